Source: an optimization exercise on an open RTL-to-GDS flow (aim: small area). Production flows keep margins and buffers that such runs may drop. Function was checked by simulation only, so behaviour that the tests miss may differ from the original. Order is by start time. A run may have started before the one above it ended, and the first run may already hold edits. The series may have gaps, and a smaller design here may also do less where the tests do not look. No activity file was given, so power comes from the tool's default toggle rates.

## flow/config.mk

```make
export PLATFORM = sky130hd
export DESIGN_NAME = tsn_switch_core
export DESIGN_NICKNAME = tsn_switch_core
export VERILOG_FILES = /design/flow/design.v
export SDC_FILE = /design/flow/constraint.sdc
export NUM_CORES = 4
export LEC_CHECK = 0
export CAP_MARGIN = 40
export CORE_MARGIN = 2
export CORE_UTILIZATION = 20
export PLACE_DENSITY = 0.35
export SLEW_MARGIN = 40
```

## flow/constraint.sdc

```tcl
create_clock -name core_clock -period 10.0 [get_ports {clk}]
set_input_delay 2.0000 -clock core_clock [delete_from_list [all_inputs] [get_ports {clk}]]
set_output_delay 2.0000 -clock core_clock [all_outputs]
set_load 0.01 [all_outputs]
```

## flow/design.v

```verilog
module tsn_switch_core (
    input  wire         clk,
    input  wire         rst_n,
    input  wire [3:0]   rx_valid,
    input  wire [3:0]   rx_sof,
    input  wire [3:0]   rx_eof,
    input  wire [127:0] rx_data,
    input  wire [7:0]   rx_mod,
    input  wire [3:0]   rx_error,
    input  wire [191:0] rx_dst_mac,
    input  wire [191:0] rx_src_mac,
    input  wire [63:0]  rx_ethertype,
    input  wire [47:0]  rx_vlan_id,
    input  wire [11:0]  rx_priority,
    input  wire [3:0]   rx_vlan_valid,
    output wire [3:0]   tx_valid,
    output wire [3:0]   tx_sof,
    output wire [3:0]   tx_eof,
    output wire [127:0] tx_data,
    output wire [7:0]   tx_mod,
    output wire [11:0]  tx_priority,
    input  wire [3:0]   tx_ready,
    input  wire [63:0]  ptp_time,
    input  wire         time_valid,
    output wire [63:0]  frame_timestamp,
    input  wire         learning_enable,
    input  wire         cut_through_enable,
    input  wire [15:0]  default_vlan,
    input  wire [3:0]   port_enable,
    input  wire         security_enable,
    input  wire [47:0]  allowed_mac_base,
    input  wire [15:0]  allowed_mac_mask,
    input  wire [15:0]  blocked_ethertypes,
    output wire [127:0] forwarded_frames_packed,
    output wire [127:0] dropped_frames_packed,
    output wire [31:0]  learned_addresses,
    output wire [31:0]  security_violations,
    output wire [15:0]  switch_status,
    output wire [31:0]  cut_through_count,
    output wire [31:0]  store_forward_count
);
    switching_matrix #(
        .NUM_PORTS(4),
        .MAC_TABLE_SIZE(8),
        .VLAN_TABLE_SIZE(256),
        .CUT_THROUGH_THRESHOLD(64)
    ) switch_matrix (
        .clk(clk),
        .rst_n(rst_n),
        .rx_valid(rx_valid),
        .rx_sof(rx_sof),
        .rx_eof(rx_eof),
        .rx_data(rx_data),
        .rx_mod(rx_mod),
        .rx_error(rx_error),
        .rx_dst_mac(rx_dst_mac),
        .rx_src_mac(rx_src_mac),
        .rx_ethertype(rx_ethertype),
        .rx_vlan_id(rx_vlan_id),
        .rx_priority(rx_priority),
        .rx_vlan_valid(rx_vlan_valid),
        .tx_valid(tx_valid),
        .tx_sof(tx_sof),
        .tx_eof(tx_eof),
        .tx_data(tx_data),
        .tx_mod(tx_mod),
        .tx_priority(tx_priority),
        .tx_ready(tx_ready),
        .ptp_time(ptp_time),
        .time_valid(time_valid),
        .frame_timestamp(frame_timestamp),
        .learning_enable(learning_enable),
        .cut_through_enable(cut_through_enable),
        .default_vlan(default_vlan),
        .port_enable(port_enable),
        .security_enable(security_enable),
        .allowed_mac_base(allowed_mac_base),
        .allowed_mac_mask(allowed_mac_mask),
        .blocked_ethertypes(blocked_ethertypes),
        .vlan_member_packed({1024{1'b1}}),
        .vlan_untag_packed({1024{1'b0}}),
        .forwarded_frames_packed(forwarded_frames_packed),
        .dropped_frames_packed(dropped_frames_packed),
        .learned_addresses(learned_addresses),
        .security_violations(security_violations),
        .switch_status(switch_status),
        .cut_through_count(cut_through_count),
        .store_forward_count(store_forward_count)
    );
endmodule

module switching_matrix #(
    parameter NUM_PORTS = 4,                 
    parameter MAC_TABLE_SIZE = 8,            
    parameter VLAN_TABLE_SIZE = 256,         
    parameter CUT_THROUGH_THRESHOLD = 64     
) (
    input  wire         clk,                 
    input  wire         rst_n,               
    input  wire [3:0]   rx_valid,            
    input  wire [3:0]   rx_sof,              
    input  wire [3:0]   rx_eof,              
    input  wire [127:0] rx_data,             
    input  wire [7:0]   rx_mod,              
    input  wire [3:0]   rx_error,            
    input  wire [191:0] rx_dst_mac,          
    input  wire [191:0] rx_src_mac,          
    input  wire [63:0]  rx_ethertype,        
    input  wire [47:0]  rx_vlan_id,          
    input  wire [11:0]  rx_priority,         
    input  wire [3:0]   rx_vlan_valid,       
    output wire [3:0]   tx_valid,            
    output wire [3:0]   tx_sof,              
    output wire [3:0]   tx_eof,              
    output wire [127:0] tx_data,             
    output wire [7:0]   tx_mod,              
    output wire [11:0]  tx_priority,         
    input  wire [3:0]   tx_ready,            
    input  wire [63:0]  ptp_time,            
    input  wire         time_valid,          
    output wire [63:0]  frame_timestamp,     
    input  wire         learning_enable,     
    input  wire         cut_through_enable,  
    input  wire [15:0]  default_vlan,        
    input  wire [3:0]   port_enable,         
    input  wire         security_enable,     
    input  wire [47:0]  allowed_mac_base,    
    input  wire [15:0]  allowed_mac_mask,    
    input  wire [15:0]  blocked_ethertypes,  
    input  wire [1023:0] vlan_member_packed,    
    input  wire [1023:0] vlan_untag_packed,     
    output wire [127:0]  forwarded_frames_packed,  
    output wire [127:0]  dropped_frames_packed,    
    output wire [31:0]  learned_addresses,       
    output wire [31:0]  security_violations,     
    output wire [15:0]  switch_status,           
    output wire [31:0]  cut_through_count,       
    output wire [31:0]  store_forward_count      
);
    reg [47:0]  mac_table_addr [0:MAC_TABLE_SIZE-1];     
    reg [1:0]   mac_table_port [0:MAC_TABLE_SIZE-1];     
    reg [11:0]  mac_table_vlan [0:MAC_TABLE_SIZE-1];     
    reg [31:0]  mac_table_timestamp [0:MAC_TABLE_SIZE-1];  
    reg         mac_table_valid [0:MAC_TABLE_SIZE-1];    
    reg [9:0]   mac_table_next_free;         
    reg [3:0]   forward_port_mask [0:3];     
    reg [2:0]   forward_priority [0:3];      
    reg         forward_valid [0:3];         
    reg         forward_drop [0:3];          
    reg         forward_cut_through [0:3];   
    reg [7:0]   cut_through_count_reg [0:3];  
    reg [63:0]  frame_start_time [0:3];       
    reg [31:0]  forwarded_frames_reg [0:3];
    reg [31:0]  dropped_frames_reg [0:3];
    reg [31:0]  learned_addresses_reg;
    reg [31:0]  security_violations_reg;
    reg [31:0]  cut_through_count_reg_total;
    reg [31:0]  store_forward_count_reg;
    wire [3:0] vlan_member [0:255];
    wire [3:0] vlan_untag [0:255];
    genvar v;
    generate
        for (v = 0; v < 256; v = v + 1) begin : unpack_vlan
            assign vlan_member[v] = vlan_member_packed[4*v+3:4*v];
            assign vlan_untag[v] = vlan_untag_packed[4*v+3:4*v];
        end
    endgenerate
    wire [47:0] port_src_mac [0:3];
    wire [47:0] port_dst_mac [0:3];
    wire [11:0] port_vlan_id [0:3];
    wire [15:0] port_ethertype [0:3];
    wire [2:0]  port_priority [0:3];
    genvar port;
    generate
        for (port = 0; port < NUM_PORTS; port = port + 1) begin : gen_fields
            assign port_src_mac[port] = rx_src_mac[(port*48) +: 48];
            assign port_dst_mac[port] = rx_dst_mac[(port*48) +: 48];
            assign port_vlan_id[port] = rx_vlan_valid[port] ? rx_vlan_id[(port*12) +: 12] : default_vlan[11:0];
            assign port_ethertype[port] = rx_ethertype[(port*16) +: 16];
            assign port_priority[port] = rx_priority[(port*3) +: 3];
        end
    endgenerate
    integer lp, li;
    reg learn_found;
    always @(posedge clk or negedge rst_n) begin
        if (!rst_n) begin
            for (li = 0; li < MAC_TABLE_SIZE; li = li + 1) begin
                mac_table_valid[li] <= 1'b0;
            end
            mac_table_next_free <= 10'h0;
            learned_addresses_reg <= 32'h0;
        end else begin
            for (lp = 0; lp < NUM_PORTS; lp = lp + 1) begin
                if (learning_enable && rx_valid[lp] && rx_sof[lp]) begin
                    learn_found = 1'b0;
                    for (li = 0; li < MAC_TABLE_SIZE; li = li + 1) begin
                        if (mac_table_valid[li] && 
                            mac_table_addr[li] == port_src_mac[lp] && 
                            mac_table_vlan[li] == port_vlan_id[lp]) begin
                            mac_table_port[li] <= lp[1:0];
                            mac_table_timestamp[li] <= ptp_time[31:0];
                            learn_found = 1'b1;
                        end
                    end
                    if (!learn_found && mac_table_next_free < MAC_TABLE_SIZE) begin
                        mac_table_addr[mac_table_next_free] <= port_src_mac[lp];
                        mac_table_port[mac_table_next_free] <= lp[1:0];
                        mac_table_vlan[mac_table_next_free] <= port_vlan_id[lp];
                        mac_table_timestamp[mac_table_next_free] <= ptp_time[31:0];
                        mac_table_valid[mac_table_next_free] <= 1'b1;
                        mac_table_next_free <= mac_table_next_free + 1;
                        learned_addresses_reg <= learned_addresses_reg + 1;
                    end
                end
            end
        end
    end
    integer fp, fi;
    reg [3:0] output_ports;
    reg drop_frame;
    reg security_violation;
    reg lookup_found;
    always @(posedge clk or negedge rst_n) begin
        if (!rst_n) begin
            for (fp = 0; fp < NUM_PORTS; fp = fp + 1) begin
                forward_port_mask[fp] <= 4'h0;
                forward_priority[fp] <= 3'h0;
                forward_valid[fp] <= 1'b0;
                forward_drop[fp] <= 1'b0;
                forward_cut_through[fp] <= 1'b0;
                cut_through_count_reg[fp] <= 8'h0;
                forwarded_frames_reg[fp] <= 32'h0;
                dropped_frames_reg[fp] <= 32'h0;
                frame_start_time[fp] <= 64'h0;
            end
            security_violations_reg <= 32'h0;
        end else begin
            for (fp = 0; fp < NUM_PORTS; fp = fp + 1) begin
                if (rx_valid[fp] && rx_sof[fp] && !rx_error[fp]) begin
                    output_ports = 4'h0;
                    drop_frame = 1'b0;
                    security_violation = 1'b0;
                    if (security_enable) begin
                        if ((port_src_mac[fp] & {32'hFFFFFFFF, allowed_mac_mask}) != 
                            (allowed_mac_base & {32'hFFFFFFFF, allowed_mac_mask})) begin
                            security_violation = 1'b1;
                            drop_frame = 1'b1;
                        end
                        if (blocked_ethertypes[port_ethertype[fp][3:0]]) begin
                            drop_frame = 1'b1;
                        end
                    end
                    if (!drop_frame) begin
                        if (port_dst_mac[fp][40]) begin  
                            if (port_dst_mac[fp] == 48'hFFFFFFFFFFFF) begin
                                output_ports = vlan_member[port_vlan_id[fp][7:0]] & ~(4'b0001 << fp);
                            end else begin
                                output_ports = vlan_member[port_vlan_id[fp][7:0]] & ~(4'b0001 << fp);
                            end
                        end else begin
                            lookup_found = 1'b0;
                            for (fi = 0; fi < MAC_TABLE_SIZE; fi = fi + 1) begin
                                if (mac_table_valid[fi] && 
                                    mac_table_addr[fi] == port_dst_mac[fp] && 
                                    mac_table_vlan[fi] == port_vlan_id[fp]) begin
                                    if (mac_table_port[fi] != fp[1:0]) begin  
                                        output_ports = 4'b0001 << mac_table_port[fi];
                                    end
                                    lookup_found = 1'b1;
                                end
                            end
                            if (!lookup_found) begin
                                output_ports = vlan_member[port_vlan_id[fp][7:0]] & ~(4'b0001 << fp);
                            end
                        end
                    end
                    output_ports = output_ports & port_enable;
                    forward_port_mask[fp] <= output_ports;
                    forward_priority[fp] <= port_priority[fp];
                    forward_valid[fp] <= 1'b1;
                    forward_drop[fp] <= drop_frame;
                    forward_cut_through[fp] <= cut_through_enable && 
                                               (cut_through_count_reg[fp] >= CUT_THROUGH_THRESHOLD) &&
                                               !drop_frame;
                    if (drop_frame) begin
                        dropped_frames_reg[fp] <= dropped_frames_reg[fp] + 1;
                        if (security_violation) begin
                            security_violations_reg <= security_violations_reg + 1;
                        end
                    end else if (|output_ports) begin
                        forwarded_frames_reg[fp] <= forwarded_frames_reg[fp] + 1;
                    end
                    frame_start_time[fp] <= ptp_time;
                end else if (rx_eof[fp]) begin
                    forward_valid[fp] <= 1'b0;
                    cut_through_count_reg[fp] <= 8'h0;
                end else if (rx_valid[fp]) begin
                    if (cut_through_count_reg[fp] < 8'hFF) begin
                        cut_through_count_reg[fp] <= cut_through_count_reg[fp] + 4;
                    end
                end
            end
        end
    end
    reg [3:0]  output_arbitration [0:3];  
    reg [1:0]  current_input [0:3];       
    reg        output_active [0:3];
    reg [31:0] output_data [0:3];
    reg        output_valid [0:3];
    reg        output_sof [0:3];
    reg        output_eof [0:3];
    reg [1:0]  output_mod [0:3];
    reg [2:0]  output_priority [0:3];
    integer op, oi, check_port;
    reg [1:0] selected_input;
    reg found;
    always @(posedge clk or negedge rst_n) begin
        if (!rst_n) begin
            for (op = 0; op < NUM_PORTS; op = op + 1) begin
                current_input[op] <= 2'h0;
                output_active[op] <= 1'b0;
                output_valid[op] <= 1'b0;
                output_sof[op] <= 1'b0;
                output_eof[op] <= 1'b0;
                output_data[op] <= 32'h0;
                output_mod[op] <= 2'h0;
                output_priority[op] <= 3'h0;
                output_arbitration[op] <= 4'h1;  
            end
            cut_through_count_reg_total <= 32'h0;
            store_forward_count_reg <= 32'h0;
        end else begin
            for (op = 0; op < NUM_PORTS; op = op + 1) begin
                output_sof[op] <= 1'b0;
                output_eof[op] <= 1'b0;
                if (!output_active[op] && tx_ready[op]) begin
                    found = 1'b0;
                    selected_input = 2'h0;
                    for (oi = 0; oi < NUM_PORTS; oi = oi + 1) begin
                        check_port = (oi + output_arbitration[op]) % NUM_PORTS;
                        if (!found && forward_valid[check_port] && 
                            forward_port_mask[check_port][op] && 
                            !forward_drop[check_port]) begin
                            selected_input = check_port[1:0];
                            found = 1'b1;
                        end
                    end
                    if (found) begin
                        current_input[op] <= selected_input;
                        output_active[op] <= 1'b1;
                        output_priority[op] <= forward_priority[selected_input];
                        output_sof[op] <= 1'b1;
                        output_valid[op] <= 1'b1;
                        output_arbitration[op] <= (output_arbitration[op] + 1) % NUM_PORTS;
                        output_data[op] <= rx_data[(selected_input*32) +: 32];
                        if (forward_cut_through[selected_input]) begin
                            cut_through_count_reg_total <= cut_through_count_reg_total + 1;
                        end else begin
                            store_forward_count_reg <= store_forward_count_reg + 1;
                        end
                    end
                end else if (output_active[op]) begin
                    output_valid[op] <= rx_valid[current_input[op]];
                    output_data[op] <= rx_data[(current_input[op]*32) +: 32];
                    output_mod[op] <= rx_mod[(current_input[op]*2) +: 2];
                    if (rx_eof[current_input[op]]) begin
                        output_eof[op] <= 1'b1;
                        output_active[op] <= 1'b0;
                    end
                end else begin
                    output_valid[op] <= 1'b0;
                end
            end
        end
    end
    generate
        for (port = 0; port < NUM_PORTS; port = port + 1) begin : gen_output
            assign tx_valid[port] = output_valid[port];
            assign tx_sof[port] = output_sof[port];
            assign tx_eof[port] = output_eof[port];
            assign tx_data[(port*32) +: 32] = output_data[port];
            assign tx_mod[(port*2) +: 2] = output_mod[port];
            assign tx_priority[(port*3) +: 3] = output_priority[port];
        end
    endgenerate
    assign forwarded_frames_packed = {forwarded_frames_reg[3], forwarded_frames_reg[2], 
                                     forwarded_frames_reg[1], forwarded_frames_reg[0]};
    assign dropped_frames_packed = {dropped_frames_reg[3], dropped_frames_reg[2], 
                                   dropped_frames_reg[1], dropped_frames_reg[0]};
    assign learned_addresses = learned_addresses_reg;
    assign security_violations = security_violations_reg;
    assign cut_through_count = cut_through_count_reg_total;
    assign store_forward_count = store_forward_count_reg;
    assign switch_status = {
        security_violations_reg[31],      
        |dropped_frames_reg[0],           
        |dropped_frames_reg[1],           
        |dropped_frames_reg[2],           
        |dropped_frames_reg[3],           
        cut_through_enable,               
        learning_enable,                  
        security_enable,                  
        port_enable                       
    };
    assign frame_timestamp = frame_start_time[0];  
endmodule
```

## flow/run.sh

```bash
#!/bin/bash
# synth_recipe.tcl (not shown) runs the flow's synth.tcl, then flattens the netlist and writes it again
# the make line also repeats each setting of config.mk as NAME=value (left out here)
make -C /OpenROAD-flow-scripts/flow DESIGN_CONFIG=/design/flow/config.mk WORK_HOME=/design/flow/orfs CLKGATE_MAP_FILE= SYNTH_SCRIPT=/design/flow/synth_recipe.tcl finish
```

==> impl_metrics.env, run 1 <==
export IMPL_reg2reg_to="switch_matrix.mac_table_addr[7][24]"
export IMPL_synth_warnings=24
export IMPL_largest_reg_flops=384
export IMPL_synth_edf_count=496
export IMPL_combPwrFrac_pct=48.0
export IMPL_final_common_cell="xnor2_1"
export IMPL_core_area_mm2=0.5931
export IMPL_power_switching_share_pct=47.43
export IMPL_synth_area_mm2=0.1189
export IMPL_globalplace_congestion=1.116
export IMPL_drc=0
export IMPL_dr_pass1_iters=9
export IMPL_nNetsFinal=16380
export IMPL_synth_top_family_by_area="XOR/XNOR gates"
export IMPL_cp_max_fo=35
export IMPL_cp_start_kind="input pin"
export IMPL_final_hold_viol_count=0
export IMPL_wire_per_inst_um=48.31
export IMPL_hold_depth=0
export IMPL_synth_top_cell_area_share_pct=18.25
export IMPL_cpMostUsedCell="buf_4"
export IMPL_synth_cell_types=113
export IMPL_synth_async_reset_ratio_pct=58.74
export IMPL_routed_wl_um=1138000
export IMPL_synth_xor_area_share_pct=27.91
export IMPL_hpwl_um=851000
export IMPL_synthAdderAreaFrac_pct=0.6101
export IMPL_overflow=0
export IMPL_grt_util_all_layers_pct=35.96
export IMPL_yosys_area_share_simple_pct=19.27
export IMPL_reg2reg_from="switch_matrix.mac_table_addr[5][15]"
export IMPL_initial_core_util_pct=20.06
export IMPL_ant_nets=0
export IMPL_cts_repair_resized=0
export IMPL_htree_levels=4
export IMPL_routed_via_density=5.923
export IMPL_fin_tns_setup_ps=0
export IMPL_synthFlopType="dfrtp_1"
export IMPL_clk_path_buf_depth=4
export IMPL_cts_hold_buffers=0
export IMPL_cp_slowest_cell="mux2i_4"
export IMPL_p_leak_uw=0.05526
export IMPL_p_int_uw=14320
export IMPL_slowest_delay_ps=750
export IMPL_yosys_area_top_type="xnor2_1"
export IMPL_status="no timing/DRC/antenna violations"
export IMPL_cts_inserted_buffers=180
export IMPL_worst_pin_slew_ps=1154
export IMPL_grt_pass1_vias=124000
export IMPL_fmax_mhz=129.1
export IMPL_fin_crit_ps=7747
export IMPL_endpoint="switch_matrix.mac_table_addr[7][16]"
export IMPL_critPathRequiredTime_ps=10660
export IMPL_clk_pin_slew_ps=60
export IMPL_grt_pass1_wl_um=1422000
export IMPL_critical_path_startpoint="default_vlan[0]"
export IMPL_peakVddDrop_v=0.0001636
export IMPL_synth_area_top_cells="xnor2_1 18%, dfrtp_1 15%, edfxtp_1 13%"
export IMPL_finClkSkew_ps=121.3
export IMPL_top_register="switch_matrix.mac_table_addr"
export IMPL_io_buffer_count=1404
export IMPL_arrival_ps=8410
export IMPL_clock_latency_ps=1010
export IMPL_cts_root_buf="clkbuf_16"
export IMPL_die_w_um=775.2
export IMPL_first_iter_violations=24020
export IMPL_synth_seq_area_share_pct=27.38
export IMPL_dr_total_vias=139600
export IMPL_switchingPower_uw=12920
export IMPL_setup_violations=0
export IMPL_synth_seq_cells=1202
export IMPL_maxCapViolations=0
export IMPL_cts_sinks=1202
export IMPL_io_pin_count=1462
export IMPL_timing_worst_setup_path_type="input pin to register"
export IMPL_pwr_share_seq_pct=26.7
export IMPL_crit_path_cell_trace="clkdlybuf4s50_1 -> mux2i_4 -> buf_4 -> xor2_1 -> nand2_1 -> or4_1 -> buf_4 -> nor4_2 -> buf_4 -> or4b_1 -> or4_4 -> or2_4 -> buf_4 -> nor2_4 -> buf_4 -> buf_4 -> a211o_1 -> o21ai_0"
export IMPL_final_max_slew_viol_count=0
export IMPL_holdCritPathClass="register to register"
export IMPL_num_rows=283
export IMPL_final_min_period_over_clock_period_pct=77.47
export IMPL_rsz0062_at_grt="false"
export IMPL_synthMuxAreaShare_pct=4.194
export IMPL_synth_compound_area_share_pct=13.90
export IMPL_synth_avg_cell_area_um2=8.171
export IMPL_die_h_um=775.2
export IMPL_cts_tree="yes"
export IMPL_fin_util_pct=25.46
export IMPL_drive_gt1_share_pct=12.15
export IMPL_p_per_area_mw_per_mm2=180.5
export IMPL_rr_worst_depth=14
export IMPL_reg2reg_slack_ps=3680
export IMPL_die_area_mm2=0.6009
export IMPL_grt_max_degree=123
export IMPL_antenna_found_initial=209
export IMPL_final_cell_mix="2478 x xnor2_1, 1783 x nand2_1, 1312 x xor2_1, 1187 x clkdlybuf4s50_1, 998 x buf_4"
export IMPL_crit_path_end_kind="register"
export IMPL_pwr_share_clk_pct=25.3
export IMPL_synth_cells=14560
export IMPL_relSlewSlack_pct=22.84
export IMPL_postCtsSetupRepairBufs=0
export IMPL_area_growth_pct=26.93
Yosys cell counts (all sizes together) (31+ instances only):
master   number
xnor2      2478
nand2      1804
clkbuf     1395
xor2       1312
o21ai       828
nand4       765
dfrtp       702
nor4        562
edfxtp      496
nor2        458
buf         353
nand3       350
o211ai      312
mux2i       296
a22oi       267
inv         257
a21oi       204
o22ai       189
nor3        151
and3        106
nand2b       87
a211oi       84
nor2b        81
mux2         76
a31oi        64
ha           58
o221ai       57
a21boi       54
o21a         54
and2         53
a222oi       48
a22o         48
mux4         37
or4          37
a221o        34
o2111ai      33
and4         32
or3          31
cells by family after synthesis:
family / after synthesis
xor+xnor: 3790
other cells: 1
buf+inv: 2009
simple gates: 4600
compound gates: 2488
mux: 409
fa+ha+maj: 58
flops: 1202
layer usage:
metal / GRT usage, % / vias to the layer above / wire length (um)
met2: 49.96 / 12430 / 447200
li1: - / 52850 / -
met3: 15.07 / 4046 / 147500
met1: 43.47 / 70130 / 430000
met5: 0.5137 / - / 1352
met4: 27.94 / 86 / 112200
area by class of cell:
| class | count | area (um^2) |
|---|---|---|
| fillers | 64460 | 442100 |
| multi-input cells | 11350 | 79260 |
| flip-flops and latches | 1202 | 32570 |
| repair buffers | 2489 | 22210 |
| well taps | 7837 | 9806 |
| clock buffers | 240 | 4954 |
| inverters | 261 | 980.9 |
| clock inverters | 86 | 962.2 |
| diodes | 98 | 245.2 |
worst max-delay path, delay by kind of cell:
family | cells | cell delay [ps]
buffers and inverters | 7 | 2900
and+or+nand+nor | 7 | 2330
muxes | 1 | 750
AOI/OAI and AO/OA | 2 | 220
xor gates and xnor gates | 1 | 90
through the flow:
step | power (uW) | setup slack, ps | cell area, um^2 | instances | hold slack, ps
detailed placement | 19730 | 1504 | 144400 | 23120 | 359.9
global placement | 19660 | 1453 | 143300 | 23040 | 360.1
floorplan | 12970 | 4189 | 119000 | 14560 | 421.4
CTS | 26670 | 2457 | 150400 | 23450 | 371.9
finish | 27250 | 2253 | 151000 | 23560 | 371.4
global route | 27700 | 2310 | 150800 | 23480 | 388.7
worst min path at each step:
stage | slack [ps] | to | from
global placement | 360 | switch_matrix.mac_table_next_free[6] | switch_matrix.mac_table_next_free[6]
finish | 370 | switch_matrix.mac_table_next_free[5] | switch_matrix.mac_table_next_free[5]
detailed placement | 360 | switch_matrix.mac_table_next_free[4] | switch_matrix.mac_table_next_free[4]
global route | 390 | switch_matrix.mac_table_next_free[6] | switch_matrix.mac_table_next_free[6]
CTS | 370 | switch_matrix.mac_table_next_free[4] | switch_matrix.mac_table_next_free[4]
floorplan | 420 | switch_matrix.mac_table_next_free[6] | switch_matrix.mac_table_next_free[6]
power by group through the flow:
stage	sequential [uW]	combinational [uW]	clock [uW]
3_3_place_gp	7460	12200	0
3_5_place_dp	7340	12400	0
2_1_floorplan	6740	6230	0
4_1_cts	7250	12400	6980
5_1_grt	7330	13200	7130
6_report	7280	13100	6900
==> run 2: changes to the inputs <==
==> flow/design.v (replaced) <==
module tsn_switch_core (
    input  wire         clk,
    input  wire         rst_n,
    input  wire [3:0]   rx_valid,
    input  wire [3:0]   rx_sof,
    input  wire [3:0]   rx_eof,
    input  wire [127:0] rx_data,
    input  wire [7:0]   rx_mod,
    input  wire [3:0]   rx_error,
    input  wire [191:0] rx_dst_mac,
    input  wire [191:0] rx_src_mac,
    input  wire [63:0]  rx_ethertype,
    input  wire [47:0]  rx_vlan_id,
    input  wire [11:0]  rx_priority,
    input  wire [3:0]   rx_vlan_valid,
    output wire [3:0]   tx_valid,
    output wire [3:0]   tx_sof,
    output wire [3:0]   tx_eof,
    output wire [127:0] tx_data,
    output wire [7:0]   tx_mod,
    output wire [11:0]  tx_priority,
    input  wire [3:0]   tx_ready,
    input  wire [63:0]  ptp_time,
    input  wire         time_valid,
    output wire [63:0]  frame_timestamp,
    input  wire         learning_enable,
    input  wire         cut_through_enable,
    input  wire [15:0]  default_vlan,
    input  wire [3:0]   port_enable,
    input  wire         security_enable,
    input  wire [47:0]  allowed_mac_base,
    input  wire [15:0]  allowed_mac_mask,
    input  wire [15:0]  blocked_ethertypes,
    output wire [127:0] forwarded_frames_packed,
    output wire [127:0] dropped_frames_packed,
    output wire [31:0]  learned_addresses,
    output wire [31:0]  security_violations,
    output wire [15:0]  switch_status,
    output wire [31:0]  cut_through_count,
    output wire [31:0]  store_forward_count
);
    switching_matrix #(
        .NUM_PORTS(4),
        .MAC_TABLE_SIZE(8),
        .VLAN_TABLE_SIZE(256),
        .CUT_THROUGH_THRESHOLD(64)
    ) switch_matrix (
        .clk(clk),
        .rst_n(rst_n),
        .rx_valid(rx_valid),
        .rx_sof(rx_sof),
        .rx_eof(rx_eof),
        .rx_data(rx_data),
        .rx_mod(rx_mod),
        .rx_error(rx_error),
        .rx_dst_mac(rx_dst_mac),
        .rx_src_mac(rx_src_mac),
        .rx_ethertype(rx_ethertype),
        .rx_vlan_id(rx_vlan_id),
        .rx_priority(rx_priority),
        .rx_vlan_valid(rx_vlan_valid),
        .tx_valid(tx_valid),
        .tx_sof(tx_sof),
        .tx_eof(tx_eof),
        .tx_data(tx_data),
        .tx_mod(tx_mod),
        .tx_priority(tx_priority),
        .tx_ready(tx_ready),
        .ptp_time(ptp_time),
        .time_valid(time_valid),
        .frame_timestamp(frame_timestamp),
        .learning_enable(learning_enable),
        .cut_through_enable(cut_through_enable),
        .default_vlan(default_vlan),
        .port_enable(port_enable),
        .security_enable(security_enable),
        .allowed_mac_base(allowed_mac_base),
        .allowed_mac_mask(allowed_mac_mask),
        .blocked_ethertypes(blocked_ethertypes),
        .vlan_member_packed({1024{1'b1}}),
        .vlan_untag_packed({1024{1'b0}}),
        .forwarded_frames_packed(forwarded_frames_packed),
        .dropped_frames_packed(dropped_frames_packed),
        .learned_addresses(learned_addresses),
        .security_violations(security_violations),
        .switch_status(switch_status),
        .cut_through_count(cut_through_count),
        .store_forward_count(store_forward_count)
    );
endmodule

module switching_matrix #(
    parameter NUM_PORTS = 4,
    parameter MAC_TABLE_SIZE = 8,
    parameter VLAN_TABLE_SIZE = 256,
    parameter CUT_THROUGH_THRESHOLD = 64
) (
    input  wire         clk,
    input  wire         rst_n,
    input  wire [3:0]   rx_valid,
    input  wire [3:0]   rx_sof,
    input  wire [3:0]   rx_eof,
    input  wire [127:0] rx_data,
    input  wire [7:0]   rx_mod,
    input  wire [3:0]   rx_error,
    input  wire [191:0] rx_dst_mac,
    input  wire [191:0] rx_src_mac,
    input  wire [63:0]  rx_ethertype,
    input  wire [47:0]  rx_vlan_id,
    input  wire [11:0]  rx_priority,
    input  wire [3:0]   rx_vlan_valid,
    output wire [3:0]   tx_valid,
    output wire [3:0]   tx_sof,
    output wire [3:0]   tx_eof,
    output wire [127:0] tx_data,
    output wire [7:0]   tx_mod,
    output wire [11:0]  tx_priority,
    input  wire [3:0]   tx_ready,
    input  wire [63:0]  ptp_time,
    input  wire         time_valid,
    output wire [63:0]  frame_timestamp,
    input  wire         learning_enable,
    input  wire         cut_through_enable,
    input  wire [15:0]  default_vlan,
    input  wire [3:0]   port_enable,
    input  wire         security_enable,
    input  wire [47:0]  allowed_mac_base,
    input  wire [15:0]  allowed_mac_mask,
    input  wire [15:0]  blocked_ethertypes,
    input  wire [1023:0] vlan_member_packed,
    input  wire [1023:0] vlan_untag_packed,
    output wire [127:0]  forwarded_frames_packed,
    output wire [127:0]  dropped_frames_packed,
    output wire [31:0]  learned_addresses,
    output wire [31:0]  security_violations,
    output wire [15:0]  switch_status,
    output wire [31:0]  cut_through_count,
    output wire [31:0]  store_forward_count
);
    integer p, i, o, k;
    reg [47:0] src [0:3];
    reg [47:0] dst [0:3];
    reg [11:0] vid [0:3];
    always @(*) begin
        for (p = 0; p < 4; p = p + 1) begin
            src[p] = rx_src_mac[p*48 +: 48];
            dst[p] = rx_dst_mac[p*48 +: 48];
            vid[p] = rx_vlan_valid[p] ? rx_vlan_id[p*12 +: 12] : default_vlan[11:0];
        end
    end
    reg [47:0] t_addr [0:7];
    reg [11:0] t_vlan [0:7];
    reg [1:0]  t_port [0:7];
    reg [3:0]  next_free;                  
    reg [7:0]  t_valid;
    reg [7:0]  vhit [0:3];                 
    reg [7:0]  lhit [0:3];                 
    reg [7:0]  fhit [0:3];                 
    reg [3:0]  learn_req, add;
    reg        any_add;
    reg [1:0]  add_port;
    reg [7:0]  slot_sel;
    reg [7:0]  port_we;
    reg [1:0]  port_wd [0:7];
    always @(*) begin
        for (i = 0; i < 8; i = i + 1)
            t_valid[i] = (next_free > i);
        for (p = 0; p < 4; p = p + 1) begin
            for (i = 0; i < 8; i = i + 1) begin
                vhit[p][i] = t_valid[i] && (t_vlan[i] == vid[p]);
                lhit[p][i] = vhit[p][i] && (t_addr[i] == src[p]);
                fhit[p][i] = vhit[p][i] && (t_addr[i] == dst[p]);
            end
            learn_req[p] = learning_enable && rx_valid[p] && rx_sof[p];
            add[p] = learn_req[p] && !(|lhit[p]) && !next_free[3];
        end
        any_add = |add;
        add_port = add[3] ? 2'd3 : add[2] ? 2'd2 : add[1] ? 2'd1 : 2'd0;
        for (i = 0; i < 8; i = i + 1)
            slot_sel[i] = any_add && (next_free[2:0] == i);
        for (i = 0; i < 8; i = i + 1) begin
            port_we[i] = slot_sel[i];
            port_wd[i] = add_port;
            for (p = 0; p < 4; p = p + 1) begin
                if (learn_req[p] && lhit[p][i]) begin
                    port_we[i] = 1'b1;
                    port_wd[i] = p;
                end
            end
        end
    end
    always @(posedge clk or negedge rst_n) begin
        if (!rst_n)
            next_free <= 4'd0;
        else if (any_add)
            next_free <= next_free + 4'd1;
    end
    always @(posedge clk) begin
        for (i = 0; i < 8; i = i + 1) begin
            if (slot_sel[i]) begin
                t_addr[i] <= src[add_port];
                t_vlan[i] <= vid[add_port];
            end
            if (port_we[i])
                t_port[i] <= port_wd[i];
        end
    end
    reg [3:0]  fwd_req;
    reg [3:0]  viol, drop;
    reg [3:0]  ports [0:3];
    reg [3:0]  uni;
    reg [3:0]  fwd_inc, drop_inc;
    always @(*) begin
        for (p = 0; p < 4; p = p + 1) begin
            fwd_req[p] = rx_valid[p] && rx_sof[p] && !rx_error[p];
            viol[p] = security_enable &&
                      ((src[p][47:16] != allowed_mac_base[47:16]) ||
                       (((src[p][15:0] ^ allowed_mac_base[15:0]) & allowed_mac_mask) != 16'h0));
            drop[p] = viol[p] || (security_enable && blocked_ethertypes[rx_ethertype[p*16 +: 4]]);
            uni = 4'h0;
            for (i = 0; i < 8; i = i + 1)
                if (fhit[p][i])
                    uni = uni | (4'b0001 << t_port[i]);
            if (drop[p])
                ports[p] = 4'h0;
            else if (dst[p][40] || !(|fhit[p]))
                ports[p] = ~(4'b0001 << p) & port_enable;
            else
                ports[p] = uni & ~(4'b0001 << p) & port_enable;
            drop_inc[p] = fwd_req[p] && drop[p];
            fwd_inc[p]  = fwd_req[p] && !drop[p] && (|ports[p]);
        end
    end
    reg [3:0]  pend [0:3];
    reg [2:0]  fprio [0:3];
    reg [3:0]  fct;
    reg [5:0]  wcnt [0:3];                 
    reg [63:0] ts0;
    reg [31:0] fwd_cnt [0:3];
    reg [31:0] drop_cnt [0:3];
    reg [31:0] sec_cnt;
    always @(posedge clk or negedge rst_n) begin
        if (!rst_n) begin
            for (p = 0; p < 4; p = p + 1) begin
                pend[p] <= 4'h0;
                fprio[p] <= 3'h0;
                fct[p] <= 1'b0;
                wcnt[p] <= 6'h0;
                fwd_cnt[p] <= 32'h0;
                drop_cnt[p] <= 32'h0;
            end
            ts0 <= 64'h0;
            sec_cnt <= 32'h0;
        end else begin
            for (p = 0; p < 4; p = p + 1) begin
                if (fwd_req[p]) begin
                    pend[p] <= ports[p];
                    fprio[p] <= rx_priority[p*3 +: 3];
                    fct[p] <= cut_through_enable && (wcnt[p][5:4] != 2'b00);
                end else if (rx_eof[p]) begin
                    pend[p] <= 4'h0;
                    wcnt[p] <= 6'h0;
                end else if (rx_valid[p]) begin
                    wcnt[p] <= wcnt[p] + 6'd1;
                end
                if (fwd_inc[p])
                    fwd_cnt[p] <= fwd_cnt[p] + 32'd1;
                if (drop_inc[p])
                    drop_cnt[p] <= drop_cnt[p] + 32'd1;
            end
            if (fwd_req[0])
                ts0 <= ptp_time;
            if (|(fwd_req & viol))
                sec_cnt <= sec_cnt + 32'd1;
        end
    end
    reg [1:0]  arb [0:3];
    reg [1:0]  cur [0:3];
    reg [3:0]  active;
    reg [3:0]  o_valid, o_sof, o_eof;
    reg [31:0] o_data [0:3];
    reg [1:0]  o_mod [0:3];
    reg [2:0]  o_prio [0:3];
    reg [31:0] ct_cnt, sf_cnt;
    reg [3:0]  start;                      
    reg [1:0]  sel [0:3];
    reg        hit;
    reg [1:0]  cp;
    reg [3:0]  ld_src [0:3];               
    reg        ct_inc, sf_inc;
    always @(*) begin
        ct_inc = 1'b0;
        sf_inc = 1'b0;
        for (o = 0; o < 4; o = o + 1) begin
            hit = 1'b0;
            sel[o] = 2'd0;
            for (k = 0; k < 4; k = k + 1) begin
                cp = arb[o] + k;
                if (!hit && cp != o && pend[cp][o]) begin
                    sel[o] = cp;
                    hit = 1'b1;
                end
            end
            start[o] = !active[o] && tx_ready[o] && hit;
            for (k = 0; k < 4; k = k + 1)
                ld_src[o][k] = (k != o) &&
                               ((active[o] && cur[o] == k) || (start[o] && sel[o] == k));
            if (start[o]) begin
                if (fct[sel[o]])
                    ct_inc = 1'b1;
                else
                    sf_inc = 1'b1;
            end
        end
    end
    reg [31:0] dnext;
    always @(posedge clk or negedge rst_n) begin
        if (!rst_n) begin
            for (o = 0; o < 4; o = o + 1) begin
                arb[o] <= 2'd1;
                cur[o] <= 2'd0;
                active[o] <= 1'b0;
                o_valid[o] <= 1'b0;
                o_sof[o] <= 1'b0;
                o_eof[o] <= 1'b0;
                o_data[o] <= 32'h0;
                o_mod[o] <= 2'h0;
                o_prio[o] <= 3'h0;
            end
            ct_cnt <= 32'h0;
            sf_cnt <= 32'h0;
        end else begin
            for (o = 0; o < 4; o = o + 1) begin
                o_sof[o] <= start[o];
                o_eof[o] <= active[o] && rx_eof[cur[o]];
                if (|ld_src[o]) begin
                    dnext = 32'h0;
                    for (k = 0; k < 4; k = k + 1)
                        if (ld_src[o][k])
                            dnext = dnext | rx_data[k*32 +: 32];
                    o_data[o] <= dnext;
                end
                if (start[o]) begin
                    cur[o] <= sel[o];
                    active[o] <= 1'b1;
                    o_prio[o] <= fprio[sel[o]];
                    o_valid[o] <= 1'b1;
                    arb[o] <= arb[o] + 2'd1;
                end else if (active[o]) begin
                    o_valid[o] <= rx_valid[cur[o]];
                    o_mod[o] <= rx_mod[cur[o]*2 +: 2];
                    if (rx_eof[cur[o]])
                        active[o] <= 1'b0;
                end else if (!tx_ready[o]) begin
                    o_valid[o] <= 1'b0;
                end
            end
            if (ct_inc)
                ct_cnt <= ct_cnt + 32'd1;
            if (sf_inc)
                sf_cnt <= sf_cnt + 32'd1;
        end
    end
    genvar g;
    generate
        for (g = 0; g < 4; g = g + 1) begin : gen_out
            assign tx_valid[g] = o_valid[g];
            assign tx_sof[g] = o_sof[g];
            assign tx_eof[g] = o_eof[g];
            assign tx_data[g*32 +: 32] = o_data[g];
            assign tx_mod[g*2 +: 2] = o_mod[g];
            assign tx_priority[g*3 +: 3] = o_prio[g];
            assign forwarded_frames_packed[g*32 +: 32] = fwd_cnt[g];
            assign dropped_frames_packed[g*32 +: 32] = drop_cnt[g];
        end
    endgenerate
    assign learned_addresses = {28'h0, next_free};
    assign security_violations = sec_cnt;
    assign cut_through_count = ct_cnt;
    assign store_forward_count = sf_cnt;
    assign frame_timestamp = ts0;
    assign switch_status = {
        sec_cnt[31],
        |drop_cnt[0],
        |drop_cnt[1],
        |drop_cnt[2],
        |drop_cnt[3],
        cut_through_enable,
        learning_enable,
        security_enable,
        port_enable
    };
endmodule
==> run 2 against run 1 <==
Net effect: critical path depth down 5; via count down 28%; core utilization up 1.2 points; critical path type unchanged; critical endpoint is now switch_matrix.t_addr[0][27]; largest cell class unchanged.
==> impl_metrics.env, run 2 <==
export IMPL_synth_top_cell_area_share_pct=22.11
export IMPL_fmax_mhz=134.0
export IMPL_cts_root_buf="clkbuf_16"
export IMPL_worst_pin_slew_ps=1027
export IMPL_synth_area_mm2=0.09368
export IMPL_routed_wl_um=966500
export IMPL_grt_pass1_wl_um=1173000
export IMPL_dr_total_vias=100200
export IMPL_cp_max_fo=69
export IMPL_synth_cells=9960
export IMPL_synth_warnings=24
export IMPL_io_pin_count=1462
export IMPL_reg2reg_slack_ps=4160
export IMPL_setup_violations=0
export IMPL_arrival_ps=7990
export IMPL_cts_repair_resized=0
export IMPL_first_iter_violations=16040
export IMPL_reg2reg_to="switch_matrix.t_addr[3][20]"
export IMPL_final_common_cell="xnor2_1"
export IMPL_dp_cells=17450
export IMPL_peakVddDrop_v=0.0001955
export IMPL_postCtsSetupRepairBufs=0
export IMPL_p_int_uw=12460
export IMPL_routed_via_density=5.617
export IMPL_globalplace_congestion=1.075
export IMPL_drive_gt1_share_pct=14.22
export IMPL_grt_max_degree=140
export IMPL_p_leak_uw=0.04467
export IMPL_p_per_area_mw_per_mm2=182.1
export IMPL_power_switching_share_pct=45.07
export IMPL_fin_tns_setup_ps=0
export IMPL_synth_cell_types=85
export IMPL_reg2reg_from="switch_matrix.t_addr[4][41]"
export IMPL_critical_path_startpoint="rx_vlan_valid[3]"
export IMPL_die_h_um=688.4
export IMPL_pwr_share_clk_pct=26.9
export IMPL_area_growth_pct=32.90
export IMPL_clock_latency_ps=950
export IMPL_core_area_mm2=0.4670
export IMPL_cp_start_kind="input pin"
export IMPL_final_min_period_over_clock_period_pct=74.64
export IMPL_cts_inserted_buffers=159
export IMPL_die_w_um=688.4
export IMPL_critPathRequiredTime_ps=10530
export IMPL_drc=0
export IMPL_clk_pin_slew_ps=60
export IMPL_wire_per_inst_um=54.20
export IMPL_crit_path_end_kind="register"
export IMPL_final_hold_viol_count=0
export IMPL_rr_worst_depth=12
export IMPL_grt_util_all_layers_pct=39.22
export IMPL_cts_sinks=1148
export IMPL_top_register="switch_matrix.t_addr"
export IMPL_fin_cells=17830
export IMPL_final_cell_mix="2365 x xnor2_1, 1637 x xor2_1, 1208 x clkdlybuf4s50_1, 878 x buf_4, 670 x nand4_1"
export IMPL_ys_top_cells_by_count="2365 x xnor2_1, 1637 x xor2_1, 846 x clkbuf_1"
export IMPL_pwr_share_seq_pct=30.2
export IMPL_grt_pass1_vias=91730
export IMPL_final_max_slew_viol_count=0
export IMPL_synth_async_reset_ratio_pct=56.79
export IMPL_holdCritPathClass="register to register"
export IMPL_synth_seq_area_share_pct=33.32
export IMPL_switchingPower_uw=10220
export IMPL_maxCapViolations=0
export IMPL_synth_edf_count=496
export IMPL_hpwl_um=737000
export IMPL_status="no timing/DRC/antenna violations"
export IMPL_relSlewSlack_pct=31.34
export IMPL_yosysMostFrequentCell="xnor2_1"
export IMPL_timing_worst_setup_path_type="input pin to register"
export IMPL_dr_pass1_iters=9
export IMPL_num_rows=251
export IMPL_io_buffer_count=1376
export IMPL_ant_nets=0
export IMPL_overflow=0
export IMPL_combPwrFrac_pct=43.0
export IMPL_cts_hold_buffers=0
export IMPL_antenna_found_initial=168
export IMPL_synth_seq_cells=1148
export IMPL_yosys_area_top_type="xnor2_1"
export IMPL_endpoint="switch_matrix.t_addr[0][27]"
export IMPL_htree_levels=4
export IMPL_die_area_mm2=0.4739
export IMPL_finClkSkew_ps=94.75
export IMPL_synth_avg_cell_area_um2=9.406
export IMPL_rsz0062_at_grt="false"
export IMPL_cts_tree="yes"
export IMPL_largest_reg_flops=384
export IMPL_synth_area_top_cells="xnor2_1 22%, dfrtp_1 17%, edfxtp_1 16%"
export IMPL_clk_path_buf_depth=4
export IMPL_initial_core_util_pct=20.06
export IMPL_synthFlopType="dfrtp_1"
export IMPL_nNetsFinal=12320
export IMPL_fin_crit_ps=7464
run 2: cell types whose count changed after synthesis, sizes merged, moves of 152 or more:
cell,change
nand2,-1159
o21ai,-745
clkbuf,-549
xor2,+325
o211ai,-302
mux2i,-228
a22oi,-222
inv,-167
nand3,-153
nor2,-152
run 2: area by class of cell:
class | count | area (um^2)
timing repair buffer | 2343 | 20740
multi-input combinational | 7679 | 58960
clock inverter | 73 | 853.3
inverter | 90 | 337.8
sequential | 1148 | 31210
fill | 49530 | 342500
clock buffer | 211 | 4428
antenna | 89 | 222.7
tap | 6198 | 7755
run 2: cells by family (layout without fill, tap and decap cells):
group	after synthesis	in the layout	synth area share, %
xor+xnor	4002	4002	37.41
buf+inv	1164	2717	4.913
compound gates	634	634	5.004
flops	1148	1148	33.32
other cells	1	121	0.004003
simple gates	2816	2816	16.09
mux	138	138	2.492
fa+ha+maj	57	57	0.7613
run 2: critical path, cell delays in order:
cell and delay, ps:
clkdlybuf4s50_1 460, buf_4 350, mux2i_2 770, xor2_1 200, nand4_1 110, nor4_1 510
nand3_1 790, nor4_2 650, buf_4 290, or4_4 190, buf_12 360, nor2_1 160
a211oi_4 860
run 2: per-stage QoR:
step	util, %	setup WS [ps]	total power (uW)	hold WS [ps]	area (um^2)
after detailed placement	25.45	1768	16360	462.0	118900
final	26.66	2536	22680	462.8	124500
after CTS	26.58	2739	22500	470.7	124100
after global routing	26.63	2639	23160	483.3	124300
after floorplan	-	3035	10330	446.6	93800
after global placement	25.23	1137	16260	457.7	117800
run 2: per-layer routing:
metal | GRT usage, % | up-vias | wire length, um
met4 | 33.88 | 72 | 103400
met5 | 0.03061 | - | 506
met2 | 58.24 | 8461 | 404700
li1 | - | 37310 | -
met3 | 13.36 | 2753 | 102200
met1 | 45.03 | 51560 | 355600
run 2: power groups by stage:
stage / clock [uW] / combinational [uW] / sequential [uW]
after floorplan: 0 / 3970 / 6360
after global placement: 0 / 9290 / 6960
after detailed placement: 0 / 9420 / 6940
after CTS: 6180 / 9460 / 6860
after global routing: 6350 / 9920 / 6890
final: 6100 / 9740 / 6840
run 2: worst min path at each step:
| stage | from | to | slack, ps | cells after the start |
|---|---|---|---|---|
| after floorplan | switch_matrix.pend[0][2] | switch_matrix.pend[0][2] | 450 | 2 |
| after global placement | switch_matrix.fwd_cnt[2][31] | switch_matrix.fwd_cnt[2][31] | 460 | 1 |
| after detailed placement | switch_matrix.o_data[1][25] | switch_matrix.o_data[1][25] | 460 | 2 |
| after CTS | switch_matrix.fwd_cnt[2][31] | switch_matrix.fwd_cnt[2][31] | 470 | 1 |
| after global routing | switch_matrix.fwd_cnt[2][31] | switch_matrix.fwd_cnt[2][31] | 480 | 1 |
| final | switch_matrix.fwd_cnt[2][31] | switch_matrix.fwd_cnt[2][31] | 460 | 1 |
==> run 3: changes to the inputs <==
--- a/flow/design.v
+++ b/flow/design.v
@@ -241,2 +241,46 @@
     reg [31:0] sec_cnt;
+    reg [31:0] fwd_tgl [0:3];
+    reg [31:0] drop_tgl [0:3];
+    reg [31:0] sec_tgl;
+    reg        fwd_lo [0:3];
+    reg        drop_lo [0:3];
+    reg        sec_lo;
+    integer    ci, cn;
+    always @(*) begin
+        for (cn = 0; cn < 4; cn = cn + 1) begin
+            fwd_lo[cn] = 1'b1;
+            drop_lo[cn] = 1'b1;
+            for (ci = 0; ci < 32; ci = ci + 1) begin
+                if (ci % 8 == 0) begin
+                    if (ci > 0) begin
+                        fwd_lo[cn] = fwd_lo[cn] & (&fwd_cnt[cn][ci-8 +: 8]);
+                        drop_lo[cn] = drop_lo[cn] & (&drop_cnt[cn][ci-8 +: 8]);
+                    end
+                    fwd_tgl[cn][ci] = fwd_inc[cn] & fwd_lo[cn];
+                    drop_tgl[cn][ci] = drop_inc[cn] & drop_lo[cn];
+                end else begin
+                    fwd_tgl[cn][ci] = fwd_tgl[cn][ci-1] & fwd_cnt[cn][ci-1];
+                    drop_tgl[cn][ci] = drop_tgl[cn][ci-1] & drop_cnt[cn][ci-1];
+                end
+            end
+        end
+        sec_lo = 1'b1;
+        for (ci = 0; ci < 32; ci = ci + 1) begin
+            if (ci % 8 == 0) begin
+                if (ci > 0)
+                    sec_lo = sec_lo & (&sec_cnt[ci-8 +: 8]);
+                sec_tgl[ci] = (|(fwd_req & viol)) & sec_lo;
+            end else begin
+                sec_tgl[ci] = sec_tgl[ci-1] & sec_cnt[ci-1];
+            end
+        end
+    end
+    always @(posedge clk) begin
+        for (p = 0; p < 4; p = p + 1) begin
+            if (fwd_req[p]) begin
+                fprio[p] <= rx_priority[p*3 +: 3];
+                fct[p] <= cut_through_enable && (wcnt[p][5:4] != 2'b00);
+            end
+        end
+    end
     always @(posedge clk or negedge rst_n) begin
@@ -245,4 +289,2 @@
                 pend[p] <= 4'h0;
-                fprio[p] <= 3'h0;
-                fct[p] <= 1'b0;
                 wcnt[p] <= 6'h0;
@@ -257,4 +299,2 @@
                     pend[p] <= ports[p];
-                    fprio[p] <= rx_priority[p*3 +: 3];
-                    fct[p] <= cut_through_enable && (wcnt[p][5:4] != 2'b00);
                 end else if (rx_eof[p]) begin
@@ -265,6 +305,4 @@
                 end
-                if (fwd_inc[p])
-                    fwd_cnt[p] <= fwd_cnt[p] + 32'd1;
-                if (drop_inc[p])
-                    drop_cnt[p] <= drop_cnt[p] + 32'd1;
+                fwd_cnt[p] <= fwd_cnt[p] ^ fwd_tgl[p];
+                drop_cnt[p] <= drop_cnt[p] ^ drop_tgl[p];
             end
@@ -272,4 +310,3 @@
                 ts0 <= ptp_time;
-            if (|(fwd_req & viol))
-                sec_cnt <= sec_cnt + 32'd1;
+            sec_cnt <= sec_cnt ^ sec_tgl;
         end
@@ -316,2 +353,27 @@
     reg [31:0] dnext;
+    reg [31:0] ct_tgl, sf_tgl;
+    reg        ct_lo, sf_lo;
+    integer    ei;
+    always @(*) begin
+        ct_lo = 1'b1;
+        sf_lo = 1'b1;
+        for (ei = 0; ei < 32; ei = ei + 1) begin
+            if (ei % 8 == 0) begin
+                if (ei > 0) begin
+                    ct_lo = ct_lo & (&ct_cnt[ei-8 +: 8]);
+                    sf_lo = sf_lo & (&sf_cnt[ei-8 +: 8]);
+                end
+                ct_tgl[ei] = ct_inc & ct_lo;
+                sf_tgl[ei] = sf_inc & sf_lo;
+            end else begin
+                ct_tgl[ei] = ct_tgl[ei-1] & ct_cnt[ei-1];
+                sf_tgl[ei] = sf_tgl[ei-1] & sf_cnt[ei-1];
+            end
+        end
+    end
+    always @(posedge clk) begin
+        for (o = 0; o < 4; o = o + 1)
+            if (start[o])
+                cur[o] <= sel[o];
+    end
     always @(posedge clk or negedge rst_n) begin
@@ -320,3 +382,2 @@
                 arb[o] <= 2'd1;
-                cur[o] <= 2'd0;
                 active[o] <= 1'b0;
@@ -343,3 +404,2 @@
                 if (start[o]) begin
-                    cur[o] <= sel[o];
                     active[o] <= 1'b1;
@@ -357,6 +417,4 @@
             end
-            if (ct_inc)
-                ct_cnt <= ct_cnt + 32'd1;
-            if (sf_inc)
-                sf_cnt <= sf_cnt + 32'd1;
+            ct_cnt <= ct_cnt ^ ct_tgl;
+            sf_cnt <= sf_cnt ^ sf_tgl;
         end
==> flow/flow/run.sh (new file) <==
#!/bin/bash
# The standard layout (standard.sh) with these changes:
#  - after the standard synthesis, the combinational logic is mapped again
#    with ABC's area-oriented mapper (amap); flip-flops, their names and
#    cell types are left exactly as the standard synthesis made them
#  - ports get the smallest buffer, sky130_fd_sc_hd__buf_1
#  - the buffers Yosys/ABC inserted are removed at floorplan
set -euo pipefail
WORK=$(pwd)
R=$WORK/orfs/results/$FLOW_PLATFORM/tsn_switch_core/base
LIB=$FLOW_HOME/platforms/$FLOW_PLATFORM/lib/sky130_fd_sc_hd__tt_025C_1v80.lib
YOSYS=$FLOW_HOME/../tools/install/yosys/bin/yosys
[[ -x $YOSYS ]] || YOSYS=yosys

export BUFFER_PORTS_ARGS="-buffer_cell sky130_fd_sc_hd__buf_1"
export REMOVE_ABC_BUFFERS=1
export CTS_ARGS="-sink_clustering_enable -repair_clock_nets -dont_use_dummy_load"

# 1. standard synthesis
bash standard.sh synth > make_synth.log 2>&1

# 2. remap the combinational cells
cp $R/1_2_yosys.v $WORK/standard_synth.v
printf 'strash\ndch -f\namap\ntopo\n' > $WORK/amap.abc
cat > $WORK/remap.ys <<EOT
read_liberty -ignore_miss_func $LIB
blackbox sky130_fd_sc_hd__df* sky130_fd_sc_hd__edf* sky130_fd_sc_hd__sdf* sky130_fd_sc_hd__sedf* sky130_fd_sc_hd__dl* sky130_fd_sc_hd__conb_1
read_verilog $WORK/standard_synth.v
hierarchy -check -top $FLOW_TOP
flatten
opt_clean -purge
abc -script $WORK/amap.abc -liberty $LIB -dont_use sky130_fd_sc_hd__probe_p_8 -dont_use sky130_fd_sc_hd__probec_p_8 -dont_use sky130_fd_sc_hd__lpflow_*
opt_clean -purge
hilomap -singleton -hicell sky130_fd_sc_hd__conb_1 HI -locell sky130_fd_sc_hd__conb_1 LO
insbuf -buf sky130_fd_sc_hd__buf_1 A X
splitnets
opt_clean -purge
check
stat -liberty $LIB
write_verilog -noattr -nohex -nodec $WORK/remapped.v
EOT
$YOSYS -l $WORK/remap.log -q $WORK/remap.ys > /dev/null
cp $WORK/remapped.v $R/1_2_yosys.v
rm -f $R/1_synth.odb $R/1_synth.sdc

# 3. the rest of the standard layout
bash standard.sh > make_layout.log 2>&1
==> flow/standard.sh (new file) <==
#!/bin/bash
# synth_recipe.tcl (not shown) runs the flow's synth.tcl, then flattens the netlist and writes it again
# the make line also repeats each setting of config.mk as NAME=value (left out here)
make -C /OpenROAD-flow-scripts/flow DESIGN_CONFIG=/design/flow/config.mk WORK_HOME=/design/flow/orfs CLKGATE_MAP_FILE= SYNTH_SCRIPT=/design/flow/synth_recipe.tcl "${@:-finish}"
--- a/flow/config.mk
+++ b/flow/config.mk
@@ -7,6 +7,7 @@
 export LEC_CHECK = 0
-export CAP_MARGIN = 40
+export CAP_MARGIN = 0
 export CORE_MARGIN = 2
 export CORE_UTILIZATION = 20
+export GPL_TIMING_DRIVEN = 0
 export PLACE_DENSITY = 0.35
-export SLEW_MARGIN = 40
+export SLEW_MARGIN = 0
removed: flow/run.sh
==> run 3 against run 2 <==
Net effect: the run now fails in global routing (5_1_grt); synthesized area is 9.8% lower; synthesized cell count is 4.1% higher.
==> impl_metrics.env, run 3 <==
export IMPL_hpwl_um=1231000
export IMPL_initial_core_util_pct=20.10
export IMPL_die_w_um=654.1
export IMPL_io_pin_count=1462
export IMPL_pre_cts_ws_ps=-2798
export IMPL_grt_pass1_wl_um=2302000
export IMPL_die_h_um=654.1
export IMPL_clk_path_buf_depth=4
export IMPL_grt_pass1_vias=162000
export IMPL_cts_inserted_buffers=157
export IMPL_lastStage="global routing (5_1_grt)"
export IMPL_globalplace_congestion=1.505
export IMPL_synth_avg_cell_area_um2=8.151
export IMPL_first_error="[ERROR GRT-0116] Global routing finished with congestion. Check the congestion regions in the DRC Viewer."
export IMPL_grt_max_degree=78
export IMPL_io_buffer_count=1376
export IMPL_htree_levels=4
export IMPL_synth_area_mm2=0.08452
export IMPL_cts_hold_buffers=0
export IMPL_dp_cells=17260
export IMPL_synth_warnings=28
export IMPL_num_rows=238
export IMPL_overflow=2389
export IMPL_cts_root_buf="clkbuf_16"
export IMPL_grt_util_all_layers_pct=82.72
export IMPL_synth_cells=10370
export IMPL_status="did not finish"
[run 3: per-layer routing]
layer	GRT overflow	track usage, %
met1	352	84.74
met2	831	91.04
met3	463	75.41
met4	707	75.96
met5	36	61.65
[run 3: how the worst max path moves through the flow]
| stage | depth (start not counted) | endpoint | startpoint |
|---|---|---|---|
| CTS | 23 | switch_matrix.fwd_cnt[0][31] | rx_vlan_valid[0] |
| detailed placement | 25 | switch_matrix.fwd_cnt[2][31] | rx_vlan_valid[2] |
| global placement | 14 | switch_matrix.t_port[6][0] | rx_src_mac[116] |
| floorplan | 15 | switch_matrix.t_port[2][0] | rx_vlan_valid[2] |
[run 3: timing repair]
action	4_1_cts
buffers inserted	24
setup endpoints to repair	840
pin swaps	8
cloned	0
resized for setup	60
[run 3: per-stage QoR]
| step | utilization, % | setup TNS, ps | instance area (um^2) | total power [uW] |
|---|---|---|---|---|
| 2_1_floorplan | - | -3238790 | 82340 | 8550 |
| 3_3_place_gp | 22.49 | - | 94560 | 12650 |
| 3_5_place_dp | 24.88 | -1275370 | 104600 | 13040 |
| 4_1_cts | 25.92 | 0 | 109000 | 18130 |
[run 3: power groups by stage]
stage | combinational [uW] | sequential [uW] | clock (uW)
CTS | 6830 | 6150 | 5140
detailed placement | 6810 | 6230 | 0
global placement | 6450 | 6200 | 0
floorplan | 2380 | 6170 | 0
==> run 4: changes to the inputs <==
--- a/flow/config.mk
+++ b/flow/config.mk
@@ -9,5 +9,5 @@
 export CORE_MARGIN = 2
-export CORE_UTILIZATION = 20
+export CORE_UTILIZATION = 13
 export GPL_TIMING_DRIVEN = 0
-export PLACE_DENSITY = 0.35
+export PLACE_DENSITY = 0.3
 export SLEW_MARGIN = 0
==> run 4 against run 3 <==
Net effect: the flow stops in global placement (3_3_place_gp); synthesized cell count is the same; synthesized area is the same.
==> impl_metrics.env, run 4 <==
export IMPL_io_pin_count=1462
export IMPL_synth_cells=10370
export IMPL_lastStage="global placement (3_3_place_gp)"
export IMPL_synth_area_mm2=0.08452
export IMPL_first_error="[ERROR GPL-0305] RePlAce diverged during gradient descent calculation, resulting in an invalid step length (Inf or NaN). This is often caused by numerical instability ..."
export IMPL_die_h_um=810.3
export IMPL_synth_avg_cell_area_um2=8.151
export IMPL_status="did not finish"
export IMPL_die_w_um=810.3
export IMPL_io_buffer_count=1376
export IMPL_num_rows=296
export IMPL_synth_warnings=28
export IMPL_initial_core_util_pct=13.03
==> run 5: changes to the inputs <==
==> flow/flow/run.sh (replaced) <==
#!/bin/bash
# The standard layout (standard.sh) with these changes:
#  - ports get the smallest buffer, sky130_fd_sc_hd__buf_1
#  - the buffers Yosys/ABC inserted are removed at floorplan
#  - after the (unchanged) standard synthesis, buf_8/12/16 join the platform's
#    don't-use list, so repair builds buffer trees from smaller buffers
set -euo pipefail
export BUFFER_PORTS_ARGS="-buffer_cell sky130_fd_sc_hd__buf_1"
export REMOVE_ABC_BUFFERS=1
export CTS_ARGS="-sink_clustering_enable -repair_clock_nets -dont_use_dummy_load -buf_list sky130_fd_sc_hd__clkbuf_8 -sink_clustering_size 25 -sink_clustering_max_diameter 60"

# standard synthesis, unchanged
bash standard.sh synth > make_synth.log 2>&1

# the rest of the layout, with the extra don't-use cells on make's command line
# (the platform's own list is repeated, as a command-line value replaces it)
PLATFORM_DU=$(sed -n '/^export DONT_USE_CELLS += /,/^#/p' "$FLOW_HOME/platforms/$FLOW_PLATFORM/config.mk" | grep -o 'sky130_fd_sc_hd__[a-z0-9_]*' | tr '\n' ' ')
bash standard.sh "DONT_USE_CELLS=$PLATFORM_DU sky130_fd_sc_hd__buf_8 sky130_fd_sc_hd__buf_12 sky130_fd_sc_hd__buf_16" finish > make_layout.log 2>&1
--- a/flow/config.mk
+++ b/flow/config.mk
@@ -7,7 +7,7 @@
 export LEC_CHECK = 0
-export CAP_MARGIN = 0
+export CAP_MARGIN = 30
 export CORE_MARGIN = 2
-export CORE_UTILIZATION = 13
+export CORE_UTILIZATION = 20
 export GPL_TIMING_DRIVEN = 0
-export PLACE_DENSITY = 0.3
-export SLEW_MARGIN = 0
+export PLACE_DENSITY = 0.35
+export SLEW_MARGIN = 30
==> run 5 against run 4 <==
Net effect: now clean on timing, DRC and antenna; synthesized area increased by 10%; synthesized cell count is 9.5% lower.
==> impl_metrics.env, run 5 <==
export IMPL_setup_violations=0
export IMPL_drive_gt1_share_pct=17.98
export IMPL_cts_tree="yes"
export IMPL_final_cell_mix="2076 x xnor2_1, 1629 x xor2_1, 1005 x buf_6, 991 x buf_1, 706 x nand4_1"
export IMPL_final_common_cell="xnor2_1"
export IMPL_pre_cts_ws_ps=842.8
export IMPL_core_area_mm2=0.4633
export IMPL_finClkSkew_ps=197.7
export IMPL_grt_util_all_layers_pct=38.75
export IMPL_cts_hold_buffers=0
export IMPL_crit_buf_inv=5
export IMPL_dr_pass1_iters=22
export IMPL_htree_levels=4
export IMPL_synth_top_cell_area_share_pct=19.56
export IMPL_antenna_found_initial=145
export IMPL_drc=0
export IMPL_clock_latency_ps=1230
export IMPL_synth_edf_count=520
export IMPL_synth_cell_types=88
export IMPL_final_area_mm2=0.1183
export IMPL_die_area_mm2=0.4703
export IMPL_final_hold_viol_count=0
export IMPL_synth_area_mm2=0.09297
export IMPL_grt_pass1_vias=90220
export IMPL_ys_top_cells_by_count="2076 x xnor2_1, 1629 x xor2_1, 795 x clkbuf_1"
export IMPL_hpwl_um=774100
export IMPL_peakVddDrop_v=0.0001540
export IMPL_rsz0062_at_grt="false"
export IMPL_routed_wl_um=950400
export IMPL_relSlewSlack_pct=17.16
export IMPL_cts_repair_resized=0
export IMPL_die_w_um=685.8
export IMPL_fin_cells=17340
export IMPL_holdCritPathClass="register to register"
export IMPL_postCtsSetupRepairBufs=0
export IMPL_slowest_delay_ps=1000
export IMPL_cp_max_fo=9
export IMPL_die_h_um=685.8
export IMPL_crit_path_end_kind="register"
export IMPL_setup_ws_ps=1705
export IMPL_fin_tns_setup_ps=0
export IMPL_reg2reg_slack_ps=2340
export IMPL_ant_nets=0
export IMPL_synth_seq_cells=1148
export IMPL_area_growth_pct=27.25
export IMPL_io_buffer_count=1376
export IMPL_synth_warnings=28
export IMPL_yosys_area_top_type="xnor2_1"
export IMPL_place_area_mm2=0.1152
export IMPL_clk_path_buf_depth=4
export IMPL_first_iter_violations=18670
export IMPL_fin_crit_ps=8295
export IMPL_dp_cells=17010
export IMPL_rr_worst_depth=20
export IMPL_synth_async_reset_ratio_pct=54.70
export IMPL_initial_core_util_pct=20.07
export IMPL_num_rows=250
export IMPL_synth_area_top_cells="xnor2_1 20%, dfrtp_1 17%, edfxtp_1 17%"
export IMPL_largest_reg_flops=384
export IMPL_overflow=0
export IMPL_synth_cells=9384
export IMPL_clk_pin_slew_ps=60
export IMPL_arrival_ps=9280
export IMPL_synthFlopType="dfrtp_1"
export IMPL_yosysMostFrequentCell="xnor2_1"
export IMPL_path_depth=23
export IMPL_nNetsFinal=12220
export IMPL_worst_pin_slew_ps=1243
export IMPL_synth_seq_area_share_pct=33.71
export IMPL_synth_avg_cell_area_um2=9.907
export IMPL_status="no timing/DRC/antenna violations"
export IMPL_p_leak_uw=0.04458
export IMPL_p_per_area_mw_per_mm2=141.3
export IMPL_cts_root_buf="clkbuf_8"
export IMPL_timing_worst_setup_path_type="input pin to register"
export IMPL_hold_depth=1
export IMPL_io_pin_count=1462
export IMPL_crit_path_cell_trace="buf_2 -> buf_6 -> mux2i_4 -> xnor2_1 -> nor4_1 -> nand4_1 -> buf_6 -> nor4_2 -> buf_4 -> buf_6 -> nor4b_1 -> a31oi_2 -> a311o_1 -> nand3_2 -> nor3b_2 -> ha_1 -> ha_1 -> ha_1 -> ha_1 -> ha_1 -> ha_1 -> ha_1 -> xor2_1"
export IMPL_maxCapViolations=0
export IMPL_final_max_slew_viol_count=0
export IMPL_cts_sinks=1148
export IMPL_critPathRequiredTime_ps=10980
export IMPL_cpMostUsedCell="ha_1"
export IMPL_cp_top_family="simple AND/OR/NAND/NOR gates"
export IMPL_cp_start_kind="input pin"
export IMPL_routed_via_density=5.843
export IMPL_globalplace_congestion=1.141
export IMPL_final_min_period_over_clock_period_pct=82.95
export IMPL_cp_slowest_cell="nor4_1"
export IMPL_fmax_mhz=120.5
export IMPL_grt_max_degree=65
export IMPL_cts_inserted_buffers=187
export IMPL_dr_total_vias=101300
export IMPL_grt_pass1_wl_um=1151000
export IMPL_top_register="switch_matrix.t_addr"
export IMPL_wire_per_inst_um=54.82
==> run 5: path summary, 6_finish.rpt <==
path	startpoint	endpoint
max	rx_vlan_valid[1]	switch_matrix.fwd_cnt[1][15]
max reg2reg	switch_matrix.t_addr[6][13]	switch_matrix.fwd_cnt[3][31]
max in group asynchronous	rst_n	switch_matrix.sec_cnt[2]
min	switch_matrix.ct_cnt[31]	switch_matrix.ct_cnt[31]
min reg2reg	switch_matrix.ct_cnt[31]	switch_matrix.ct_cnt[31]
min in group asynchronous	rst_n	switch_matrix.ts0[33]
==> run 5: per-layer routing <==
| metal | part of all wire, % | global-route usage (%) |
|---|---|---|
| met1 | 35 | 40.90 |
| met2 | 39 | 53.39 |
| met3 | 15 | 22.83 |
| met4 | 11 | 34.37 |
| met5 | 0.51 | 8.327 |
==> run 5: kinds of logic after synthesis <==
family / Yosys count / synth area share, %
flops: 1148 / 33.71
buf+inv: 1082 / 4.689
compound gates: 576 / 4.494
mux: 247 / 3.989
simple gates: 2275 / 13.50
xor+xnor: 3705 / 34.90
fa+ha+maj: 350 / 4.710
other cells: 1 / 0.004034
==> run 5: cell type report <==
class                      count  area [um^2]
fill                       50200       345000
multi-input combinational   7185        58430
sequential                  1148        31340
timing repair buffer        2456        17690
tap                         6174         7725
clock buffer                 187         2574
antenna                      132        330.3
inverter                      56        222.7
==> run 5: report_power, final <==
| part | leakage [uW] | total, uW | switching [uW] | internal (uW) |
|---|---|---|---|---|
| registers | 0.0129 | 6130 | 617 | 5520 |
| logic | 0.0303 | 6810 | 4720 | 2090 |
| clock network | 0.00135 | 3780 | 2150 | 1630 |
| total | 0.0446 | 16700 | 7480 | 9240 |
==> run 5: metrics by stage <==
stage | power (uW) | utilization, % | hold slack (ps)
after floorplan | 8880 | - | 469.3
after global placement | 12520 | 21.98 | 451.5
after detailed placement | 12850 | 24.88 | 459.7
after CTS | 16670 | 25.43 | 466.9
after global routing | 17250 | 25.49 | 490.0
final | 16720 | 25.54 | 466.2
==> run 6: changes to the inputs <==
--- a/flow/design.v
+++ b/flow/design.v
@@ -139,3 +139,2 @@
 );
-    integer p, i, o, k;
     reg [47:0] src [0:3];
@@ -143,7 +142,8 @@
     reg [11:0] vid [0:3];
+    integer    hp;
     always @(*) begin
-        for (p = 0; p < 4; p = p + 1) begin
-            src[p] = rx_src_mac[p*48 +: 48];
-            dst[p] = rx_dst_mac[p*48 +: 48];
-            vid[p] = rx_vlan_valid[p] ? rx_vlan_id[p*12 +: 12] : default_vlan[11:0];
+        for (hp = 0; hp < 4; hp = hp + 1) begin
+            src[hp] = rx_src_mac[hp*48 +: 48];
+            dst[hp] = rx_dst_mac[hp*48 +: 48];
+            vid[hp] = rx_vlan_valid[hp] ? rx_vlan_id[hp*12 +: 12] : default_vlan[11:0];
         end
@@ -161,16 +161,19 @@
     reg [1:0]  add_port;
-    reg [7:0]  slot_sel;
+    reg [7:0]  free_slot;
     reg [7:0]  port_we;
     reg [1:0]  port_wd [0:7];
+    integer    lp, li;
     always @(*) begin
-        for (i = 0; i < 8; i = i + 1)
-            t_valid[i] = (next_free > i);
-        for (p = 0; p < 4; p = p + 1) begin
-            for (i = 0; i < 8; i = i + 1) begin
-                vhit[p][i] = t_valid[i] && (t_vlan[i] == vid[p]);
-                lhit[p][i] = vhit[p][i] && (t_addr[i] == src[p]);
-                fhit[p][i] = vhit[p][i] && (t_addr[i] == dst[p]);
+        for (li = 0; li < 8; li = li + 1) begin
+            t_valid[li] = (next_free > li);
+            free_slot[li] = (next_free == li);
+        end
+        for (lp = 0; lp < 4; lp = lp + 1) begin
+            for (li = 0; li < 8; li = li + 1) begin
+                vhit[lp][li] = t_valid[li] && (t_vlan[li] == vid[lp]);
+                lhit[lp][li] = vhit[lp][li] && (t_addr[li] == src[lp]);
+                fhit[lp][li] = vhit[lp][li] && (t_addr[li] == dst[lp]);
             end
-            learn_req[p] = learning_enable && rx_valid[p] && rx_sof[p];
-            add[p] = learn_req[p] && !(|lhit[p]) && !next_free[3];
+            learn_req[lp] = learning_enable && rx_valid[lp] && rx_sof[lp];
+            add[lp] = learn_req[lp] && !(|lhit[lp]) && !next_free[3];
         end
@@ -178,11 +181,9 @@
         add_port = add[3] ? 2'd3 : add[2] ? 2'd2 : add[1] ? 2'd1 : 2'd0;
-        for (i = 0; i < 8; i = i + 1)
-            slot_sel[i] = any_add && (next_free[2:0] == i);
-        for (i = 0; i < 8; i = i + 1) begin
-            port_we[i] = slot_sel[i];
-            port_wd[i] = add_port;
-            for (p = 0; p < 4; p = p + 1) begin
-                if (learn_req[p] && lhit[p][i]) begin
-                    port_we[i] = 1'b1;
-                    port_wd[i] = p;
+        for (li = 0; li < 8; li = li + 1) begin
+            port_we[li] = free_slot[li];
+            port_wd[li] = add_port;
+            for (lp = 0; lp < 4; lp = lp + 1) begin
+                if (learn_req[lp] && lhit[lp][li]) begin
+                    port_we[li] = 1'b1;
+                    port_wd[li] = lp;
                 end
@@ -197,10 +198,11 @@
     end
+    integer wi;
     always @(posedge clk) begin
-        for (i = 0; i < 8; i = i + 1) begin
-            if (slot_sel[i]) begin
-                t_addr[i] <= src[add_port];
-                t_vlan[i] <= vid[add_port];
+        for (wi = 0; wi < 8; wi = wi + 1) begin
+            if (free_slot[wi]) begin
+                t_addr[wi] <= src[add_port];
+                t_vlan[wi] <= vid[add_port];
             end
-            if (port_we[i])
-                t_port[i] <= port_wd[i];
+            if (port_we[wi])
+                t_port[wi] <= port_wd[wi];
         end
@@ -212,21 +214,22 @@
     reg [3:0]  fwd_inc, drop_inc;
+    integer    fp, fi;
     always @(*) begin
-        for (p = 0; p < 4; p = p + 1) begin
-            fwd_req[p] = rx_valid[p] && rx_sof[p] && !rx_error[p];
-            viol[p] = security_enable &&
-                      ((src[p][47:16] != allowed_mac_base[47:16]) ||
-                       (((src[p][15:0] ^ allowed_mac_base[15:0]) & allowed_mac_mask) != 16'h0));
-            drop[p] = viol[p] || (security_enable && blocked_ethertypes[rx_ethertype[p*16 +: 4]]);
+        for (fp = 0; fp < 4; fp = fp + 1) begin
+            fwd_req[fp] = rx_valid[fp] && rx_sof[fp] && !rx_error[fp];
+            viol[fp] = security_enable &&
+                       ((src[fp][47:16] != allowed_mac_base[47:16]) ||
+                        (((src[fp][15:0] ^ allowed_mac_base[15:0]) & allowed_mac_mask) != 16'h0));
+            drop[fp] = viol[fp] || (security_enable && blocked_ethertypes[rx_ethertype[fp*16 +: 4]]);
             uni = 4'h0;
-            for (i = 0; i < 8; i = i + 1)
-                if (fhit[p][i])
-                    uni = uni | (4'b0001 << t_port[i]);
-            if (drop[p])
-                ports[p] = 4'h0;
-            else if (dst[p][40] || !(|fhit[p]))
-                ports[p] = ~(4'b0001 << p) & port_enable;
+            for (fi = 0; fi < 8; fi = fi + 1)
+                if (fhit[fp][fi])
+                    uni = uni | (4'b0001 << t_port[fi]);
+            if (drop[fp])
+                ports[fp] = 4'h0;
+            else if (dst[fp][40] || !(|fhit[fp]))
+                ports[fp] = ~(4'b0001 << fp) & port_enable;
             else
-                ports[p] = uni & ~(4'b0001 << p) & port_enable;
-            drop_inc[p] = fwd_req[p] && drop[p];
-            fwd_inc[p]  = fwd_req[p] && !drop[p] && (|ports[p]);
+                ports[fp] = uni & ~(4'b0001 << fp) & port_enable;
+            drop_inc[fp] = fwd_req[fp] && drop[fp];
+            fwd_inc[fp]  = fwd_req[fp] && !drop[fp] && (|ports[fp]);
         end
@@ -234,4 +237,4 @@
     reg [3:0]  pend [0:3];
-    reg [2:0]  fprio [0:3];
-    reg [3:0]  fct;
+    reg [2:0]  fprio [0:3];                
+    reg [3:0]  fct;                        
     reg [5:0]  wcnt [0:3];                 
@@ -244,10 +247,8 @@
     reg [31:0] sec_tgl;
-    reg        fwd_lo [0:3];
-    reg        drop_lo [0:3];
-    reg        sec_lo;
-    integer    ci, cn;
+    reg        fwd_lo, drop_lo, sec_lo;
+    integer    cn, ci;
     always @(*) begin
         for (cn = 0; cn < 4; cn = cn + 1) begin
-            fwd_lo[cn] = 1'b1;
-            drop_lo[cn] = 1'b1;
+            fwd_lo = 1'b1;
+            drop_lo = 1'b1;
             for (ci = 0; ci < 32; ci = ci + 1) begin
@@ -255,7 +256,7 @@
                     if (ci > 0) begin
-                        fwd_lo[cn] = fwd_lo[cn] & (&fwd_cnt[cn][ci-8 +: 8]);
-                        drop_lo[cn] = drop_lo[cn] & (&drop_cnt[cn][ci-8 +: 8]);
+                        fwd_lo = fwd_lo & (&fwd_cnt[cn][ci-8 +: 8]);
+                        drop_lo = drop_lo & (&drop_cnt[cn][ci-8 +: 8]);
                     end
-                    fwd_tgl[cn][ci] = fwd_inc[cn] & fwd_lo[cn];
-                    drop_tgl[cn][ci] = drop_inc[cn] & drop_lo[cn];
+                    fwd_tgl[cn][ci] = fwd_inc[cn] & fwd_lo;
+                    drop_tgl[cn][ci] = drop_inc[cn] & drop_lo;
                 end else begin
@@ -277,7 +278,8 @@
     end
+    integer dp;
     always @(posedge clk) begin
-        for (p = 0; p < 4; p = p + 1) begin
-            if (fwd_req[p]) begin
-                fprio[p] <= rx_priority[p*3 +: 3];
-                fct[p] <= cut_through_enable && (wcnt[p][5:4] != 2'b00);
+        for (dp = 0; dp < 4; dp = dp + 1) begin
+            if (fwd_req[dp]) begin
+                fprio[dp] <= rx_priority[dp*3 +: 3];
+                fct[dp] <= cut_through_enable && (wcnt[dp][5:4] != 2'b00);
             end
@@ -285,9 +287,10 @@
     end
+    integer rp;
     always @(posedge clk or negedge rst_n) begin
         if (!rst_n) begin
-            for (p = 0; p < 4; p = p + 1) begin
-                pend[p] <= 4'h0;
-                wcnt[p] <= 6'h0;
-                fwd_cnt[p] <= 32'h0;
-                drop_cnt[p] <= 32'h0;
+            for (rp = 0; rp < 4; rp = rp + 1) begin
+                pend[rp] <= 4'h0;
+                wcnt[rp] <= 6'h0;
+                fwd_cnt[rp] <= 32'h0;
+                drop_cnt[rp] <= 32'h0;
             end
@@ -296,13 +299,13 @@
         end else begin
-            for (p = 0; p < 4; p = p + 1) begin
-                if (fwd_req[p]) begin
-                    pend[p] <= ports[p];
-                end else if (rx_eof[p]) begin
-                    pend[p] <= 4'h0;
-                    wcnt[p] <= 6'h0;
-                end else if (rx_valid[p]) begin
-                    wcnt[p] <= wcnt[p] + 6'd1;
+            for (rp = 0; rp < 4; rp = rp + 1) begin
+                if (fwd_req[rp]) begin
+                    pend[rp] <= ports[rp];
+                end else if (rx_eof[rp]) begin
+                    pend[rp] <= 4'h0;
+                    wcnt[rp] <= 6'h0;
+                end else if (rx_valid[rp]) begin
+                    wcnt[rp] <= wcnt[rp] + 6'd1;
                 end
-                fwd_cnt[p] <= fwd_cnt[p] ^ fwd_tgl[p];
-                drop_cnt[p] <= drop_cnt[p] ^ drop_tgl[p];
+                fwd_cnt[rp] <= fwd_cnt[rp] ^ fwd_tgl[rp];
+                drop_cnt[rp] <= drop_cnt[rp] ^ drop_tgl[rp];
             end
@@ -314,3 +317,3 @@
     reg [1:0]  arb [0:3];
-    reg [1:0]  cur [0:3];
+    reg [1:0]  cur [0:3];                  
     reg [3:0]  active;
@@ -324,5 +327,6 @@
     reg        hit;
-    reg [1:0]  cp;
+    reg [1:0]  cand;
     reg [3:0]  ld_src [0:3];               
     reg        ct_inc, sf_inc;
+    integer    so, sk;
     always @(*) begin
@@ -330,9 +334,9 @@
         sf_inc = 1'b0;
-        for (o = 0; o < 4; o = o + 1) begin
+        for (so = 0; so < 4; so = so + 1) begin
             hit = 1'b0;
-            sel[o] = 2'd0;
-            for (k = 0; k < 4; k = k + 1) begin
-                cp = arb[o] + k;
-                if (!hit && cp != o && pend[cp][o]) begin
-                    sel[o] = cp;
+            sel[so] = 2'd0;
+            for (sk = 0; sk < 4; sk = sk + 1) begin
+                cand = arb[so] + sk;
+                if (!hit && cand != so && pend[cand][so]) begin
+                    sel[so] = cand;
                     hit = 1'b1;
@@ -340,8 +344,8 @@
             end
-            start[o] = !active[o] && tx_ready[o] && hit;
-            for (k = 0; k < 4; k = k + 1)
-                ld_src[o][k] = (k != o) &&
-                               ((active[o] && cur[o] == k) || (start[o] && sel[o] == k));
-            if (start[o]) begin
-                if (fct[sel[o]])
+            start[so] = !active[so] && tx_ready[so] && hit;
+            for (sk = 0; sk < 4; sk = sk + 1)
+                ld_src[so][sk] = (sk != so) &&
+                                 ((active[so] && cur[so] == sk) || (start[so] && sel[so] == sk));
+            if (start[so]) begin
+                if (fct[sel[so]])
                     ct_inc = 1'b1;
@@ -352,3 +356,2 @@
     end
-    reg [31:0] dnext;
     reg [31:0] ct_tgl, sf_tgl;
@@ -373,18 +376,21 @@
     end
+    integer co;
     always @(posedge clk) begin
-        for (o = 0; o < 4; o = o + 1)
-            if (start[o])
-                cur[o] <= sel[o];
+        for (co = 0; co < 4; co = co + 1)
+            if (start[co])
+                cur[co] <= sel[co];
     end
+    reg [31:0] dnext;
+    integer    oo, ok;
     always @(posedge clk or negedge rst_n) begin
         if (!rst_n) begin
-            for (o = 0; o < 4; o = o + 1) begin
-                arb[o] <= 2'd1;
-                active[o] <= 1'b0;
-                o_valid[o] <= 1'b0;
-                o_sof[o] <= 1'b0;
-                o_eof[o] <= 1'b0;
-                o_data[o] <= 32'h0;
-                o_mod[o] <= 2'h0;
-                o_prio[o] <= 3'h0;
+            for (oo = 0; oo < 4; oo = oo + 1) begin
+                arb[oo] <= 2'd1;
+                active[oo] <= 1'b0;
+                o_valid[oo] <= 1'b0;
+                o_sof[oo] <= 1'b0;
+                o_eof[oo] <= 1'b0;
+                o_data[oo] <= 32'h0;
+                o_mod[oo] <= 2'h0;
+                o_prio[oo] <= 3'h0;
             end
@@ -393,24 +399,24 @@
         end else begin
-            for (o = 0; o < 4; o = o + 1) begin
-                o_sof[o] <= start[o];
-                o_eof[o] <= active[o] && rx_eof[cur[o]];
-                if (|ld_src[o]) begin
+            for (oo = 0; oo < 4; oo = oo + 1) begin
+                o_sof[oo] <= start[oo];
+                o_eof[oo] <= active[oo] && rx_eof[cur[oo]];
+                if (|ld_src[oo]) begin
                     dnext = 32'h0;
-                    for (k = 0; k < 4; k = k + 1)
-                        if (ld_src[o][k])
-                            dnext = dnext | rx_data[k*32 +: 32];
-                    o_data[o] <= dnext;
+                    for (ok = 0; ok < 4; ok = ok + 1)
+                        if (ld_src[oo][ok])
+                            dnext = dnext | rx_data[ok*32 +: 32];
+                    o_data[oo] <= dnext;
                 end
-                if (start[o]) begin
-                    active[o] <= 1'b1;
-                    o_prio[o] <= fprio[sel[o]];
-                    o_valid[o] <= 1'b1;
-                    arb[o] <= arb[o] + 2'd1;
-                end else if (active[o]) begin
-                    o_valid[o] <= rx_valid[cur[o]];
-                    o_mod[o] <= rx_mod[cur[o]*2 +: 2];
-                    if (rx_eof[cur[o]])
-                        active[o] <= 1'b0;
-                end else if (!tx_ready[o]) begin
-                    o_valid[o] <= 1'b0;
+                if (start[oo]) begin
+                    active[oo] <= 1'b1;
+                    o_prio[oo] <= fprio[sel[oo]];
+                    o_valid[oo] <= 1'b1;
+                    arb[oo] <= arb[oo] + 2'd1;
+                end else if (active[oo]) begin
+                    o_valid[oo] <= rx_valid[cur[oo]];
+                    o_mod[oo] <= rx_mod[cur[oo]*2 +: 2];
+                    if (rx_eof[cur[oo]])
+                        active[oo] <= 1'b0;
+                end else if (!tx_ready[oo]) begin
+                    o_valid[oo] <= 1'b0;
                 end
==> flow/flow/run.sh (replaced) <==
#!/bin/bash
# The standard layout (standard.sh) with these changes:
#  - ports get the smallest buffer, sky130_fd_sc_hd__buf_1
#  - the buffers Yosys/ABC inserted are removed at floorplan
#  - after the (unchanged) standard synthesis, the buffers larger than buf_4
#    join the platform's don't-use list, so repair fixes slew and load with
#    small buffers
set -euo pipefail
export BUFFER_PORTS_ARGS="-buffer_cell sky130_fd_sc_hd__buf_1"
export REMOVE_ABC_BUFFERS=1
export CTS_ARGS="-sink_clustering_enable -repair_clock_nets -dont_use_dummy_load -buf_list sky130_fd_sc_hd__clkbuf_8 -sink_clustering_size 20 -sink_clustering_max_diameter 50"

# standard synthesis, unchanged
bash standard.sh synth > make_synth.log 2>&1

# the rest of the layout, with the extra don't-use cells on make's command line
# (the platform's own list is repeated, as a command-line value replaces it)
PLATFORM_DU=$(sed -n '/^export DONT_USE_CELLS += /,/^#/p' "$FLOW_HOME/platforms/$FLOW_PLATFORM/config.mk" | grep -o 'sky130_fd_sc_hd__[a-z0-9_]*' | tr '\n' ' ')
EXTRA_DU="sky130_fd_sc_hd__buf_6 sky130_fd_sc_hd__buf_8 sky130_fd_sc_hd__buf_12 sky130_fd_sc_hd__buf_16 sky130_fd_sc_hd__bufbuf_8 sky130_fd_sc_hd__bufbuf_16 sky130_fd_sc_hd__bufinv_8 sky130_fd_sc_hd__bufinv_16"
bash standard.sh "DONT_USE_CELLS=$PLATFORM_DU $EXTRA_DU" finish > make_layout.log 2>&1
--- a/flow/config.mk
+++ b/flow/config.mk
@@ -9,5 +9,6 @@
 export CORE_MARGIN = 2
-export CORE_UTILIZATION = 20
+export CORE_UTILIZATION = 25
 export GPL_TIMING_DRIVEN = 0
 export PLACE_DENSITY = 0.35
+export SETUP_SLACK_MARGIN = 0.3
 export SLEW_MARGIN = 30
==> run 6 against run 5 <==
Net effect: worst setup slack better by 52 ps; cell count is 9.7% lower; core utilization is 4.5 points higher; critical path type unchanged; global-route usage is 6.7 points higher; largest cell class unchanged; worst hold slack worse by 5.7 ps; still clean on timing, DRC and antenna; clock-buffer cell count is 38 higher; via count is 3.5% lower; fmax is 0.63% higher; synthesized area is 1.1% lower; non-clock buffer count is 238 lower.
==> impl_metrics.env, run 6 <==
export IMPL_status="no timing/DRC/antenna violations"
export IMPL_pre_cts_ws_ps=1041
export IMPL_synth_area_top_cells="xnor2_1 21%, dfrtp_1 17%, edfxtp_1 17%"
export IMPL_synth_async_reset_ratio_pct=54.70
export IMPL_path_depth=18
export IMPL_core_area_mm2=0.3658
export IMPL_cts_sinks=1148
export IMPL_final_max_slew_viol_count=0
export IMPL_antenna_found_initial=84
export IMPL_setup_violations=0
export IMPL_initial_core_util_pct=25.14
export IMPL_reg2reg_slack_ps=2590
export IMPL_grt_max_degree=60
export IMPL_endpoint="switch_matrix.t_addr[7][27]"
export IMPL_grt_pass1_vias=88690
export IMPL_routed_via_density=6.242
export IMPL_first_iter_violations=18280
export IMPL_top_register="switch_matrix.t_addr"
export IMPL_fin_tns_setup_ps=0
export IMPL_cp_start_kind="input pin"
export IMPL_fmax_mhz=121.3
export IMPL_postCtsSetupRepairBufs=0
export IMPL_crit_path_cell_trace="buf_2 -> buf_4 -> mux2i_4 -> xnor2_1 -> nor4_1 -> nand4_1 -> buf_4 -> nor4_2 -> buf_2 -> buf_2 -> nor4_1 -> nand2_4 -> buf_4 -> nand3_4 -> buf_4 -> o22ai_1 -> a21oi_4 -> buf_4"
export IMPL_finClkSkew_ps=241.4
export IMPL_relSlewSlack_pct=16.95
export IMPL_arrival_ps=9000
export IMPL_num_rows=222
export IMPL_p_leak_uw=0.04117
export IMPL_worst_pin_slew_ps=1246
export IMPL_holdCritPathClass="register to register"
export IMPL_synth_seq_cells=1148
export IMPL_reg2reg_to="switch_matrix.fwd_cnt[3][31]"
export IMPL_final_hold_viol_count=0
export IMPL_drc=0
export IMPL_synth_top_cell_area_share_pct=20.75
export IMPL_cts_hold_buffers=0
export IMPL_place_area_mm2=0.1067
export IMPL_final_area_mm2=0.1100
export IMPL_grt_util_all_layers_pct=45.44
export IMPL_hpwl_um=684000
export IMPL_routed_wl_um=881400
export IMPL_io_pin_count=1462
export IMPL_maxCapViolations=0
export IMPL_final_cell_mix="2179 x xnor2_1, 1527 x xor2_1, 999 x buf_1, 766 x buf_4, 672 x nand4_1"
export IMPL_ant_nets=0
export IMPL_combPwrFrac_pct=49.2
export IMPL_area_growth_pct=19.60
export IMPL_cp_max_fo=49
export IMPL_pwr_share_clk_pct=18.5
export IMPL_pwr_share_seq_pct=32.3
export IMPL_p_per_area_mw_per_mm2=205.0
export IMPL_clock_latency_ps=1240
export IMPL_crit_buf_inv=8
export IMPL_yosys_area_top_type="xnor2_1"
export IMPL_synth_seq_area_share_pct=34.07
export IMPL_cp_slowest_cell="mux2i_4"
export IMPL_htree_levels=4
export IMPL_synth_avg_cell_area_um2=9.830
export IMPL_dr_pass1_iters=14
export IMPL_die_h_um=610.5
export IMPL_clk_pin_slew_ps=70
export IMPL_timing_worst_setup_path_type="input pin to register"
export IMPL_die_area_mm2=0.3727
export IMPL_cts_repair_resized=0
export IMPL_synthFlopType="dfrtp_1"
export IMPL_synth_cells=9355
export IMPL_crit_path_end_kind="register"
export IMPL_cts_tree="yes"
export IMPL_grt_pass1_wl_um=1076000
export IMPL_switchingPower_uw=11530
export IMPL_reg2reg_from="switch_matrix.t_addr[0][30]"
export IMPL_yosysMostFrequentCell="xnor2_1"
export IMPL_nNetsFinal=11980
export IMPL_overflow=0
export IMPL_critical_path_startpoint="rx_vlan_valid[2]"
export IMPL_synth_cell_types=81
export IMPL_rsz0062_at_grt="false"
export IMPL_largest_reg_flops=384
export IMPL_synth_edf_count=520
export IMPL_drive_gt1_share_pct=15.77
export IMPL_cts_root_buf="clkbuf_8"
export IMPL_synth_warnings=26
export IMPL_peakVddDrop_v=0.0001294
export IMPL_globalplace_congestion=1.206
export IMPL_cp_top_family="buffers and inverters"
export IMPL_p_int_uw=11020
export IMPL_rr_worst_depth=19
export IMPL_final_min_period_over_clock_period_pct=82.44
export IMPL_cts_inserted_buffers=225
export IMPL_setup_ws_ps=1756
export IMPL_power_switching_share_pct=51.11
export IMPL_ys_top_cells_by_count="2179 x xnor2_1, 1527 x xor2_1, 815 x clkbuf_1"
export IMPL_fin_crit_ps=8244
export IMPL_slowest_delay_ps=800
export IMPL_critPathRequiredTime_ps=10760
export IMPL_final_common_cell="xnor2_1"
export IMPL_cpMostUsedCell="buf_4"
export IMPL_die_w_um=610.5
export IMPL_whs_ps=460.5
export IMPL_dr_total_vias=97780
export IMPL_wire_per_inst_um=56.27
export IMPL_synth_area_mm2=0.09196
export IMPL_clk_path_buf_depth=4
export IMPL_io_buffer_count=1376
run 6: cell count changes in the layout (fill, tap and decap cells not counted), sizes merged, moves of 55 or more:
cell,delta
buf,-233
xnor2,+103
mux2,-55
diode,-79
mux2i,-64
a21oi,+61
xor2,-102
run 6: worst min path at each step:
stage                     cells after the start                            to                          from  slack (ps)
after floorplan                               2      switch_matrix.pend[0][2]      switch_matrix.pend[0][2]         450
after global placement                        1  switch_matrix.fwd_cnt[0][31]  switch_matrix.fwd_cnt[0][31]         450
after detailed placement                      1  switch_matrix.fwd_cnt[3][31]  switch_matrix.fwd_cnt[3][31]         450
after CTS                                     1  switch_matrix.fwd_cnt[3][31]  switch_matrix.fwd_cnt[3][31]         470
after global routing                          1      switch_matrix.sf_cnt[31]      switch_matrix.sf_cnt[31]         480
final                                         1      switch_matrix.sf_cnt[31]      switch_matrix.sf_cnt[31]         460
run 6: kinds of logic after synthesis:
family,count (synthesis),share of synthesized area [%]
DFF,1148,34.07
muxes,128,2.469
xor gates and xnor gates,3706,35.30
AOI/OAI and AO/OA,700,5.249
other,1,0.004078
and+or+nand+nor,2237,13.49
buffers and inverters,1087,4.687
adders and majority gates,348,4.735
run 6: metal layers:
| layer | track usage, % | share of wire [%] | wire, um |
|---|---|---|---|
| met1 | 48.54 | 34 | 303400 |
| met2 | 63.78 | 40 | 349700 |
| met3 | 26.35 | 15 | 131400 |
| met4 | 37.76 | 11 | 93980 |
| met5 | 5.502 | 0.33 | 2925 |
run 6: area by class of cell:
type,count,area [um^2]
flip-flops and latches,1148,31340
multi-input cells,7151,57410
well taps,4816,6026
fillers,38530,255800
diodes,53,132.6
clock buffers,225,3097
repair buffers,2218,11780
inverters,52,205.2
run 6: worst register-to-register path, cell delays in order (launching register included):
cell and delay, ps:
edfxtp_1 840, buf_4 570, xnor2_1 200, nand4_1 140
nor4_2 810, nand3_1 790, nor3_1 790, nor2_1 110
a31oi_1 360, a311o_1 430, nand3_1 340, nor4b_2 290
ha_1 280, ha_1 220, ha_1 180, ha_1 180
ha_1 190, ha_1 190, ha_1 200, xor2_1 160
run 6: power by group through the flow:
stage / sequential, uW / clock (uW) / combinational [uW]
5_1_grt: 7260 / 4400 / 11200
3_5_place_dp: 7270 / 0 / 10400
3_3_place_gp: 8720 / 0 / 8390
4_1_cts: 7190 / 4230 / 10400
6_report: 7290 / 4170 / 11100
2_1_floorplan: 7130 / 0 / 4080
run 6: metrics by stage:
stage / power [uW] / util [%] / instances
floorplan: 11210 / - / 8351
global placement: 17110 / 27.11 / 14540
detailed placement: 17670 / 29.17 / 15380
CTS: 21870 / 30.01 / 15600
global route: 22830 / 30.04 / 15620
finish: 22550 / 30.07 / 15660
==> run 7: changes to the inputs <==
--- a/flow/flow/run.sh
+++ b/flow/flow/run.sh
@@ -4,3 +4,3 @@
 #  - the buffers Yosys/ABC inserted are removed at floorplan
-#  - after the (unchanged) standard synthesis, the buffers larger than buf_4
+#  - after the (unchanged) standard synthesis, the buffers larger than buf_2
 #    join the platform's don't-use list, so repair fixes slew and load with
@@ -18,3 +18,3 @@
 PLATFORM_DU=$(sed -n '/^export DONT_USE_CELLS += /,/^#/p' "$FLOW_HOME/platforms/$FLOW_PLATFORM/config.mk" | grep -o 'sky130_fd_sc_hd__[a-z0-9_]*' | tr '\n' ' ')
-EXTRA_DU="sky130_fd_sc_hd__buf_6 sky130_fd_sc_hd__buf_8 sky130_fd_sc_hd__buf_12 sky130_fd_sc_hd__buf_16 sky130_fd_sc_hd__bufbuf_8 sky130_fd_sc_hd__bufbuf_16 sky130_fd_sc_hd__bufinv_8 sky130_fd_sc_hd__bufinv_16"
+EXTRA_DU="sky130_fd_sc_hd__buf_4 sky130_fd_sc_hd__buf_6 sky130_fd_sc_hd__buf_8 sky130_fd_sc_hd__buf_12 sky130_fd_sc_hd__buf_16 sky130_fd_sc_hd__bufbuf_8 sky130_fd_sc_hd__bufbuf_16 sky130_fd_sc_hd__bufinv_8 sky130_fd_sc_hd__bufinv_16"
 bash standard.sh "DONT_USE_CELLS=$PLATFORM_DU $EXTRA_DU" finish > make_layout.log 2>&1
--- a/flow/config.mk
+++ b/flow/config.mk
@@ -12,3 +12,3 @@
 export PLACE_DENSITY = 0.35
-export SETUP_SLACK_MARGIN = 0.3
+export SETUP_SLACK_MARGIN = 0.5
 export SLEW_MARGIN = 30
==> run 7 against run 6 <==
Net effect: largest cell class unchanged; total power down 1.5%; synthesized area unchanged; core utilization fell by 0.52 points; sequential power is essentially flat; global-route usage up 0.15 points; still clean on timing, DRC and antenna; non-clock buffer count rose by 11.
==> impl_metrics.env, run 7 <==
export IMPL_status="no timing/DRC/antenna violations"
export IMPL_finClkSkew_ps=212.1
export IMPL_rsz0062_at_grt="false"
export IMPL_p_leak_uw=0.04053
export IMPL_core_area_mm2=0.3658
export IMPL_crit_buf_inv=9
export IMPL_io_buffer_count=1376
export IMPL_top_register="switch_matrix.t_addr"
export IMPL_drive_gt1_share_pct=15.77
export IMPL_final_max_slew_viol_count=0
export IMPL_first_iter_violations=17800
export IMPL_synth_cell_types=81
export IMPL_fillers=38860
export IMPL_cts_tree="yes"
export IMPL_hp_start="switch_matrix.fwd_cnt[3][31]"
export IMPL_slowest_delay_ps=760
export IMPL_pre_cts_ws_ps=-832.0
export IMPL_critPathRequiredTime_ps=10820
export IMPL_synth_async_reset_ratio_pct=54.70
export IMPL_setup_ws_ps=440.3
export IMPL_maxCapViolations=0
export IMPL_setup_violations=0
export IMPL_crit_path_end_kind="register"
export IMPL_cts_root_buf="clkbuf_8"
export IMPL_fin_crit_ps=9560
export IMPL_relSlewSlack_pct=18.06
export IMPL_top_usage_layer="met2"
export IMPL_synthFlopType="dfrtp_1"
export IMPL_clock_latency_ps=1170
export IMPL_grtUsageMet2_pct=64.22
export IMPL_yosysMostFrequentCell="xnor2_1"
export IMPL_globalplace_congestion=1.206
export IMPL_cts_sinks=1148
export IMPL_dr_total_vias=98210
export IMPL_reg2reg_to="switch_matrix.t_addr[7][38]"
export IMPL_num_rows=222
export IMPL_fin_cells=15680
export IMPL_fmax_mhz=104.6
export IMPL_synth_top_cell_area_share_pct=20.75
export IMPL_wire_per_inst_um=56.10
export IMPL_overflow=0
export IMPL_cp_top_family="buffers and inverters"
export IMPL_drc=0
export IMPL_dr_pass1_iters=14
export IMPL_clk_path_buf_depth=4
export IMPL_synth_warnings=26
export IMPL_final_hold_viol_count=0
export IMPL_peakVddDrop_v=0.0001291
export IMPL_reg2reg_slack_ps=1730
export IMPL_hpwl_um=684200
export IMPL_antenna_found_initial=85
export IMPL_grt_max_degree=49
export IMPL_whs_ps=461.1
export IMPL_synth_seq_area_share_pct=34.07
export IMPL_nNetsFinal=11980
export IMPL_htree_levels=4
export IMPL_routed_via_density=6.263
export IMPL_synth_cells=9355
export IMPL_die_area_mm2=0.3727
export IMPL_crit_path_cell_trace="buf_2 -> buf_2 -> mux2i_4 -> xnor2_1 -> nor4_1 -> nand4_1 -> nor4_2 -> buf_2 -> nor2_1 -> nand3_4 -> buf_2 -> clkbuf_4 -> buf_2 -> clkbuf_4 -> nand3_4 -> buf_2 -> o22ai_1 -> a21oi_4 -> clkbuf_8"
export IMPL_die_h_um=610.5
export IMPL_synth_avg_cell_area_um2=9.830
export IMPL_synth_area_top_cells="xnor2_1 21%, dfrtp_1 17%, edfxtp_1 17%"
export IMPL_globalRouteMet3Util_pct=27.31
export IMPL_fin_util_pct=29.54
export IMPL_cp_start_kind="input pin"
export IMPL_io_pin_count=1462
export IMPL_dp_cells=15390
export IMPL_hold_depth=1
export IMPL_worst_pin_slew_ps=1229
export IMPL_cp_max_fo=42
export IMPL_cts_hold_buffers=0
export IMPL_cpMostUsedCell="buf_2"
export IMPL_grt_pass1_wl_um=1079000
export IMPL_reg2reg_from="switch_matrix.t_addr[0][26]"
export IMPL_holdCritPathClass="register to register"
export IMPL_ys_top_cells_by_count="2179 x xnor2_1, 1527 x xor2_1, 815 x clkbuf_1"
export IMPL_final_min_period_over_clock_period_pct=95.60
export IMPL_use_met1_pct=48.13
export IMPL_clk_pin_slew_ps=70
export IMPL_final_common_cell="xnor2_1"
export IMPL_initial_core_util_pct=25.14
export IMPL_holdPathEnd="switch_matrix.fwd_cnt[3][31]"
export IMPL_synth_seq_cells=1148
export IMPL_p_per_area_mw_per_mm2=205.6
export IMPL_timing_worst_setup_path_type="input pin to register"
export IMPL_synth_area_mm2=0.09196
export IMPL_routed_wl_um=879800
export IMPL_synth_edf_count=520
export IMPL_cts_inserted_buffers=216
export IMPL_grt_util_all_layers_pct=45.59
export IMPL_arrival_ps=10380
export IMPL_yosys_area_top_type="xnor2_1"
export IMPL_largest_reg_flops=384
export IMPL_grt_pass1_vias=89110
export IMPL_rr_worst_depth=17
export IMPL_area_growth_pct=17.51
export IMPL_ant_nets=0
export IMPL_die_w_um=610.5
export IMPL_cp_slowest_cell="o22ai_1"
export IMPL_final_cell_mix="2179 x xnor2_1, 1527 x xor2_1, 1218 x buf_2, 999 x buf_1, 672 x nand4_1"
run 7: cell types whose count changed in the layout (fill, tap and decap cells not counted):
| cell | change |
|---|---|
| a21oi_1 | +1 |
| buf_2 | +772 |
| clkbuf_4 | +4 |
| clkbuf_2 | -1 |
| buf_4 | -766 |
| a21oi_2 | -1 |
| diode_2 | +17 |
| clkbuf_8 | -7 |
run 7: stage by stage:
step	cell area [um^2]	TNS, ps	power (uW)
after global placement	99160	-	17110
after floorplan	87960	0	11210
after global routing	107900	0	22530
after detailed placement	104800	-199370	17450
final	108100	0	22220
after CTS	107800	0	21560
run 7: what timing repair did:
action | in CTS | in global routing
buffers inserted | 2 | 0
pin swaps | 1 | 0
resized for setup | 0 | 2
cloned | 1 | 0
setup endpoints to repair | 135 | 177
run 7: cells by family after synthesis:
family | Yosys count | share of synthesized area [%]
other | 1 | 0.004078
AOI/OAI and AO/OA | 700 | 5.249
adders and majority gates | 348 | 4.735
muxes | 128 | 2.469
and+or+nand+nor | 2237 | 13.49
xor gates and xnor gates | 3706 | 35.30
DFF | 1148 | 34.07
buffers and inverters | 1087 | 4.687
run 7: metal layers:
metal | vias to the layer above | wire, um
met1 | 49620 | 300900
met2 | 9856 | 351100
li1 | 35380 | -
met4 | 73 | 91970
met3 | 3284 | 132800
met5 | - | 3011
run 7: how the worst max path moves through the flow:
stage                          start                          end  slack [ps]  cells after the start
CTS                 rx_vlan_valid[3]   switch_matrix.t_addr[4][1]         570                     19
finish              rx_vlan_valid[3]  switch_matrix.t_addr[7][38]         440                     19
floorplan           rx_vlan_valid[3]   switch_matrix.t_addr[0][0]        1890                     10
global route        rx_vlan_valid[3]  switch_matrix.t_addr[7][38]         530                     19
detailed placement  rx_vlan_valid[3]   switch_matrix.t_addr[6][1]        -830                     19
global placement               rst_n  switch_matrix.o_data[2][21]      -28800                      1
run 7: report_power, final:
| group | total [uW] | internal, uW | switching, uW |
|---|---|---|---|
| Sequential | 7300 | 5960 | 1340 |
| Combinational | 10900 | 2930 | 7950 |
| Clock | 4050 | 1870 | 2170 |
| Total | 22200 | 10800 | 11500 |
run 7: layout make-up:
| type | count | area, um^2 | area share (%) |
|---|---|---|---|
| multi-input cells | 7151 | 57410 | 53.12 |
| flip-flops and latches | 1148 | 31340 | 29.00 |
| repair buffers | 2229 | 9945 | 9.202 |
| well taps | 4816 | 6026 | 5.576 |
| clock buffers | 216 | 2973 | 2.751 |
| inverters | 52 | 205.2 | 0.1899 |
| diodes | 70 | 175.2 | 0.1621 |
==> run 8: changes to the inputs <==
--- a/flow/config.mk
+++ b/flow/config.mk
@@ -9,3 +9,3 @@
 export CORE_MARGIN = 2
-export CORE_UTILIZATION = 25
+export CORE_UTILIZATION = 30
 export GPL_TIMING_DRIVEN = 0
==> run 8 against run 7 <==
Net effect: sequential share of layout area is 0.23 points higher; core utilization grew 5.6 points; highest routed layer unchanged; first-iteration DRC count rose by 16%; wire length up 3.3%; global-route usage rose by 11 points; non-clock buffer count up 58.
==> impl_metrics.env, run 8 <==
export IMPL_cp_slowest_cell="mux2i_4"
export IMPL_nNetsFinal=12020
export IMPL_die_h_um=557.7
export IMPL_synth_top_cell_area_share_pct=20.75
export IMPL_yosys_area_top_type="xnor2_1"
export IMPL_antenna_found_initial=149
export IMPL_finClkSkew_ps=174.7
export IMPL_globalplace_congestion=1.201
export IMPL_htree_levels=4
export IMPL_top_register="switch_matrix.t_addr"
export IMPL_cts_tree="yes"
export IMPL_hpwl_um=730400
export IMPL_initial_core_util_pct=30.12
export IMPL_timing_worst_setup_path_type="input pin to register"
export IMPL_p_per_area_mw_per_mm2=209.5
export IMPL_drc=0
export IMPL_cts_inserted_buffers=196
export IMPL_synth_async_reset_ratio_pct=54.70
export IMPL_largest_reg_flops=384
export IMPL_synth_top_family_by_area="XOR/XNOR gates"
export IMPL_clock_latency_ps=1120
export IMPL_fin_crit_ps=9681
export IMPL_dr_pass1_iters=20
export IMPL_final_max_slew_viol_count=0
export IMPL_clk_path_buf_depth=4
export IMPL_slowest_delay_ps=820
export IMPL_synth_cells=9355
export IMPL_synth_xor_area_share_pct=35.30
export IMPL_arrival_ps=10380
export IMPL_grt_pass1_vias=88270
export IMPL_routed_wl_um=908900
export IMPL_reg2reg_slack_ps=1440
export IMPL_maxCapViolations=0
export IMPL_final_cell_mix="2179 x xnor2_1, 1527 x xor2_1, 1244 x buf_2, 1031 x buf_1, 672 x nand4_1"
export IMPL_clk_pin_slew_ps=90
export IMPL_ys_top_cells_by_count="2179 x xnor2_1, 1527 x xor2_1, 815 x clkbuf_1"
export IMPL_grt_max_degree=48
export IMPL_synth_area_top_cells="xnor2_1 21%, dfrtp_1 17%, edfxtp_1 17%"
export IMPL_crit_path_cell_trace="buf_2 -> buf_2 -> mux2i_4 -> xnor2_1 -> nor4_1 -> nand4_1 -> nor4_4 -> nor2_1 -> nand3_4 -> clkbuf_4 -> buf_2 -> buf_2 -> nand3_4 -> buf_2 -> o22ai_1 -> a21oi_2 -> buf_2"
export IMPL_yosysMostFrequentCell="xnor2_1"
export IMPL_synth_seq_cells=1148
export IMPL_final_min_period_over_clock_period_pct=96.81
export IMPL_rr_worst_depth=14
export IMPL_die_area_mm2=0.3110
export IMPL_core_area_mm2=0.3053
export IMPL_first_iter_violations=20600
export IMPL_fin_util_pct=35.12
export IMPL_io_pin_count=1462
export IMPL_cpMostUsedCell="buf_2"
export IMPL_status="no timing/DRC/antenna violations"
export IMPL_num_rows=203
export IMPL_synth_compound_area_share_pct=5.249
export IMPL_cts_hold_buffers=0
export IMPL_cts_sinks=1148
export IMPL_grt_util_all_layers_pct=56.13
export IMPL_final_hold_viol_count=0
export IMPL_holdCritPathClass="register to register"
export IMPL_reg2reg_to="switch_matrix.t_addr[3][21]"
export IMPL_synthFlopType="dfrtp_1"
export IMPL_cp_max_fo=34
export IMPL_setup_violations=0
export IMPL_peakVddDrop_v=0.0002065
export IMPL_final_common_cell="xnor2_1"
export IMPL_cts_root_buf="clkbuf_8"
export IMPL_synth_avg_cell_area_um2=9.830
export IMPL_relSlewSlack_pct=18.13
export IMPL_dr_total_vias=102200
export IMPL_worst_pin_slew_ps=1228
export IMPL_synthMuxAreaShare_pct=2.469
export IMPL_wire_per_inst_um=60.37
export IMPL_synth_edf_count=520
export IMPL_holdPathEnd="switch_matrix.fwd_cnt[3][31]"
export IMPL_die_w_um=557.7
export IMPL_io_buffer_count=1376
export IMPL_synth_seq_area_share_pct=34.07
export IMPL_fmax_mhz=103.3
export IMPL_critical_path_startpoint="rx_vlan_valid[3]"
export IMPL_drive_gt1_share_pct=15.82
export IMPL_yosys_area_share_simple_pct=13.49
export IMPL_hp_start="switch_matrix.fwd_cnt[3][31]"
export IMPL_area_growth_pct=16.60
export IMPL_hold_depth=1
export IMPL_crit_path_end_kind="register"
export IMPL_synth_warnings=26
export IMPL_routed_via_density=6.788
export IMPL_synth_cell_types=81
export IMPL_p_leak_uw=0.04055
export IMPL_overflow=0
export IMPL_synthAdderAreaFrac_pct=4.735
export IMPL_total_power_uw=22470
export IMPL_rsz0062_at_grt="false"
export IMPL_ant_nets=0
export IMPL_grt_pass1_wl_um=1097000
export IMPL_synth_area_mm2=0.09196
export IMPL_cp_start_kind="input pin"
export IMPL_reg2reg_from="switch_matrix.next_free[3]"
export IMPL_critPathRequiredTime_ps=10700
## run 8: cell types whose count changed in the layout (fill, tap and decap cells not counted), sizes merged
| cell | before | now |
|---|---|---|
| buf | 2217 | 2275 |
| diode | 70 | 122 |
| clkbuf | 228 | 208 |
## run 8: per-layer routing
layer  share of wire [%]  global-route usage (%)  wire [um]  vias up
li1                    -                       -          -    35500
met2                  36                   71.59     330000    11400
met1                  34                   60.54     312300    51740
met3                  17                   37.81     154500     3460
met5                0.56                   12.87       5116        -
met4                  12                   50.67     106900      104
## run 8: worst max-delay path by stage
stage                                    endpoint  cells after the start
floorplan              switch_matrix.t_addr[0][0]                     10
global placement    switch_matrix.drop_cnt[1][19]                      1
detailed placement    switch_matrix.t_addr[1][21]                     17
CTS                   switch_matrix.t_addr[4][16]                     17
global route          switch_matrix.t_addr[4][16]                     17
finish                switch_matrix.t_addr[3][21]                     17
## run 8: cells by family after synthesis
logic type | after synthesis
compound gates | 700
xor+xnor | 3706
fa+ha+maj | 348
buf+inv | 1087
flops | 1148
mux | 128
other cells | 1
simple gates | 2237
## run 8: through the flow
step | area [um^2] | hold WS [ps] | TNS, ps | setup WS (ps) | std cells
floorplan | 87960 | 446.6 | 0 | 1895 | 8351
finish | 107200 | 464.0 | 0 | 319.0 | 15060
CTS | 106800 | 467.1 | 0 | 816.0 | 14930
global route | 107000 | 483.5 | 0 | 650.0 | 14980
detailed placement | 104100 | 453.3 | -139700 | -817.0 | 14730
global placement | 98260 | 450.5 | - | -28080 | 13830
## run 8: timing repair
action,4_1_cts,5_1_grt
setup buffers,2,2
cloned,1,0
endpoints found under the setup margin,109,65
gates resized for setup,1,2
pin swaps,1,2
## run 8: critical path, delay by kind of cell
| family | cells | cell delay [ps] |
|---|---|---|
| mux | 1 | 820 |
| simple gates | 6 | 3110 |
| xor+xnor | 1 | 120 |
| buf+inv | 7 | 3330 |
| compound gates | 2 | 840 |
## run 8: area by class of cell
cell class / instances / area, um^2
antenna: 122 / 305.3
sequential: 1148 / 31340
fill: 31900 / 198100
inverter: 52 / 205.2
tap: 4100 / 5130
clock buffer: 196 / 2698
timing repair buffer: 2287 / 10180
multi-input combinational: 7151 / 57370
## run 8: where the power goes
part           internal [uW]  total [uW]  switching, uW
clock network           1710        3780           2070
registers               5960        7420           1460
logic                   2900       11300           8370
total                  10600       22500          11900
==> run 9: changes to the inputs <==
--- a/flow/config.mk
+++ b/flow/config.mk
@@ -9,3 +9,3 @@
 export CORE_MARGIN = 2
-export CORE_UTILIZATION = 30
+export CORE_UTILIZATION = 25
 export GPL_TIMING_DRIVEN = 0
@@ -13,2 +13,2 @@
 export SETUP_SLACK_MARGIN = 0.5
-export SLEW_MARGIN = 30
+export SLEW_MARGIN = 25
==> run 9 against run 8 <==
Net effect: synthesized cell count unchanged; clock-buffer cell count increased by 28; global-route usage shrank 11 points; still clean.
==> impl_metrics.env, run 9 <==
export IMPL_maxCapViolations=0
export IMPL_p_leak_uw=0.04011
export IMPL_yosysMostFrequentCell="xnor2_1"
export IMPL_routed_via_density=6.247
export IMPL_p_int_uw=10790
export IMPL_synth_cells=9355
export IMPL_io_buffer_count=1376
export IMPL_path_depth=19
export IMPL_synth_edf_count=520
export IMPL_drc=0
export IMPL_status="no timing/DRC/antenna violations"
export IMPL_core_area_mm2=0.3658
export IMPL_yosys_area_top_type="xnor2_1"
export IMPL_relSlewSlack_pct=14.44
export IMPL_cts_root_buf="clkbuf_8"
export IMPL_endpoint="switch_matrix.t_addr[7][44]"
export IMPL_setup_violations=0
export IMPL_critical_path_startpoint="rx_vlan_valid[3]"
export IMPL_synth_avg_cell_area_um2=9.830
export IMPL_rsz0062_at_grt="false"
export IMPL_synth_cell_types=81
export IMPL_wl_met2_um=348500
export IMPL_wire_per_inst_um=56.23
export IMPL_grt_util_all_layers_pct=45.28
export IMPL_ys_top_cells_by_count="2179 x xnor2_1, 1527 x xor2_1, 815 x clkbuf_1"
export IMPL_hpwl_um=678700
export IMPL_critPathRequiredTime_ps=10610
export IMPL_final_max_slew_viol_count=0
export IMPL_synth_warnings=26
export IMPL_rr_worst_depth=17
export IMPL_pwr_share_seq_pct=33.3
export IMPL_slowest_delay_ps=800
export IMPL_die_h_um=610.5
export IMPL_reg2reg_from="switch_matrix.t_addr[5][42]"
export IMPL_cp_slowest_cell="nor4_2"
export IMPL_nNetsFinal=11890
export IMPL_place_area_mm2=0.1042
export IMPL_holdCritPathClass="register to register"
export IMPL_clock_latency_ps=1230
export IMPL_fmax_mhz=102.6
export IMPL_io_pin_count=1462
export IMPL_initial_core_util_pct=25.14
export IMPL_peakVddDrop_v=0.0001321
export IMPL_switchingPower_uw=11470
export IMPL_combPwrFrac_pct=48.0
export IMPL_routed_wl_um=875800
export IMPL_drive_gt1_share_pct=14.81
export IMPL_p_per_area_mw_per_mm2=207.0
export IMPL_cts_tree="yes"
export IMPL_final_cell_mix="2179 x xnor2_1, 1527 x xor2_1, 1091 x buf_2, 1024 x buf_1, 672 x nand4_1"
export IMPL_drt_met1_wl_um=300600
export IMPL_maxUsedRoutingLayer="met5"
export IMPL_final_min_period_over_clock_period_pct=97.43
export IMPL_grt_max_degree=49
export IMPL_dr_total_vias=97310
export IMPL_final_hold_viol_count=0
export IMPL_synth_seq_cells=1148
export IMPL_cts_inserted_buffers=224
export IMPL_final_area_mm2=0.1076
export IMPL_synth_top_cell_area_share_pct=20.75
export IMPL_pwr_share_clk_pct=18.7
export IMPL_reg2reg_slack_ps=1510
export IMPL_cpMostUsedCell="buf_2"
export IMPL_worst_pin_slew_ps=1283
export IMPL_grt_pass1_wl_um=1071000
export IMPL_globalplace_congestion=1.206
export IMPL_timing_worst_setup_path_type="input pin to register"
export IMPL_grt_pass1_vias=87750
export IMPL_die_w_um=610.5
export IMPL_largest_reg_flops=384
export IMPL_wl_met3_um=129800
export IMPL_cp_max_fo=42
export IMPL_cp_top_family="buffers and inverters"
export IMPL_die_area_mm2=0.3727
export IMPL_synth_area_mm2=0.09196
export IMPL_synth_seq_area_share_pct=34.07
export IMPL_pre_cts_ws_ps=-683.3
export IMPL_dr_pass1_iters=10
export IMPL_fin_crit_ps=9743
export IMPL_htree_levels=4
export IMPL_crit_path_end_kind="register"
export IMPL_overflow=0
export IMPL_finClkSkew_ps=196.9
export IMPL_first_iter_violations=18040
export IMPL_arrival_ps=10360
export IMPL_antenna_found_initial=73
export IMPL_ant_nets=0
export IMPL_top_register="switch_matrix.t_addr"
export IMPL_clk_path_buf_depth=4
export IMPL_crit_path_cell_trace="buf_2 -> buf_2 -> mux2i_4 -> xnor2_1 -> nor4_1 -> nand4_1 -> nor4_2 -> buf_2 -> nor2_1 -> nand3_4 -> buf_2 -> buf_2 -> buf_2 -> clkbuf_4 -> nand3_4 -> buf_2 -> o22ai_1 -> a21oi_4 -> buf_2"
export IMPL_clk_pin_slew_ps=80
export IMPL_synth_area_top_cells="xnor2_1 21%, dfrtp_1 17%, edfxtp_1 17%"
export IMPL_synthFlopType="dfrtp_1"
export IMPL_num_rows=222
export IMPL_crit_buf_inv=9
export IMPL_synth_async_reset_ratio_pct=54.70
export IMPL_reg2reg_to="switch_matrix.t_addr[7][44]"
export IMPL_setup_ws_ps=256.5
export IMPL_power_switching_share_pct=51.52
export IMPL_area_growth_pct=16.98
export IMPL_cp_start_kind="input pin"
export IMPL_cts_sinks=1148
export IMPL_final_common_cell="xnor2_1"
run 9: metal layers:
layer | GRT usage (%) | vias to the layer above
li1 | - | 35160
met1 | 48.34 | 49110
met2 | 63.77 | 9737
met3 | 26.08 | 3215
met4 | 37.42 | 88
met5 | 5.850 | -
run 9: stage by stage:
step	hold slack (ps)	cells	util [%]	TNS (ps)	total power, uW
detailed placement	453.1	15280	28.49	-146810	17420
global placement	452.2	14540	27.11	-	17110
finish	461.8	15580	29.41	0	22270
floorplan	446.6	8351	-	0	11210
global route	477.5	15530	29.37	0	22550
CTS	466.0	15510	29.34	0	21630
run 9: kinds of logic after synthesis:
group / synth area share [%]
other: 0.004078
buffers and inverters: 4.687
AND/OR/NAND/NOR: 13.49
flip-flops: 34.07
adder cells (fa/ha/maj): 4.735
multiplexers: 2.469
AO/OA/AOI/OAI: 5.249
XOR/XNOR: 35.30
run 9: repair_timing:
item / in CTS / in global routing
endpoints found under the setup margin: 12 / 46
hold endpoints to repair: 0 / 0
pin swaps: 1 / 0
gates resized for setup: 0 / 1
hold buffers: 0 / 0
buffers inserted: 2 / 0
gates cloned: 1 / 0
run 9: how the worst min path moves through the flow:
stage	slack, ps	depth (start not counted)	end	startpoint
6_report	460	1	switch_matrix.sf_cnt[31]	switch_matrix.sf_cnt[31]
3_5_place_dp	450	1	switch_matrix.fwd_cnt[3][31]	switch_matrix.fwd_cnt[3][31]
4_1_cts	470	1	switch_matrix.fwd_cnt[3][31]	switch_matrix.fwd_cnt[3][31]
5_1_grt	480	1	switch_matrix.sf_cnt[31]	switch_matrix.sf_cnt[31]
2_1_floorplan	450	2	switch_matrix.pend[0][2]	switch_matrix.pend[0][2]
3_3_place_gp	450	1	switch_matrix.fwd_cnt[0][31]	switch_matrix.fwd_cnt[0][31]
run 9: cell type report:
class / instances / area (um^2)
diodes: 56 / 140.1
clock buffers: 224 / 3083
fillers: 38850 / 258200
inverters: 52 / 205.2
multi-input cells: 7151 / 57360
flip-flops and latches: 1148 / 31340
well taps: 4816 / 6026
repair buffers: 2129 / 9430
run 9: worst register-to-register path, stage by stage, from the launching register on:
cell and delay, ps:
edfxtp_1 740, buf_2 790, xor2_1 200, nor4_1 300
nand4_1 150, nor4_2 790, buf_2 380, nor2_1 120
nand3_4 80, buf_2 640, buf_2 570, buf_2 740
clkbuf_4 630, nand3_4 220, buf_2 560, o22ai_1 400
a21oi_4 40, buf_2 400
run 9: power groups by stage:
stage	registers [uW]	clock network, uW	logic (uW)
after floorplan	7130	0	4080
after global routing	7370	4400	10800
final	7420	4160	10700
after global placement	8720	0	8390
after detailed placement	7380	0	10000
after CTS	7300	4240	10100
==> run 10: changes to the inputs <==
--- a/flow/config.mk
+++ b/flow/config.mk
@@ -10,2 +10,3 @@
 export CORE_UTILIZATION = 25
+export GPL_ROUTABILITY_DRIVEN = 0
 export GPL_TIMING_DRIVEN = 0
==> run 10 against run 9 <==
Net effect: global-route usage decreased by 3.2 points; clock skew increased by 8.9 ps; still clean on timing, DRC and antenna; synthesized area unchanged; via count increased by 3.0%; wire length decreased by 6.2%; sequential share of layout area increased by 0.30 points; fmax increased by 4.0%; non-clock buffer count decreased by 107; synthesized cell count unchanged; critical path depth decreased by 2; cell count decreased by 0.72%; combinational power about the same.
==> impl_metrics.env, run 10 <==
export IMPL_routed_wl_um=821900
export IMPL_final_hold_viol_count=0
export IMPL_drc=0
export IMPL_synth_area_top_cells="xnor2_1 21%, dfrtp_1 17%, edfxtp_1 17%"
export IMPL_grt_pass1_wl_um=1012000
export IMPL_routed_via_density=6.483
export IMPL_htree_levels=4
export IMPL_timing_worst_setup_path_type="input pin to register"
export IMPL_combPwrFrac_pct=47.7
export IMPL_endpoint="switch_matrix.t_addr[1][20]"
export IMPL_synth_edf_count=520
export IMPL_synth_cell_types=81
export IMPL_cts_inserted_buffers=199
export IMPL_io_pin_count=1462
export IMPL_hpwl_um=627000
export IMPL_die_area_mm2=0.3727
export IMPL_dp_cells=15170
export IMPL_initial_core_util_pct=25.14
export IMPL_synth_seq_area_share_pct=34.07
export IMPL_holdCritPathClass="register to register"
export IMPL_synth_avg_cell_area_um2=9.830
export IMPL_synth_top_cell_area_share_pct=20.75
export IMPL_hp_start="switch_matrix.fwd_cnt[3][31]"
export IMPL_maxCapViolations=0
export IMPL_cp_start_kind="input pin"
export IMPL_io_buffer_count=1376
export IMPL_antenna_found_initial=87
export IMPL_place_area_mm2=0.1033
export IMPL_crit_path_end_kind="register"
export IMPL_synth_seq_cells=1148
export IMPL_fin_cells=15460
export IMPL_yosys_area_top_type="xnor2_1"
export IMPL_cts_root_buf="clkbuf_8"
export IMPL_largest_reg_flops=384
export IMPL_cts_sinks=1148
export IMPL_nNetsFinal=11760
export IMPL_pwr_share_seq_pct=34.8
export IMPL_clk_pin_slew_ps=60
export IMPL_fmax_mhz=106.8
export IMPL_p_per_area_mw_per_mm2=204.0
export IMPL_num_rows=222
export IMPL_reg2reg_from="switch_matrix.next_free[3]"
export IMPL_arrival_ps=10110
export IMPL_grt_pass1_vias=87150
export IMPL_worst_pin_slew_ps=1357
export IMPL_ys_top_cells_by_count="2179 x xnor2_1, 1527 x xor2_1, 815 x clkbuf_1"
export IMPL_die_h_um=610.5
export IMPL_peakVddDrop_v=0.0001423
export IMPL_final_area_mm2=0.1065
export IMPL_relSlewSlack_pct=9.516
export IMPL_ant_nets=0
export IMPL_cts_hold_buffers=0
export IMPL_p_leak_uw=0.03929
export IMPL_rsz0062_at_grt="false"
export IMPL_drive_gt1_share_pct=12.88
export IMPL_clock_latency_ps=1130
export IMPL_postCtsSetupRepairBufs=0
export IMPL_power_switching_share_pct=51.41
export IMPL_first_iter_violations=21680
export IMPL_dr_total_vias=100300
export IMPL_area_growth_pct=15.76
export IMPL_top_register="switch_matrix.t_addr"
export IMPL_core_area_mm2=0.3658
export IMPL_clk_path_buf_depth=4
export IMPL_cts_tree="yes"
export IMPL_setup_violations=0
export IMPL_synthFlopType="dfrtp_1"
export IMPL_final_min_period_over_clock_period_pct=93.66
export IMPL_reg2reg_to="switch_matrix.t_addr[1][20]"
export IMPL_reg2reg_slack_ps=1990
export IMPL_die_w_um=610.5
export IMPL_cp_max_fo=34
export IMPL_fin_crit_ps=9366
export IMPL_rr_worst_depth=14
export IMPL_synth_cells=9355
export IMPL_fin_util_pct=29.10
export IMPL_pwr_share_clk_pct=17.5
export IMPL_p_int_uw=10550
export IMPL_yosysMostFrequentCell="xnor2_1"
export IMPL_grt_max_degree=48
export IMPL_critical_path_startpoint="rx_vlan_valid[2]"
export IMPL_synth_area_mm2=0.09196
export IMPL_status="no timing/DRC/antenna violations"
export IMPL_synth_async_reset_ratio_pct=54.70
export IMPL_grt_util_all_layers_pct=42.12
export IMPL_finClkSkew_ps=205.8
export IMPL_fillers=38890
export IMPL_synth_warnings=26
export IMPL_final_cell_mix="2179 x xnor2_1, 1527 x xor2_1, 1094 x buf_1, 908 x buf_2, 672 x nand4_1"
export IMPL_final_common_cell="xnor2_1"
export IMPL_cts_repair_resized=0
export IMPL_wire_per_inst_um=53.15
export IMPL_final_max_slew_viol_count=0
export IMPL_switchingPower_uw=11160
export IMPL_overflow=0
export IMPL_dr_pass1_iters=25
export IMPL_critPathRequiredTime_ps=10740
## run 10: cell counts after synthesis
Identical to the previous run, type by type.
## run 10: area by class of cell
| cell class | count | area [um^2] | area share [%] |
|---|---|---|---|
| flip-flops and latches | 1148 | 31340 | 29.43 |
| multi-input cells | 7151 | 57130 | 53.67 |
| diodes | 76 | 190.2 | 0.1786 |
| well taps | 4816 | 6026 | 5.660 |
| inverters | 52 | 205.2 | 0.1927 |
| repair buffers | 2022 | 8833 | 8.297 |
| clock buffers | 199 | 2739 | 2.573 |
## run 10: cell families after synthesis
logic type	synth area share, %
and+or+nand+nor	13.49
DFF	34.07
muxes	2.469
adders and majority gates	4.735
AOI/OAI and AO/OA	5.249
buffers and inverters	4.687
xor gates and xnor gates	35.30
other	0.004078
## run 10: power by group through the flow
stage	Combinational (uW)	Clock, uW	Sequential (uW)
after global routing	10500	4040	7440
after detailed placement	9610	0	7400
after floorplan	4080	0	7130
after global placement	8160	0	8580
after CTS	9650	3870	7330
final	10400	3800	7550
## run 10: layer usage
layer / routed length (um) / part of all wire (%) / track usage (%)
met2: 314700 / 38 / 57.21
met1: 275900 / 34 / 44.57
met3: 141700 / 17 / 28.67
met4: 82130 / 10 / 30.86
met5: 7427 / 0.90 / 15.51
## run 10: worst max-delay path, stage by stage
cell and delay, ps:
buf_2 170, buf_2 550, mux2i_4 780, xnor2_1 160
nor4_1 380, nand4_1 760, buf_2 500, nor4_2 1040
buf_2 410, nor4_1 130, nand2_4 530, buf_2 730
nand3_4 330, buf_2 500, o22ai_1 430, a21oi_2 190
buf_2 350
## run 10: stage by stage
stage | total power (uW) | worst slack [ps] | hold slack, ps | setup TNS, ps
global placement | 16750 | -28910 | 452.3 | -
finish | 21710 | 633.9 | 461.4 | 0
floorplan | 11210 | 1895 | 446.6 | 0
global route | 21940 | 561.6 | 472.8 | 0
CTS | 20850 | 861.8 | 465.6 | 0
detailed placement | 17010 | -237.4 | 453.5 | -12180
## run 10: how the worst min path moves through the flow
| stage | end | slack, ps | depth (start not counted) |
|---|---|---|---|
| 3_3_place_gp | switch_matrix.fwd_cnt[2][31] | 450 | 1 |
| 5_1_grt | switch_matrix.fwd_cnt[2][31] | 470 | 1 |
| 3_5_place_dp | switch_matrix.fwd_cnt[3][31] | 450 | 1 |
| 4_1_cts | switch_matrix.fwd_cnt[3][31] | 470 | 1 |
| 2_1_floorplan | switch_matrix.pend[0][2] | 450 | 2 |
| 6_report | switch_matrix.fwd_cnt[3][31] | 460 | 1 |
==> run 11: changes to the inputs <==
--- a/flow/config.mk
+++ b/flow/config.mk
@@ -14,2 +14,2 @@
 export SETUP_SLACK_MARGIN = 0.5
-export SLEW_MARGIN = 25
+export SLEW_MARGIN = 20
==> run 11 against run 10 <==
Net effect: worst setup slack got worse by 210 ps; cell count about the same; synthesized area did not move; non-clock buffer count fell by 2; total power fell by 0.31%; via count is 0.34% lower.
==> impl_metrics.env, run 11 <==
export IMPL_status="no timing/DRC/antenna violations"
export IMPL_top_register="switch_matrix.t_addr"
export IMPL_grt_max_degree=48
export IMPL_cts_inserted_buffers=198
export IMPL_antenna_found_initial=81
export IMPL_finClkSkew_ps=229.7
export IMPL_drive_gt1_share_pct=12.48
export IMPL_yosys_area_top_type="xnor2_1"
export IMPL_pwr_share_clk_pct=17.5
export IMPL_timing_worst_setup_path_type="input pin to register"
export IMPL_cts_hold_buffers=0
export IMPL_synthFlopType="dfrtp_1"
export IMPL_synth_avg_cell_area_um2=9.830
export IMPL_clock_latency_ps=1140
export IMPL_worst_pin_slew_ps=1350
export IMPL_cts_tree="yes"
export IMPL_fin_cells=15470
export IMPL_synth_area_top_cells="xnor2_1 21%, dfrtp_1 17%, edfxtp_1 17%"
export IMPL_io_buffer_count=1376
export IMPL_peakVddDrop_v=0.0001241
export IMPL_relSlewSlack_pct=10.01
export IMPL_cp_max_fo=33
export IMPL_final_cell_mix="2179 x xnor2_1, 1527 x xor2_1, 1126 x buf_1, 877 x buf_2, 672 x nand4_1"
export IMPL_initial_core_util_pct=25.14
export IMPL_ant_nets=0
export IMPL_die_w_um=610.5
export IMPL_cp_start_kind="input pin"
export IMPL_routed_wl_um=819700
export IMPL_clk_path_buf_depth=4
export IMPL_crit_path_end_kind="register"
export IMPL_cts_sinks=1148
export IMPL_dp_cells=15170
export IMPL_seq_area_mm2=0.03134
export IMPL_p_int_uw=10530
export IMPL_die_area_mm2=0.3727
export IMPL_htree_levels=4
export IMPL_die_h_um=610.5
export IMPL_place_area_mm2=0.1032
export IMPL_dr_total_vias=99910
export IMPL_area_growth_pct=15.58
export IMPL_fin_util_pct=29.06
export IMPL_num_rows=222
export IMPL_p_leak_uw=0.03915
export IMPL_multi_input_area_mm2=0.05701
export IMPL_combPwrFrac_pct=47.4
export IMPL_nNetsFinal=11760
export IMPL_final_hold_viol_count=0
export IMPL_synth_cells=9355
export IMPL_pwr_share_seq_pct=35.0
export IMPL_final_common_cell="xnor2_1"
export IMPL_whs_ps=461.9
export IMPL_clk_pin_slew_ps=60
export IMPL_synth_warnings=26
export IMPL_critPathRequiredTime_ps=10710
export IMPL_rsz0062_at_grt="false"
export IMPL_final_area_mm2=0.1063
export IMPL_routed_via_density=6.459
export IMPL_wire_per_inst_um=52.99
export IMPL_synth_edf_count=520
export IMPL_synth_seq_area_share_pct=34.07
export IMPL_ys_top_cells_by_count="2179 x xnor2_1, 1527 x xor2_1, 815 x clkbuf_1"
export IMPL_setup_violations=0
export IMPL_synth_cell_types=81
export IMPL_grt_pass1_vias=86750
export IMPL_largest_reg_flops=384
export IMPL_arrival_ps=10280
export IMPL_maxCapViolations=0
export IMPL_first_iter_violations=21090
export IMPL_final_max_slew_viol_count=0
export IMPL_io_pin_count=1462
export IMPL_fillers=38880
export IMPL_final_min_period_over_clock_period_pct=95.74
export IMPL_hpwl_um=626700
export IMPL_holdCritPathClass="register to register"
export IMPL_switchingPower_uw=11120
export IMPL_synth_area_mm2=0.09196
export IMPL_fmax_mhz=104.5
export IMPL_synth_top_cell_area_share_pct=20.75
export IMPL_setup_ws_ps=426.2
export IMPL_synth_seq_cells=1148
export IMPL_cts_root_buf="clkbuf_8"
export IMPL_pre_cts_ws_ps=-527.4
export IMPL_synth_async_reset_ratio_pct=54.70
export IMPL_drc=0
export IMPL_overflow=0
export IMPL_power_switching_share_pct=51.38
export IMPL_core_area_mm2=0.3658
export IMPL_grt_pass1_wl_um=1007000
export IMPL_p_per_area_mw_per_mm2=203.7
export IMPL_dr_pass1_iters=17
export IMPL_fin_crit_ps=9574
export IMPL_yosysMostFrequentCell="xnor2_1"
export IMPL_grt_util_all_layers_pct=41.97
[run 11: what timing repair did]
action / 4_1_cts / 5_1_grt
resized for setup: 0 / 4
setup buffers: 0 / 0
endpoints found under the setup margin: 0 / 62
[run 11: critical path, cell delays in order]
cell and delay [ps]:
buf_2 590, mux2i_4 800, xnor2_1 130, nor4_1 370, nand4_1 960, buf_2 570, nor4_2 1010, buf_2 410
nor4_1 140, nand2_4 500, buf_2 780, nand3_4 330, buf_2 500, o22ai_1 490, a21oi_2 180, buf_2 350
[run 11: power by group through the flow]
stage | combinational [uW] | clock [uW] | sequential (uW)
final | 10300 | 3790 | 7580
after global routing | 10400 | 4020 | 7470
after CTS | 9590 | 3860 | 7360
after detailed placement | 9550 | 0 | 7430
after global placement | 8160 | 0 | 8580
after floorplan | 4080 | 0 | 7130
[run 11: cell type report]
| cell class | instances | area share [%] |
|---|---|---|
| multi-input combinational | 7151 | 53.64 |
| tap | 4816 | 5.669 |
| clock buffer | 198 | 2.564 |
| inverter | 52 | 0.1883 |
| antenna | 83 | 0.1954 |
| timing repair buffer | 2020 | 8.267 |
| sequential | 1148 | 29.48 |
[run 11: metrics by stage]
step	setup TNS, ps	power [uW]
CTS	0	20810
floorplan	0	11210
global route	0	21850
finish	0	21650
detailed placement	-31660	16980
global placement	-	16750
[run 11: cells by family (layout without fill, tap and decap cells)]
kind of cell               Yosys count  after routing  share of synthesized area (%)
DFF                               1148           1148                          34.07
adders and majority gates          348            348                          4.735
buffers and inverters             1087           2270                          4.687
other                                1            115                       0.004078
muxes                              128            128                          2.469
AOI/OAI and AO/OA                  700            700                          5.249
xor gates and xnor gates          3706           3706                          35.30
and+or+nand+nor                   2237           2237                          13.49
[run 11: metal layers]
layer  share of wire [%]  GRT usage (%)  vias to the layer above  wire [um]
met5                0.67          12.95                        -       5492
met2                  39          57.48                    11120     316500
met3                  17          28.25                     3471     139600
met1                  34          44.49                    50240     276800
li1                    -              -                    34960          -
met4                 9.9          30.59                      126      81350
[run 11: worst paths after layout]
kind / from / to / slack (ps) / depth (start not counted)
max in group asynchronous: rst_n / switch_matrix.o_data[0][25] / 1730 / 13
setup / recovery: rx_vlan_valid[2] / switch_matrix.t_addr[1][20] / 430 / 16
hold reg to reg: switch_matrix.fwd_cnt[3][31] / switch_matrix.fwd_cnt[3][31] / 460 / 1
hold / removal: switch_matrix.fwd_cnt[3][31] / switch_matrix.fwd_cnt[3][31] / 460 / 1
setup reg to reg: switch_matrix.next_free[3] / switch_matrix.t_addr[1][20] / 1710 / 14
min in group asynchronous: rst_n / switch_matrix.sf_cnt[19] / 930 / 1

## separate check: timing with driven ports
How much do the figures lean on ideal ports? The routed layouts below were timed once more, with nothing changed but the port constraints.
Step 1 assumes that a clkbuf_16 drives the clock port and a buf_2 every other input.
Step 2 adds t to the input delays and takes it off the output delays; t is the mean of the earliest and latest rising clock arrival at the registers after step 1. Input paths then give back, and output paths get back, about the clock's delay inside the block.
Three values: ideal, step 1, step 2; two values: the first two.
| run | t (ns) | setup WS [ns] | worst setup path after step 2 | slew at the worst register clock pin (ns) | pins driven straight from the clock port |
|---|---|---|---|---|---|
| run 1 | 1.088 | 2.253 / 2.333 / 1.245 | input to register | 0.07 / 0.07 | 1 |
| run 2 | 1.042 | 2.536 / 2.588 / 1.545 | input to register | 0.07 / 0.07 | 1 |
| run 5 | 1.224 | 1.705 / 1.779 / 0.555 | input to register | 0.12 / 0.12 | 1 |
| run 6 | 1.235 | 1.756 / 1.853 / 0.618 | input to register | 0.10 / 0.10 | 1 |
| run 7 | 1.184 | 0.440 / 0.533 / -0.651 | input to register | 0.10 / 0.10 | 1 |
| run 8 | 1.156 | 0.319 / 0.414 / -0.742 | input to register | 0.11 / 0.11 | 1 |
| run 9 | 1.246 | 0.257 / 0.347 / -0.899 | input to register | 0.09 / 0.09 | 1 |
| run 10 | 1.146 | 0.634 / 0.729 / -0.417 | input to register | 0.10 / 0.10 | 1 |
| run 11 | 1.141 | 0.426 / 0.521 / -0.621 | input to register | 0.10 / 0.10 | 1 |
Met with ideal ports but missed after step 2: setup timing in 5 of these runs. The setup slack of run 9, which loses most, moves by +0.090 ns with the drivers and by -1.156 ns with both steps.
